From an optimization exercise on the open Yosys and OpenROAD flow, aimed at small area; shortcuts taken in it are not production practice.
Only simulation tests tie the RTL to the original design; equivalence was not proved.
The runs stand in the order in which they began. Some may have run side by side, so a run need not build on the results above it, and the first need not be the original design.
Not every run is shown, and edits may drop behaviour that the tests do not exercise.

[design/flow/config.mk]
export PLATFORM = sky130hd
export DESIGN_NAME = cpu
export DESIGN_NICKNAME = cpu
export VERILOG_FILES = /design/flow/design.v
export SDC_FILE = /design/flow/constraint.sdc
export NUM_CORES = 4
export LEC_CHECK = 0
export CAP_MARGIN = 20
export CORE_AREA = 10 10 240 240
export DIE_AREA = 0 0 250 250
export PLACE_DENSITY = 0.6
export SLEW_MARGIN = 20
[design/flow/constraint.sdc]
create_clock -name core_clock -period 9.0 [get_ports {CLK}]
set_input_delay 1.8000 -clock core_clock [delete_from_list [all_inputs] [get_ports {CLK}]]
set_output_delay 1.8000 -clock core_clock [all_outputs]
set_load 0.01 [all_outputs]
[design/flow/design.v]
module adder (
  input  wire a,  
  input  wire b,  
  input  wire ci,  
  output wire s,  
  output wire co  
  );
  assign s = (a^b)^ci;
  assign co = ((a^b)&ci)|(a&b);
endmodule
module mux_1_4 (
  input  wire in_a,
  input  wire in_b,
  input  wire in_c,
  input  wire in_d,
  input  wire [1:0] sel,
  output wire out
  );
  wire ab;
  wire cd;
  assign ab = sel == 0 ? in_a : in_b;
  assign cd = sel == 2 ? in_c : in_d;
  assign out = (sel == 0 || sel == 1) ? ab : cd;
endmodule
module alu_cell (
  input  wire a_invert,  
  input  wire b_invert,  
  input  wire ci,        
  input  wire [1:0] op,  
  input  wire a,         
  input  wire b,         
  input  wire less,      
  output wire result,    
  output wire co         
  );
  wire ainv = a_invert ? ~a : a;
  wire binv = b_invert ? ~b : b;
  wire sum;
  adder adder(.a(ainv), .b(binv), .ci(ci), .s(sum), .co(co));
  mux_1_4 mux(.in_a(ainv & binv),
              .in_b(ainv | binv),
              .in_c(sum),
              .in_d(less),
              .sel(op),
              .out(result));
endmodule
module alu_cell_last (
  input  wire a_invert,  
  input  wire b_invert,  
  input  wire ci,        
  input  wire [1:0] op,  
  input  wire a,         
  input  wire b,         
  input  wire less,      
  output wire result,    
  output wire co,        
  output wire set
  );
  assign set = sum;
  wire ainv = a_invert ? ~a : a;
  wire binv = b_invert ? ~b : b;
  wire sum;
  adder adder(.a(ainv), .b(binv), .ci(ci), .s(sum), .co(co));
  mux_1_4 mux(.in_a(ainv & binv),
              .in_b(ainv | binv),
              .in_c(sum),
              .in_d(less),
              .sel(op),
              .out(result));
endmodule
module alu_16 (
  input  wire [4:0] aluop,    
  input  wire [15:0] a,       
  input  wire [15:0] b,       
  output wire [15:0] result,  
  output wire ovf           
  );
  wire a_invert = aluop[4];    
  wire b_invert = aluop[3];    
  wire ci       = aluop[2];    
  wire [1:0] op = aluop[1:0];  
  wire c_o0_i1;
  wire c_o1_i2;
  wire c_o2_i3;
  wire c_o3_i4;
  wire c_o4_i5;
  wire c_o5_i6;
  wire c_o6_i7;
  wire c_o7_i8;
  wire c_o8_i9;
  wire c_o9_i10;
  wire c_o10_i11;
  wire c_o11_i12;
  wire c_o12_i13;
  wire c_o13_i14;
  wire c_o14_i15;
  wire c_o15;
  wire set;
  assign ovf = c_o14_i15 ^ c_o15;
  alu_cell cell_0(.ci(ci),
                  .a(a[0]),
                  .b(b[0]),
                  .result(result[0]),
                  .a_invert(a_invert),
                  .b_invert(b_invert),
                  .op(op),
                  .less(set),
                  .co(c_o0_i1));
  alu_cell cell_1(.ci(c_o0_i1),
                  .a(a[1]),
                  .b(b[1]),
                  .result(result[1]),
                  .a_invert(a_invert),
                  .b_invert(b_invert),
                  .op(op),
                  .less(1'b0),
                  .co(c_o1_i2));
  alu_cell cell_2(.ci(c_o1_i2),
                  .a(a[2]),
                  .b(b[2]),
                  .result(result[2]),
                  .a_invert(a_invert),
                  .b_invert(b_invert),
                  .op(op),
                  .less(1'b0),
                  .co(c_o2_i3));
  alu_cell cell_3(.ci(c_o2_i3),
                  .a(a[3]),
                  .b(b[3]),
                  .result(result[3]),
                  .a_invert(a_invert),
                  .b_invert(b_invert),
                  .op(op),
                  .less(1'b0),
                  .co(c_o3_i4));
  alu_cell cell_4(.ci(c_o3_i4),
                  .a(a[4]),
                  .b(b[4]),
                  .result(result[4]),
                  .a_invert(a_invert),
                  .b_invert(b_invert),
                  .op(op),
                  .less(1'b0),
                  .co(c_o4_i5));
  alu_cell cell_5(.ci(c_o4_i5),
                  .a(a[5]),
                  .b(b[5]),
                  .result(result[5]),
                  .a_invert(a_invert),
                  .b_invert(b_invert),
                  .op(op),
                  .less(1'b0),
                  .co(c_o5_i6));
  alu_cell cell_6(.ci(c_o5_i6),
                  .a(a[6]),
                  .b(b[6]),
                  .result(result[6]),
                  .a_invert(a_invert),
                  .b_invert(b_invert),
                  .op(op),
                  .less(1'b0),
                  .co(c_o6_i7));
  alu_cell cell_7(.ci(c_o6_i7),
                  .a(a[7]),
                  .b(b[7]),
                  .result(result[7]),
                  .a_invert(a_invert),
                  .b_invert(b_invert),
                  .op(op),
                  .less(1'b0),
                  .co(c_o7_i8));
  alu_cell cell_8(.ci(c_o7_i8),
                  .a(a[8]),
                  .b(b[8]),
                  .result(result[8]),
                  .a_invert(a_invert),
                  .b_invert(b_invert),
                  .op(op),
                  .less(1'b0),
                  .co(c_o8_i9));
  alu_cell cell_9(.ci(c_o8_i9),
                  .a(a[9]),
                  .b(b[9]),
                  .result(result[9]),
                  .a_invert(a_invert),
                  .b_invert(b_invert),
                  .op(op),
                  .less(1'b0),
                  .co(c_o9_i10));
  alu_cell cell_10(.ci(c_o9_i10),
                   .a(a[10]),
                   .b(b[10]),
                   .result(result[10]),
                   .a_invert(a_invert),
                   .b_invert(b_invert),
                   .op(op),
                   .less(1'b0),
                   .co(c_o10_i11));
  alu_cell cell_11(.ci(c_o10_i11),
                   .a(a[11]),
                   .b(b[11]),
                   .result(result[11]),
                   .a_invert(a_invert),
                   .b_invert(b_invert),
                   .op(op),
                   .less(1'b0),
                   .co(c_o11_i12));
  alu_cell cell_12(.ci(c_o11_i12),
                   .a(a[12]),
                   .b(b[12]),
                   .result(result[12]),
                   .a_invert(a_invert),
                   .b_invert(b_invert),
                   .op(op),
                   .less(1'b0),
                   .co(c_o12_i13));
  alu_cell cell_13(.ci(c_o12_i13),
                   .a(a[13]),
                   .b(b[13]),
                   .result(result[13]),
                   .a_invert(a_invert),
                   .b_invert(b_invert),
                   .op(op),
                   .less(1'b0),
                   .co(c_o13_i14));
  alu_cell cell_14(.ci(c_o13_i14),
                   .a(a[14]),
                   .b(b[14]),
                   .result(result[14]),
                   .a_invert(a_invert),
                   .b_invert(b_invert),
                   .op(op),
                   .less(1'b0),
                   .co(c_o14_i15));
  alu_cell_last cell_15(.ci(c_o14_i15),
                        .a(a[15]),
                        .b(b[15]),
                        .result(result[15]),
                        .a_invert(a_invert),
                        .b_invert(b_invert),
                        .op(op),
                        .less(1'b0),
                        .co(c_o15),
                        .set(set));
endmodule
module control (
  input  wire [3:0] opcode,
  output reg        ctl_alusrc,
  output reg        ctl_memsrc,
  output reg  [4:0] ctl_aluop,
  output reg        ctl_regdst,
  output reg        ctl_memwrite,
  output reg        ctl_regwrite,
  output reg        ctl_memtoreg,
  output reg  [2:0] ctl_brop
  );
  always @ (*) begin
    case (opcode)
      4'b0000 : begin  
        ctl_alusrc <=   1'b0;
        ctl_memsrc <=   1'b0;
        ctl_aluop <=    5'b00000;
        ctl_regdst <=   1'b0;
        ctl_memwrite <= 1'b0;
        ctl_regwrite <= 1'b0;
        ctl_memtoreg <= 1'b0;
        ctl_brop <=     3'b000;
      end
      4'b0001 : begin  
        ctl_alusrc <=   1'b0;
        ctl_memsrc <=   1'b0;
        ctl_aluop <=    5'b00010;
        ctl_regdst <=   1'b1;
        ctl_memwrite <= 1'b0;
        ctl_regwrite <= 1'b1;
        ctl_memtoreg <= 1'b0;
        ctl_brop <=     3'b000;
      end
      4'b0010 : begin  
        ctl_alusrc <=   1'b1;
        ctl_memsrc <=   1'b0;
        ctl_aluop <=    5'b00010;
        ctl_regdst <=   1'b0;
        ctl_memwrite <= 1'b0;
        ctl_regwrite <= 1'b1;
        ctl_memtoreg <= 1'b0;
        ctl_brop <=     3'b000;
      end
      4'b0011 : begin  
        ctl_alusrc <=   1'b0;
        ctl_memsrc <=   1'b0;
        ctl_aluop <=    5'b01110;
        ctl_regdst <=   1'b1;
        ctl_memwrite <= 1'b0;
        ctl_regwrite <= 1'b1;
        ctl_memtoreg <= 1'b0;
        ctl_brop <=     3'b000;
      end
      4'b0100 : begin  
        ctl_alusrc <=   1'b0;
        ctl_memsrc <=   1'b0;
        ctl_aluop <=    5'b00000;
        ctl_regdst <=   1'b1;
        ctl_memwrite <= 1'b0;
        ctl_regwrite <= 1'b1;
        ctl_memtoreg <= 1'b0;
        ctl_brop <=     3'b000;
      end
      4'b0101 : begin  
        ctl_alusrc <=   1'b0;
        ctl_memsrc <=   1'b0;
        ctl_aluop <=    5'b00001;
        ctl_regdst <=   1'b1;
        ctl_memwrite <= 1'b0;
        ctl_regwrite <= 1'b1;
        ctl_memtoreg <= 1'b0;
        ctl_brop <=     3'b000;
      end
      4'b0110 : begin  
        ctl_alusrc <=   1'b0;
        ctl_memsrc <=   1'b0;
        ctl_aluop <=    5'b01111;
        ctl_regdst <=   1'b1;
        ctl_memwrite <= 1'b0;
        ctl_regwrite <= 1'b1;
        ctl_memtoreg <= 1'b0;
        ctl_brop <=     3'b000;
      end
      4'b1000 : begin  
        ctl_alusrc <=   1'b0;
        ctl_memsrc <=   1'b0;
        ctl_aluop <=    5'b00000;
        ctl_regdst <=   1'b1;
        ctl_memwrite <= 1'b0;
        ctl_regwrite <= 1'b1;
        ctl_memtoreg <= 1'b1;
        ctl_brop <=     3'b000;
      end
      4'b1001 : begin  
        ctl_alusrc <=   1'b0;
        ctl_memsrc <=   1'b0;
        ctl_aluop <=    5'b00000;
        ctl_regdst <=   1'b0;
        ctl_memwrite <= 1'b1;
        ctl_regwrite <= 1'b0;
        ctl_memtoreg <= 1'b0;
        ctl_brop <=     3'b000;
      end
      4'b1010 : begin  
        ctl_alusrc <=   1'b0;
        ctl_memsrc <=   1'b1;
        ctl_aluop <=    5'b00000;
        ctl_regdst <=   1'b0;
        ctl_memwrite <= 1'b1;
        ctl_regwrite <= 1'b0;
        ctl_memtoreg <= 1'b0;
        ctl_brop <=     3'b000;
      end
      4'b1100 : begin  
        ctl_alusrc <=   1'b0;
        ctl_memsrc <=   1'b0;
        ctl_aluop <=    5'b00000;
        ctl_regdst <=   1'b0;
        ctl_memwrite <= 1'b0;
        ctl_regwrite <= 1'b0;
        ctl_memtoreg <= 1'b0;
        ctl_brop <=     3'b100;
      end
      4'b1101 : begin  
        ctl_alusrc <=   1'b0;
        ctl_memsrc <=   1'b0;
        ctl_aluop <=    5'b00000;
        ctl_regdst <=   1'b0;
        ctl_memwrite <= 1'b0;
        ctl_regwrite <= 1'b0;
        ctl_memtoreg <= 1'b0;
        ctl_brop <=     3'b101;
      end
      4'b1110 : begin  
        ctl_alusrc <=   1'b0;
        ctl_memsrc <=   1'b0;
        ctl_aluop <=    5'b00000;
        ctl_regdst <=   1'b0;
        ctl_memwrite <= 1'b0;
        ctl_regwrite <= 1'b0;
        ctl_memtoreg <= 1'b0;
        ctl_brop <=     3'b110;
      end
      4'b1111 : begin  
        ctl_alusrc <=   1'b0;
        ctl_memsrc <=   1'b0;
        ctl_aluop <=    5'b00000;
        ctl_regdst <=   1'b0;
        ctl_memwrite <= 1'b0;
        ctl_regwrite <= 1'b0;
        ctl_memtoreg <= 1'b0;
        ctl_brop <=     3'b111;
      end
      default : begin  
        ctl_alusrc <=   1'b0;
        ctl_memsrc <=   1'b0;
        ctl_aluop <=    5'b00000;
        ctl_regdst <=   1'b0;
        ctl_memwrite <= 1'b0;
        ctl_regwrite <= 1'b0;
        ctl_memtoreg <= 1'b0;
        ctl_brop <=     3'b000;
      end
    endcase
  end
endmodule
module brctl (
  input  wire [2:0] ctl_brop,
  input  wire       zero,
  output wire [1:0] pc_next,
  output wire       flush
  );
  wire do_branch = ctl_brop[2] & ((~ctl_brop[0] & zero) | (ctl_brop[0] & ~zero));
  assign flush = do_branch;
  assign pc_next = do_branch ? { 1'b1, ctl_brop[1] } : 2'b00;
endmodule  
module register_file_16x16 (
  input  wire        clk, 
  input  wire        rst, 
  input  wire [3:0]  rwa1,
  input  wire [3:0]  ra2,
  output wire [15:0] rd1,
  output wire [15:0] rd2,
  input  wire        we,
  input  wire [15:0] wd
  );
  reg [15:0] ram [15:0];
  always @ (posedge clk) begin
    if (rst) begin
      ram[15] <= 16'h0000;
      ram[14] <= 16'h0000;
      ram[13] <= 16'h0000;
      ram[12] <= 16'h0000;
      ram[11] <= 16'h0000;
      ram[10] <= 16'h0000;
      ram[9] <= 16'h0000;
      ram[8] <= 16'h0000;
      ram[7] <= 16'h0000;
      ram[6] <= 16'h0000;
      ram[5] <= 16'h0000;
      ram[4] <= 16'h0000;
      ram[3] <= 16'h0000;
      ram[2] <= 16'h0000;
      ram[1] <= 16'h0000;
      ram[0] <= 16'h0000;
    end  
    else begin
      if (we)
        ram[rwa1] <= wd;
    end  
  end
  assign rd1 = ram[rwa1];
  assign rd2 = ram[ra2];
endmodule  
`timescale 1ns / 1ps
module debouncer(
  input wire clk,
  input wire rst,
  input wire btn,
  output reg btn_state,
  output wire btn_down,  
  output wire btn_up  
  );
  reg [5:0] db_counter;  
  always @ (posedge clk) begin
    if (rst) begin
      btn_state <= 0;
      db_counter <= 0;
    end
    else if (btn == 0)
      db_counter <= 0;
    else begin
      db_counter <= db_counter + 1;
      if (&db_counter) btn_state <= ~btn_state;
    end
  end
  assign btn_down = btn & (&db_counter) & (~btn_state);
  assign btn_up   = btn & (&db_counter) & btn_state;
endmodule
module cpu (
  input  wire        CLK,  
  input  wire        PAUSE,  
  input  wire        RST,  
  input  wire        STEP,  
  input  wire [15:0] insn,
  input  wire [15:0] mem_rdata,
  output wire [3:0]  cpuout_regfile_ra,
  output wire [15:0] cpuout_regfile_rd,
  output wire [7:0]  cpuout_PC,
  output reg [15:0]  cpuout_IF_insn,
  output reg  [15:0] cpuout_ID_insn,
  output reg  [15:0] cpuout_EX_insn,
  output reg  [15:0] cpuout_MEM_insn,
  output reg  [15:0] cpuout_WB_insn,
  output wire        cpuout_memupdate,
  output wire [7:0]  cpuout_memaddr,
  output wire [15:0] cpuout_memdata
  );
  reg [5:0] counter;
  always @ (posedge CLK) begin
    if (RST) counter <= 0;
    else if (PAUSE) counter <= 0;
    else counter <= counter + 1;
  end  
  wire PCLK = &counter;  
  wire step_btn_state;
  wire step_btn_down;
  wire step_btn_up;
  debouncer debouncer(.clk(CLK),
                      .rst(RST),
                      .btn(STEP),
                      .btn_state(step_btn_state),
                      .btn_down(step_btn_down),
                      .btn_up(step_btn_up));
  reg [1:0] advance_pipeline;
  always @ (posedge CLK) begin
    if (RST) advance_pipeline <= 2'b00;
    else begin
      advance_pipeline[0] <= ((~PAUSE) && PCLK) || (PAUSE && step_btn_down);
      advance_pipeline[1] <= advance_pipeline[0];
    end
  end
  reg [3:0] scanreg_next;
  always @ (posedge CLK) begin
    if (RST) scanreg_next <= 4'h0;
    else scanreg_next <= scanreg_next + 1;
  end
  wire       ID_RD1_zero;
  wire [1:0] ID_PC_next;
  wire       ID_IFID_flush;
  wire [7:0] ID_braddr_imm;
  wire [7:0] ID_braddr_reg;
  wire        WB_CTL_regwrite = MEMWB_CTL_WB_regwrite;
  wire [3:0]  WB_writeaddr = MEMWB_wa;
  wire [15:0] WB_writedata = MEMWB_CTL_WB_memtoreg ? MEMWB_wd_mem : MEMWB_wd_reg;
  reg [7:0] PC;
  wire [15:0] IF_insn = insn;
  reg [15:0] IFID_insn;
  always @ (posedge CLK or posedge RST) begin
    if (RST) begin
      IFID_insn <= 16'h0000;
      PC <= 8'h00;
    end
    else if (advance_pipeline[1]) begin
      if      (ID_PC_next == 2'b00) PC <= PC + 1;
      else if (ID_PC_next == 2'b10) PC <= ID_braddr_imm;
      else if (ID_PC_next == 2'b11) PC <= ID_braddr_reg;
      IFID_insn <= ID_IFID_flush ? 16'h0000 : IF_insn;
    end  
  end
  wire       ID_alusrc;
  wire       ID_memsrc;
  wire [4:0] ID_aluop;
  wire       ID_regdst;
  wire       ID_memwrite;
  wire       ID_regwrite;
  wire       ID_memtoreg;
  wire [2:0] ID_brop;
  control control(.opcode(IFID_insn[15:12]),
                  .ctl_alusrc(ID_alusrc),
                  .ctl_memsrc(ID_memsrc),
                  .ctl_aluop(ID_aluop),
                  .ctl_regdst(ID_regdst),
                  .ctl_memwrite(ID_memwrite),
                  .ctl_regwrite(ID_regwrite),
                  .ctl_memtoreg(ID_memtoreg),
                  .ctl_brop(ID_brop));
  brctl brctl(.ctl_brop(ID_brop),
              .zero(ID_RD1_zero),
              .pc_next(ID_PC_next),
              .flush(ID_IFID_flush));
  wire [3:0]  ID_rs = IFID_insn[11:8];
  wire [3:0]  ID_rt = IFID_insn[7:4];
  wire [15:0] ID_RD1;
  wire [15:0] ID_RD2;
  reg ID_writewindow;
  always @ (posedge CLK) begin
    if (RST) ID_writewindow <= 0;
    else if (advance_pipeline[1]) ID_writewindow <= 1;
    else ID_writewindow <= 0;
  end
  wire WB_regwrite = WB_CTL_regwrite & ID_writewindow;
  wire [3:0] ID_rwa1 = WB_regwrite ? WB_writeaddr : ID_rs;
  wire [3:0] ID_rwa1_or_scanreg = (|advance_pipeline | ID_writewindow) ? ID_rwa1 : scanreg_next;
  register_file_16x16 regfile(.clk(CLK),
                              .rst(RST),
                              .rwa1(ID_rwa1_or_scanreg),  
                              .ra2(ID_rt),  
                              .rd1(ID_RD1),
                              .rd2(ID_RD2),
                              .we(WB_regwrite),  
                              .wd(WB_writedata));
  assign ID_RD1_zero = ~(|ID_RD1);
  assign ID_braddr_imm = IFID_insn[7:0];
  assign ID_braddr_reg = ID_RD2[7:0];
  reg        IDEX_CTL_EX_alusrc;
  reg        IDEX_CTL_EX_memsrc;
  reg [4:0]  IDEX_CTL_EX_aluop;
  reg        IDEX_CTL_EX_regdst;
  reg        IDEX_CTL_MEM_memwrite;
  reg        IDEX_CTL_WB_regwrite;
  reg        IDEX_CTL_WB_memtoreg;
  reg [15:0] IDEX_RD1;
  reg [15:0] IDEX_RD2;
  reg [7:0]  IDEX_imm;
  reg [3:0]  IDEX_rs;  
  reg [3:0]  IDEX_rd;  
  always @ (posedge CLK or posedge RST) begin
    if (RST) begin
      IDEX_CTL_EX_alusrc <= 0;
      IDEX_CTL_EX_memsrc <= 0;
      IDEX_CTL_EX_aluop <= 0;
      IDEX_CTL_EX_regdst <= 0;
      IDEX_CTL_MEM_memwrite <= 0;
      IDEX_CTL_WB_regwrite <= 0;
      IDEX_CTL_WB_memtoreg <= 0;
      IDEX_RD1 <= 0;
      IDEX_RD2 <= 0;
      IDEX_imm <= 0;
      IDEX_rs <= 0;
      IDEX_rd <= 0;
    end
    else if (advance_pipeline[1]) begin
      IDEX_CTL_EX_alusrc <= ID_alusrc;
      IDEX_CTL_EX_memsrc <= ID_memsrc;
      IDEX_CTL_EX_aluop <= ID_aluop;
      IDEX_CTL_EX_regdst <= ID_regdst;
      IDEX_CTL_MEM_memwrite <= ID_memwrite;
      IDEX_CTL_WB_regwrite <= ID_regwrite;
      IDEX_CTL_WB_memtoreg <= ID_memtoreg;
      IDEX_RD1 <= ID_RD1;
      IDEX_RD2 <= ID_RD2;
      IDEX_imm <= IFID_insn[7:0];
      IDEX_rs <= IFID_insn[11:8];
      IDEX_rd <= IFID_insn[3:0];
    end
  end
  wire [15:0] EX_sext_imm = { {8{IDEX_imm[7]}}, IDEX_imm[7:0] };
  wire [15:0] EX_aluin_b = IDEX_CTL_EX_alusrc == 0 ? IDEX_RD2 : EX_sext_imm;
  wire [15:0] EX_aluout;
  alu_16 alu(.aluop(IDEX_CTL_EX_aluop),
             .a(IDEX_RD1),
             .b(EX_aluin_b),
             .result(EX_aluout),
             .ovf());
  reg        EXMEM_CTL_MEM_memwrite;
  reg        EXMEM_CTL_WB_regwrite;
  reg        EXMEM_CTL_WB_memtoreg;
  reg [15:0] EXMEM_aluout;
  reg [15:0] EXMEM_mem_wd;
  reg [7:0]  EXMEM_mem_rwa;
  reg [15:0] EXMEM_reg_wa;
  always @ (posedge CLK or posedge RST) begin
    if (RST) begin
      EXMEM_CTL_MEM_memwrite <= 0;
      EXMEM_CTL_WB_regwrite <= 0;
      EXMEM_CTL_WB_memtoreg <= 0;
      EXMEM_aluout <= 0;
      EXMEM_mem_wd <= 0;
      EXMEM_mem_rwa <= 0;
      EXMEM_reg_wa <= 0;
    end
    else if (advance_pipeline[1]) begin
      EXMEM_CTL_MEM_memwrite <= IDEX_CTL_MEM_memwrite;
      EXMEM_CTL_WB_regwrite <= IDEX_CTL_WB_regwrite;
      EXMEM_CTL_WB_memtoreg <= IDEX_CTL_WB_memtoreg;
      EXMEM_aluout <= EX_aluout;
      EXMEM_mem_wd <= IDEX_RD1;
      EXMEM_mem_rwa <= IDEX_CTL_EX_memsrc ? IDEX_imm : IDEX_RD2;
      EXMEM_reg_wa <= IDEX_CTL_EX_regdst ? IDEX_rd : IDEX_rs;
    end
  end
  wire [15:0] MEM_data;
  wire MEM_memwrite = EXMEM_CTL_MEM_memwrite & ID_writewindow;
  assign MEM_data = mem_rdata;
  assign cpuout_memupdate = MEM_memwrite;
  assign cpuout_memaddr = EXMEM_mem_rwa;
  assign cpuout_memdata = EXMEM_mem_wd;
  reg        MEMWB_CTL_WB_regwrite;
  reg        MEMWB_CTL_WB_memtoreg;
  reg [15:0] MEMWB_wd_mem;
  reg [15:0] MEMWB_wd_reg;
  reg [3:0]  MEMWB_wa;
  always @ (posedge CLK or posedge RST) begin
    if (RST) begin
      MEMWB_CTL_WB_regwrite <= 0;
      MEMWB_CTL_WB_memtoreg <= 0;
      MEMWB_wd_mem <= 0;
      MEMWB_wd_reg <= 0;
      MEMWB_wa <= 0;
    end
    else if (advance_pipeline[1]) begin
      MEMWB_CTL_WB_regwrite <= EXMEM_CTL_WB_regwrite;
      MEMWB_CTL_WB_memtoreg <= EXMEM_CTL_WB_memtoreg;
      MEMWB_wd_mem <= MEM_data;
      MEMWB_wd_reg <= EXMEM_aluout;
      MEMWB_wa <= EXMEM_reg_wa;
    end
  end
  assign cpuout_PC = PC;
  always @ (posedge CLK or posedge RST) begin
    if (RST) begin
      cpuout_IF_insn <= 0;
      cpuout_ID_insn <= 0;
      cpuout_EX_insn <= 0;
      cpuout_MEM_insn <= 0;
      cpuout_WB_insn <= 0;
    end
    else if (advance_pipeline[1]) begin
      cpuout_IF_insn <= ID_IFID_flush ? 16'h0000 : IF_insn;
      cpuout_ID_insn <= cpuout_IF_insn;
      cpuout_EX_insn <= cpuout_ID_insn;
      cpuout_MEM_insn <= cpuout_EX_insn;
      cpuout_WB_insn <= cpuout_MEM_insn;
    end
  end
  assign cpuout_regfile_ra = scanreg_next;
  assign cpuout_regfile_rd = ID_RD1;
endmodule  
[design/flow/run.sh]
#!/bin/bash
# synth_recipe.tcl (not shown) runs the flow's synth.tcl, then flattens the netlist and writes it again
# the make line also repeats each setting of config.mk as NAME=value (left out here)
make -C /OpenROAD-flow-scripts/flow DESIGN_CONFIG=/design/flow/config.mk WORK_HOME=/design/flow/orfs CLKGATE_MAP_FILE= SYNTH_SCRIPT=/design/flow/synth_recipe.tcl finish
==> results of run 1 <==
## final timing paths
path                                     from  depth (start not counted)               end  slack (ns)
max                        IDEX_CTL_EX_alusrc                         19   EXMEM_aluout[0]        0.79
min                                counter[0]                          1        counter[0]        0.44
max reg2reg                IDEX_CTL_EX_alusrc                         19   EXMEM_aluout[0]        0.79
min reg2reg                        counter[0]                          1        counter[0]        0.44
max in group asynchronous                 RST                          3  MEMWB_wd_mem[10]        5.20
min in group asynchronous                 RST                          2      IDEX_RD2[14]        2.39
## Yosys cell counts (all sizes together), types with 4 or more instances
library cell and n:
fa 14, buf 27, and3 79, o22ai 39, edfxtp 256, a221o 4
a211o 5, nor4b 6, nor2 321, nand3 20, dfxtp 20, or3 5
xor2 8, a2111oi 16, dfrtp 214, nor4 19, nand2b 4, nor3 4
and2 6, a211oi 19, xnor2 21, o21ai 44, clkinv 4, a21oi 64
mux4 77, mux2 134, inv 64, nand2 151, clkbuf 116, a21boi 9
ha 39, a22oi 42, o211ai 4, mux2i 89, a311oi 7
## through the flow
stage	hold slack, ns	std cells
after floorplan	0.413	1974
after global placement	0.424	2731
after detailed placement	0.431	2731
after CTS	0.439	2831
after global routing	0.459	2831
final	0.436	2831
## placed cells by master (no fill, tap or decap), types with 5 or more instances in the layout
cell type	synthesis	final
sky130_fd_sc_hd__a2111oi_0	14	14
sky130_fd_sc_hd__a211o_1	5	5
sky130_fd_sc_hd__a211oi_1	18	18
sky130_fd_sc_hd__a21boi_0	8	8
sky130_fd_sc_hd__a21oi_1	63	63
sky130_fd_sc_hd__a22oi_1	42	41
sky130_fd_sc_hd__a311oi_1	7	7
sky130_fd_sc_hd__and2_1	6	5
sky130_fd_sc_hd__and3_1	79	79
sky130_fd_sc_hd__buf_4	0	43
sky130_fd_sc_hd__clkbuf_1	116	12
sky130_fd_sc_hd__clkbuf_16	0	57
sky130_fd_sc_hd__clkbuf_8	0	12
sky130_fd_sc_hd__clkdlybuf4s50_1	0	168
sky130_fd_sc_hd__clkinv_1	4	5
sky130_fd_sc_hd__clkinv_2	0	12
sky130_fd_sc_hd__dfrtp_1	214	212
sky130_fd_sc_hd__dfxtp_1	20	19
sky130_fd_sc_hd__edfxtp_1	256	256
sky130_fd_sc_hd__fa_1	14	14
sky130_fd_sc_hd__ha_1	39	39
sky130_fd_sc_hd__inv_1	64	64
sky130_fd_sc_hd__mux2_2	134	134
sky130_fd_sc_hd__mux2i_1	88	88
sky130_fd_sc_hd__mux4_2	77	77
sky130_fd_sc_hd__nand2_1	151	151
sky130_fd_sc_hd__nand3_1	20	20
sky130_fd_sc_hd__nor2_1	321	320
sky130_fd_sc_hd__nor4_1	18	17
sky130_fd_sc_hd__nor4b_1	6	6
sky130_fd_sc_hd__o21ai_0	44	44
sky130_fd_sc_hd__o22ai_1	39	39
sky130_fd_sc_hd__xnor2_1	21	21
sky130_fd_sc_hd__xor2_1	8	8
## routing by layer
layer	part of all wire, %	wire length [um]	global-route usage, %	up-vias
met3	8.1	5870	4.28	137
li1	-	-	-	7425
met5	0	0	0	-
met1	41	29900	30.2	8575
met2	47	34300	36.3	799
met4	3.7	2700	8.98	0
## final cells by class
type                            count  share of cell area [%]
Tap cell                          688                    3.06
Clock buffer                       81                    5.82
Multi-Input combinational cell   1273                    34.6
Timing Repair Buffer              212                    7.19
Sequential cell                   490                    47.8
Clock inverter                     19                   0.618
Inverter                           68                   0.934
## worst max-delay path, cell delays in order, from the launching register on
cell and delay (ns):
sky130_fd_sc_hd__dfrtp_1 0.57, sky130_fd_sc_hd__mux2i_1 0.37, sky130_fd_sc_hd__o21ai_0 0.18, sky130_fd_sc_hd__fa_1 0.44
sky130_fd_sc_hd__fa_1 0.43, sky130_fd_sc_hd__fa_1 0.43, sky130_fd_sc_hd__fa_1 0.42, sky130_fd_sc_hd__fa_1 0.43
sky130_fd_sc_hd__fa_1 0.43, sky130_fd_sc_hd__fa_1 0.43, sky130_fd_sc_hd__fa_1 0.44, sky130_fd_sc_hd__fa_1 0.44
sky130_fd_sc_hd__fa_1 0.43, sky130_fd_sc_hd__fa_1 0.43, sky130_fd_sc_hd__fa_1 0.45, sky130_fd_sc_hd__fa_1 0.45
sky130_fd_sc_hd__fa_1 0.43, sky130_fd_sc_hd__xor2_1 0.18, sky130_fd_sc_hd__mux4_2 0.45, sky130_fd_sc_hd__mux2_2 0.27
## cell families (layout without fill, tap and decap cells)
group,count (synthesis),count (layout),synth area share [%]
mux,300,300,17.3
xor+xnor,29,29,1.06
compound gates,269,269,7.48
fa+ha+maj,53,53,3.21
buf+inv,211,380,3.46
flops,490,490,56.1
simple gates,622,622,11.4
==> summary.txt, run 1 <==
Status -> no timing/DRC/antenna violations
Core Region -> 52400 um^2
Post-detailed-route via-to-cell ratio -> 5.98
Share of cells above drive strength 1 -> 16.9%
Ranking of synthesized cells by area -> sky130_fd_sc_hd__edfxtp_1, sky130_fd_sc_hd__dfrtp_1, sky130_fd_sc_hd__mux4_2
Min setup slack post-route -> 0.787 ns
Slew at the pin closest to its max-slew limit -> 1.19 ns
Startpoint Class -> flip-flop
Number of warnings printed during yosys synthesis -> 4
Share of the yosys chip area belonging to registers -> 56.1%
Final design utilization -> 53.7%
Half-perimeter wire length after placement -> 49500 um
CTS tree -> yes
FMAX -> 0.122 GHz
Reg with most FFs -> regfile.ram
Post-Syn Nets -> 2063
Cell count after synthesis -> 1974
Max_slew headroom -> 20.1%
Cell at the root of the clock tree -> sky130_fd_sc_hd__clkbuf_16
Skew-Pair Late Insertion Delay -> 0.61 ns
Hold_buf cts -> 0
H-Tree Level Count -> 2
Cell Area, Synth -> 24000 um^2
Number of antenna violations at the first check in global routing -> 1
Via count of the first global-routing pass -> 16700
Flip-flop count of the largest register after layout -> 256
Final hold violation count -> 0
Post-synth EDFFs -> 256
WL final -> 72800 um
Final setup violating endpoints -> 0
Detailed Routing Iterations Pass 1 -> 6
Number of slew-limit violations in the final report -> 0
Total die area -> 62500 um^2
Number of sinks driven by the clock tree -> 490
Signal arrival time at the worst endpoint -> 8.70 ns
Top-level I/O count -> 169
#FFs+latches synth -> 490
Crit Path Category -> flip-flop to flip-flop
Height of the die -> 250 um
Cell type with the largest total area after synthesis -> sky130_fd_sc_hd__edfxtp_1
Horizontal extent of the die -> 250 um
Number of CTS-inserted buffers -> 54
Drt wl/cell -> 25.7 um
Num rows -> 84
Largest net degree at the start of global routing -> 204
Setup repair after global routing missed its margin -> no
Critical-path maximum fanout -> 8
Top cell type's share of synthesized area -> 32.1%
Starting utilization of the core area -> 45.7%
Async set or reset register ratio after synthesis -> 43.7%
Sum of overflow across all layers after global routing -> 0
Final layout net count -> 2188
Detailed router's first-iteration violation count -> 1670
Synthesized area per cell -> 12.1 um^2
Min Tclk post-route -> 8.21 ns
Area of all placed cells without fillers -> 28100 um^2
I/O Buffers -> 168
Number of gates resized after cts -> 0
Clock-pin slew on the worst setup and hold paths -> 0.06 ns
Max-cap viol count -> 0
Post-Place Worst Slack -> 0.784 ns
Global Route Usage Sum -> 22.7%
Number of library cell types mapped by synthesis -> 63
Hold WC Path Type -> flip-flop to flip-flop
Post-CTS Setup Repair Bufs -> 0
Clk buf depth -> 3
Area taken by flip-flops and latches -> 13500 um^2
Detailed-route via count -> 16900
Critical Path RT -> 9.49 ns
Period utilization -> 91.3%
TNS Setup -> 0 ns
# DRC -> 0
Synthesis-to-layout area growth -> 17.5%
Fillers -> 4375
Post-detailed-route count of antenna-violating nets -> 0
Instance area after placement -> 26300 um^2
Clock Skew -> 0.0235 ns
Wire length of the first global-routing pass -> 109000 um
Endpoint type of the worst setup path -> flip-flop
Count of antenna diodes in the layout -> 0
RePlAce Congestion -> 0.860
Area of the multi-input gates -> 9730 um^2
Top FF cell, synth -> sky130_fd_sc_hd__edfxtp_1
Power of run 1 is not shown: the default activity estimate is doubtful for this run.
==> run 2: changes to the inputs <==
==> design/flow/design.v (replaced) <==
module cpu (
  input  wire        CLK,
  input  wire        PAUSE,
  input  wire        RST,
  input  wire        STEP,
  input  wire [15:0] insn,
  input  wire [15:0] mem_rdata,
  output wire [3:0]  cpuout_regfile_ra,
  output wire [15:0] cpuout_regfile_rd,
  output wire [7:0]  cpuout_PC,
  output reg  [15:0] cpuout_IF_insn,
  output reg  [15:0] cpuout_ID_insn,
  output reg  [15:0] cpuout_EX_insn,
  output reg  [15:0] cpuout_MEM_insn,
  output reg  [15:0] cpuout_WB_insn,
  output wire        cpuout_memupdate,
  output wire [7:0]  cpuout_memaddr,
  output wire [15:0] cpuout_memdata
  );
  reg [5:0] counter;
  always @ (posedge CLK) begin
    if (RST | PAUSE) counter <= 6'd0;
    else counter <= counter + 6'd1;
  end
  reg [5:0] db_counter;
  reg       btn_state;
  always @ (posedge CLK) begin
    if (RST) begin
      btn_state <= 1'b0;
      db_counter <= 6'd0;
    end
    else if (!STEP)
      db_counter <= 6'd0;
    else begin
      db_counter <= db_counter + 6'd1;
      if (&db_counter) btn_state <= ~btn_state;
    end
  end
  wire step_down = STEP & (&db_counter) & ~btn_state;
  reg adv0, adv1, writewindow;
  always @ (posedge CLK) begin
    if (RST) begin
      adv0 <= 1'b0;
      adv1 <= 1'b0;
      writewindow <= 1'b0;
    end
    else begin
      adv0 <= PAUSE ? step_down : (&counter);
      adv1 <= adv0;
      writewindow <= adv1;
    end
  end
  reg [3:0] scanreg;
  always @ (posedge CLK) begin
    if (RST) scanreg <= 4'h0;
    else scanreg <= scanreg + 4'h1;
  end
  wire [3:0] id_op = cpuout_IF_insn[15:12];
  wire [3:0] id_rs = cpuout_IF_insn[11:8];
  wire [3:0] id_rt = cpuout_IF_insn[7:4];
  wire [7:0] id_imm = cpuout_IF_insn[7:0];
  wire [3:0] mem_op = cpuout_EX_insn[15:12];    
  wire [3:0] wb_op = cpuout_MEM_insn[15:12];    
  wire wb_regwrite = (wb_op != 4'b0000) & (wb_op != 4'b0111) & ~wb_op[3]
                   | (wb_op == 4'b1000);
  wire [3:0] wb_wa = (wb_op == 4'b0010) ? cpuout_MEM_insn[11:8] : cpuout_MEM_insn[3:0];
  reg [15:0] wb_val;
  wire we = wb_regwrite & writewindow;
  wire [3:0] rwa1 = (adv0 | adv1 | writewindow) ? (we ? wb_wa : id_rs) : scanreg;
  reg [15:0] ram [0:15];
  wire [15:0] wd = RST ? 16'h0000 : wb_val;
  genvar gi;
  generate
    for (gi = 0; gi < 16; gi = gi + 1) begin : rf
      always @ (posedge CLK) begin
        if (RST | (we & (rwa1 == gi))) ram[gi] <= wd;
      end
    end
  endgenerate
  wire [15:0] rd1 = ram[rwa1];
  wire [15:0] rd2 = ram[id_rt];
  reg [7:0] PC;
  wire zero = ~(|rd1);
  wire taken = (id_op[3:2] == 2'b11) & (id_op[0] ^ zero);
  wire [7:0] pc_next = taken ? (id_op[1] ? rd2[7:0] : id_imm) : PC + 8'd1;
  wire is_sub = (id_op == 4'b0011) | (id_op == 4'b0110);
  wire [15:0] b = (id_op == 4'b0010) ? {{8{id_imm[7]}}, id_imm} : rd2;
  wire [15:0] sum = rd1 + (b ^ {16{is_sub}}) + {15'd0, is_sub};
  reg [15:0] alu;
  always @ (*) begin
    case (id_op)
      4'b0100: alu = rd1 & rd2;
      4'b0101: alu = rd1 | rd2;
      4'b0110: alu = {15'd0, sum[15]};
      4'b1001, 4'b1010: alu = rd1;
      default: alu = sum;
    endcase
  end
  wire [7:0] id_addr = (id_op == 4'b1010) ? id_imm : rd2[7:0];
  always @ (posedge CLK or posedge RST) begin
    if (RST) begin
      PC <= 8'h00;
      cpuout_IF_insn <= 16'h0000;
      cpuout_ID_insn <= 16'h0000;
      cpuout_EX_insn <= 16'h0000;
      cpuout_MEM_insn <= 16'h0000;
      cpuout_WB_insn <= 16'h0000;
    end
    else if (adv1) begin
      PC <= pc_next;
      cpuout_IF_insn <= taken ? 16'h0000 : insn;
      cpuout_ID_insn <= cpuout_IF_insn;
      cpuout_EX_insn <= cpuout_ID_insn;
      cpuout_MEM_insn <= cpuout_EX_insn;
      cpuout_WB_insn <= cpuout_MEM_insn;
    end
  end
  reg [15:0] ex_val;
  reg [7:0]  ex_addr;
  reg [15:0] mem_val;
  reg [7:0]  mem_addr;
  always @ (posedge CLK) begin
    if (adv1) begin
      ex_val <= alu;
      ex_addr <= id_addr;
      mem_val <= ex_val;
      mem_addr <= ex_addr;
      wb_val <= (mem_op == 4'b1000) ? mem_rdata : mem_val;
    end
  end
  assign cpuout_memupdate = writewindow & ((mem_op == 4'b1001) | (mem_op == 4'b1010));
  assign cpuout_memaddr = mem_addr;
  assign cpuout_memdata = mem_val;
  assign cpuout_PC = PC;
  assign cpuout_regfile_ra = scanreg;
  assign cpuout_regfile_rd = rd1;
endmodule
==> summary.txt, run 2 <==
Starting utilization of the core area -> 39.6% (-6.1 points)
#FFs+latches synth -> 428 (-13%)
Horizontal extent of the die -> 250 um (unchanged)
RePlAce Congestion -> 0.954 (+11%)
Global Route Usage Sum -> 25.0% (+2.3 points)
CP Launch Point -> cpuout_MEM_insn[14]
Sum of overflow across all layers after global routing -> 0 (unchanged)
Detailed-route via count -> 16800 (-0.81%)
Number of slew-limit violations in the final report -> 0 (unchanged)
Setup repair after global routing missed its margin -> no
Number of warnings printed during yosys synthesis -> 2 (-2)
Startpoint Class -> flip-flop
Crit Path Category -> flip-flop to output port
Final Instance Count excl. Fillers -> 2642 (-6.7%)
Post-detailed-route count of antenna-violating nets -> 0 (unchanged)
Flip-flop count of the largest register after layout -> 256 (unchanged)
Total buffers and inverters traversed by the critical path -> 2 (+2)
CP delay by family, top -> simple AND/OR/NAND/NOR gates
Ranking of synthesized cells by area -> sky130_fd_sc_hd__edfxtp_1, sky130_fd_sc_hd__dfrtp_1, sky130_fd_sc_hd__mux2_2
Critical-path maximum fanout -> 32 (+24)
WL final -> 81400 um (+12%)
Number of CTS-inserted buffers -> 45 (-17%)
Share of the yosys chip area belonging to registers -> 58.8% (+2.7 points)
Synthesis-to-layout area growth -> 19.6%
Cell Area, Synth -> 20800 um^2 (-13%)
Cell type with the largest total area after synthesis -> sky130_fd_sc_hd__edfxtp_1
Placed Cells incl. Taps -> 2558 (-6.3%)
Period utilization -> 81.5% (-9.8 points)
Post-detailed-route via-to-cell ratio -> 6.36 (+6.3%)
Slowest cell on the critical path -> sky130_fd_sc_hd__a31oi_1
Detailed router's first-iteration violation count -> 2366 (+42%)
Origin of the worst min-delay path -> ex_val[11]
Reg with most FFs -> ram
TNS Setup -> 0 ns (unchanged)
Clock-pin slew on the worst setup and hold paths -> 0.06 ns (about the same)
Area taken by flip-flops and latches -> 12200 um^2 (-9.2%)
H-Tree Level Count -> 2 (unchanged)
Post-CTS Setup Repair Bufs -> 0 (unchanged)
Post-synth EDFFs -> 320 (+25%)
Async set or reset register ratio after synthesis -> 20.6% (-23 points)
CTS tree -> yes
Num rows -> 84 (unchanged)
Wire length of the first global-routing pass -> 117000 um (+7.7%)
Leading cell types in the layout, fill and taps excluded -> sky130_fd_sc_hd__edfxtp_1, sky130_fd_sc_hd__clkdlybuf4s50_1, sky130_fd_sc_hd__nand2_1
FMAX -> 0.136 GHz (+12%)
Cell at the root of the clock tree -> sky130_fd_sc_hd__clkbuf_16
Cell count after synthesis -> 1741 (-12%)
Most frequent standard cell in the layout excluding fill and tap cells -> sky130_fd_sc_hd__edfxtp_1
Slew at the pin closest to its max-slew limit -> 1.18 ns (-0.00798 ns)
Critical Path RT -> 7.20 ns (-2.29 ns)
Top cell type's share of synthesized area -> 46.3% (+14 points)
Hold_buf cts -> 0 (unchanged)
Fillers -> 4667 (+6.7%)
Half-perimeter wire length after placement -> 54800 um (+11%)
Max_slew headroom -> 21.1% (+0.97 points)
Total die area -> 62500 um^2 (unchanged)
Min Tclk post-route -> 7.33 ns (-0.879 ns)
Core Region -> 52400 um^2 (unchanged)
Hold WC Path Type -> flip-flop to flip-flop
Clk buf depth -> 3 (unchanged)
Number of gates resized after cts -> 0 (unchanged)
Area of all placed cells without fillers -> 24800 um^2 (-12%)
Drt wl/cell -> 30.8 um (+20%)
Endpoint type of the worst setup path -> output port
Post-Syn Nets -> 1792 (-13%)
Instance area after placement -> 23300 um^2 (-11%)
Area of the multi-input gates -> 7930 um^2 (-19%)
Clock Skew -> 0.0295 ns (+0.00602 ns)
Top-level I/O count -> 169 (unchanged)
Height of the die -> 250 um (unchanged)
R2r startpoint -> cpuout_MEM_insn[14]
Cell with the most instances after synthesis -> sky130_fd_sc_hd__edfxtp_1
Share of cells above drive strength 1 -> 13.9% (-3.0 points)
Leading cell types by count after synthesis -> sky130_fd_sc_hd__edfxtp_1, sky130_fd_sc_hd__nand2_1, sky130_fd_sc_hd__a21oi_1
Series of cell instances along the critical path -> nor4b_4 > mux2_2 > and3_4 > nor2_4 > buf_4 > nand2_1 > a21oi_1 > nor4_1 > a31oi_1 > clkdlybuf4s50_1
Via count of the first global-routing pass -> 16500 (-1.2%)
Skew-Pair Late Insertion Delay -> 0.61 ns (about the same)
Number of sinks driven by the clock tree -> 428 (-13%)
Count of antenna diodes in the layout -> 0 (unchanged)
Final layout net count -> 1968 (-10%)
Worst hold-check slack -> 0.416 ns (-0.0195 ns)
Signal arrival time at the worst endpoint -> 5.53 ns (-3.17 ns)
# DRC -> 0 (unchanged)
Max stage delay on crit path -> 0.76 ns (+0.19 ns)
Number of library cell types mapped by synthesis -> 86 (+37%)
Synthesized area per cell -> 11.9 um^2 (-1.8%)
Detailed Routing Iterations Pass 1 -> 8 (+2)
Max-cap viol count -> 0 (unchanged)
Top FF cell, synth -> sky130_fd_sc_hd__edfxtp_1
Number of antenna violations at the first check in global routing -> 0 (-1)
Status -> no timing/DRC/antenna violations
Final hold violation count -> 0 (unchanged)
I/O Buffers -> 168 (unchanged)
Largest net degree at the start of global routing -> 80 (-61%)
Final setup violating endpoints -> 0 (unchanged)
-- run 2: cell types whose count changed in the layout (fill, tap and decap cells not counted), moves of 35 or more --
cell,before,now
sky130_fd_sc_hd__nand3_1,20,83
sky130_fd_sc_hd__a21oi_1,63,98
sky130_fd_sc_hd__mux2_2,134,90
sky130_fd_sc_hd__mux4_2,77,0
sky130_fd_sc_hd__nor2_1,320,84
sky130_fd_sc_hd__edfxtp_1,256,320
sky130_fd_sc_hd__and3_1,79,19
sky130_fd_sc_hd__dfrtp_1,212,88
sky130_fd_sc_hd__a22oi_1,41,81
-- run 2: worst paths after layout --
| check | slack [ns] | cells after the start | end |
|---|---|---|---|
| worst max-delay path | 1.67 | 10 | cpuout_regfile_rd[4] |
| worst min-delay path | 0.42 | 0 | mem_val[11] |
| worst max register to register | 2.17 | 19 | ex_val[12] |
| worst min register to register | 0.42 | 0 | mem_val[11] |
| max in group asynchronous | 6.08 | 4 | cpuout_EX_insn[7] |
| min in group asynchronous | 1.83 | 3 | cpuout_EX_insn[15] |
-- run 2: area by class of cell --
cell class | count | area share, %
timing repair buffer | 240 | 8.97
multi-input combinational | 1165 | 31.9
tap | 688 | 3.47
clock buffer | 51 | 4.71
inverter | 37 | 0.570
clock inverter | 33 | 1.14
sequential | 428 | 49.2
-- run 2: per-stage QoR --
| stage | setup WS, ns | util, % |
|---|---|---|
| 5_1_grt | 1.58 | 47.3 |
| 2_1_floorplan | 1.91 | - |
| 3_5_place_dp | 2.39 | 44.5 |
| 4_1_cts | 1.79 | 47.3 |
| 3_3_place_gp | 2.55 | 44.5 |
| 6_report | 1.67 | 47.3 |
-- run 2: layer usage --
layer / track usage [%] / vias up / part of all wire (%)
li1: - / 7117 / -
met5: 0 / - / 0
met2: 39.7 / 1089 / 46
met1: 32.1 / 8366 / 39
met3: 6.10 / 226 / 10
met4: 10.3 / 0 / 4.4
-- run 2: worst reg2reg max path: stages, from the launching register on --
cell	delay, ns
sky130_fd_sc_hd__dfrtp_1	0.51
sky130_fd_sc_hd__nor4b_4	0.49
sky130_fd_sc_hd__mux2_2	0.40
sky130_fd_sc_hd__and3_4	0.17
sky130_fd_sc_hd__nor2_4	0.61
sky130_fd_sc_hd__buf_4	0.52
sky130_fd_sc_hd__nand2_1	0.43
sky130_fd_sc_hd__a21oi_1	0.26
sky130_fd_sc_hd__nor4_1	0.08
sky130_fd_sc_hd__a31oi_1	0.76
sky130_fd_sc_hd__ha_1	0.29
sky130_fd_sc_hd__inv_1	0.08
sky130_fd_sc_hd__o31ai_1	0.23
sky130_fd_sc_hd__o21ai_0	0.18
sky130_fd_sc_hd__maj3_1	0.40
sky130_fd_sc_hd__o21ai_1	0.18
sky130_fd_sc_hd__o22ai_1	0.13
sky130_fd_sc_hd__maj3_2	0.37
sky130_fd_sc_hd__or4_1	0.51
sky130_fd_sc_hd__nand3_1	0.10
-- run 2: cells by family (layout without fill, tap and decap cells) --
logic type      Yosys count  after routing  share of synthesized area, %
flops                   428            428                          58.8
buf+inv                 148            361                          3.33
mux                     146            146                          7.59
compound gates          478            478                          15.9
simple gates            481            481                          11.5
fa+ha+maj                19             19                          1.15
xor+xnor                 41             41                          1.73
Power of run 2 is not shown: the default activity estimate is doubtful for this run.
==> run 3: changes to the inputs <==
==> design/flow/flow/run.sh (new file) <==
#!/bin/bash
# Own layout flow: the standard flow (standard.sh) with
#  - an area-oriented ABC script in synthesis (flow/synth.tcl, flow/abc.script),
#  - the smallest buffer on the ports,
#  - CTS and power-recovery settings below.
# make's full output goes to flow.log in the work folder; ORFS keeps each
# step's own log under orfs/logs.
set -euo pipefail
W=$(pwd)
export AREA_ABC_SCRIPT=$W/flow/abc.script
export FLOW_SYNTH_TCL=$W/synth_recipe.tcl
export BUFFER_PORTS_ARGS="-buffer_cell sky130_fd_sc_hd__buf_1"
export RECOVER_POWER=100
export CTS_ARGS="-sink_clustering_enable -repair_clock_nets -buf_list {sky130_fd_sc_hd__clkbuf_4 sky130_fd_sc_hd__clkbuf_8 sky130_fd_sc_hd__clkbuf_16}"
sed "s#SYNTH_SCRIPT=[^ ]*#SYNTH_SCRIPT=$W/flow/synth.tcl#" standard.sh > own_standard.sh
grep -q "SYNTH_SCRIPT=$W/flow/synth.tcl" own_standard.sh
bash own_standard.sh finish > $W/flow.log 2>&1
==> design/flow/flow/abc.script (new file) <==
strash
&get -n
&fraig -x
&put
scorr
dc2
strash
&get -n
&dch -f
&nf -R 1000
&put
topo
==> design/flow/flow/synth.tcl (new file) <==
# The standard flow's synthesis (synth_recipe.tcl), with the final ABC mapping run on an
# area-oriented script instead of ORFS's delay-oriented one.
proc abc {args} {
  set i [lsearch -exact $args -script]
  if {$i >= 0} { lset args [expr {$i + 1}] $::env(AREA_ABC_SCRIPT) }
  yosys abc {*}$args
}
source $::env(FLOW_SYNTH_TCL)
==> design/flow/standard.sh (new file) <==
#!/bin/bash
# synth_recipe.tcl (not shown) runs the flow's synth.tcl, then flattens the netlist and writes it again
# the make line also repeats each setting of config.mk as NAME=value (left out here)
make -C /OpenROAD-flow-scripts/flow DESIGN_CONFIG=/design/flow/config.mk WORK_HOME=/design/flow/orfs CLKGATE_MAP_FILE= SYNTH_SCRIPT=/design/flow/synth_recipe.tcl "${@:-finish}"
removed: design/flow/run.sh
==> summary.txt, run 3 <==
FMAX -> 0.127 GHz (-6.6%)
Total die area -> 62500 um^2 (unchanged)
Via count of the first global-routing pass -> 14100 (-15%)
Top-level I/O count -> 169 (unchanged)
Number of warnings printed during yosys synthesis -> 2 (unchanged)
M1 GR Usage -> 24.8% (-7.3 points)
Hold_buf cts -> 0 (unchanged)
Top cell type's share of synthesized area -> 52.9% (+6.6 points)
RePlAce Congestion -> 0.933 (-2.2%)
Total buffers and inverters traversed by the critical path -> 2 (unchanged)
Post-detailed-route via-to-cell ratio -> 6.13 (-3.5%)
I/O Buffers -> 168 (unchanged)
Met2 capacity usage during global routing -> 30.6% (-9.1 points)
Horizontal extent of the die -> 250 um (unchanged)
Cell Area, Synth -> 18200 um^2 (-12%)
Setup repair after global routing missed its margin -> no
Causes of the layout check failure -> max-capacitance violations, max-slew violations
Flip-flop count of the largest register after layout -> 256 (unchanged)
Post-CTS Setup Repair Bufs -> 0 (unchanged)
Detailed-route via count -> 14300 (-15%)
Most congested layer reported by global routing -> met2
Skew-Pair Late Insertion Delay -> 0.58 ns (-0.03 ns)
CP delay by family, top -> simple AND/OR/NAND/NOR gates
Endpoint type of the worst setup path -> flip-flop
Number of CTS-inserted buffers -> 43 (-4.4%)
Height of the die -> 250 um (unchanged)
Period utilization -> 87.3% (+5.8 points)
Leading cell types in the layout, fill and taps excluded -> sky130_fd_sc_hd__edfxtp_1, sky130_fd_sc_hd__buf_1, sky130_fd_sc_hd__nand2_1
Detailed Routing Iterations Pass 1 -> 14 (+6)
Half-perimeter wire length after placement -> 41400 um (-25%)
Number of library cell types mapped by synthesis -> 44 (-49%)
H-Tree Level Count -> 2 (unchanged)
Most frequent standard cell in the layout excluding fill and tap cells -> sky130_fd_sc_hd__edfxtp_1
WL final -> 64400 um (-21%)
# DRC -> 0 (unchanged)
Area of the multi-input gates -> 5960 um^2 (-25%)
Wire length of the first global-routing pass -> 93400 um (-20%)
Ranking of synthesized cells by area -> sky130_fd_sc_hd__edfxtp_1, sky130_fd_sc_hd__dfrtp_1, sky130_fd_sc_hd__mux2_1
Final setup violating endpoints -> 0 (unchanged)
Slowest cell on the critical path -> sky130_fd_sc_hd__a211oi_1
Detailed router's first-iteration violation count -> 3146 (+33%)
Reg with most FFs -> ram
Clk buf depth -> 3 (unchanged)
Sum of overflow across all layers after global routing -> 0 (unchanged)
Clock-pin slew on the worst setup and hold paths -> 0.06 ns (about the same)
Startpoint Class -> flip-flop
Signal arrival time at the worst endpoint -> 8.15 ns (+2.62 ns)
Fillers -> 4872 (+4.4%)
Cell count after synthesis -> 1343 (-23%)
Post-detailed-route count of antenna-violating nets -> 0 (unchanged)
Crit Path Category -> flip-flop to flip-flop
Number of sinks driven by the clock tree -> 428 (unchanged)
Min Tclk post-route -> 7.85 ns (+0.519 ns)
Share of cells above drive strength 1 -> 7.57% (-6.3 points)
Count of antenna diodes in the layout -> 0 (unchanged)
Series of cell instances along the critical path -> nor3_1 > xnor2_1 > and3_1 > mux2i_1 > o21ai_0 > or2_0 > nor2_1 > clkbuf_1 > a22o_1 > a221oi_1 > and4_1 > nand3_1 > nor4_1 > nand4_1 > nor4_1 > o21ai_0 > a211oi_1 > buf_4 > o21ai_0 > a21oi_1 > o22ai_1
Cell with the most instances after synthesis -> sky130_fd_sc_hd__edfxtp_1
Max-cap viol count -> 7 (+7)
Final layout net count -> 1655 (-16%)
Starting utilization of the core area -> 34.7% (-4.9 points)
TNS Setup -> 0 ns (unchanged)
Top FF cell, synth -> sky130_fd_sc_hd__edfxtp_1
Num rows -> 84 (unchanged)
Area taken by flip-flops and latches -> 12200 um^2 (unchanged)
Global Route Usage Sum -> 19.5% (-5.5 points)
Number of antenna violations at the first check in global routing -> 0 (unchanged)
GR Layer Usage met3 -> 5.62% (-0.49 points)
Async set or reset register ratio after synthesis -> 20.6% (unchanged)
Post-Syn Nets -> 1394 (-22%)
Most prevalent standard cell on the critical path -> sky130_fd_sc_hd__o21ai_0
Max_slew headroom -> -127% (-150 points)
Leading cell types by count after synthesis -> sky130_fd_sc_hd__edfxtp_1, sky130_fd_sc_hd__nand2_1, sky130_fd_sc_hd__nor2_1
Clock Skew -> 0.0377 ns (+0.00821 ns)
#FFs+latches synth -> 428 (unchanged)
Critical Path RT -> 9.30 ns (+2.10 ns)
Core Region -> 52400 um^2 (unchanged)
CTS tree -> yes
Max stage delay on crit path -> 1.44 ns (+0.68 ns)
Drt wl/cell -> 27.7 um (-10%)
Final hold violation count -> 0 (unchanged)
Hold WC Path Type -> flip-flop to flip-flop
Number of gates resized after cts -> 0 (unchanged)
Cell type with the largest total area after synthesis -> sky130_fd_sc_hd__edfxtp_1
Synthesized area per cell -> 13.5 um^2 (+14%)
Number of slew-limit violations in the final report -> 310 (+310)
Synthesis-to-layout area growth -> 18.5%
Status -> complete, but fails checks
Slew at the pin closest to its max-slew limit -> 3.40 ns (+2.22 ns)
Share of the yosys chip area belonging to registers -> 67.2% (+8.3 points)
Critical-path maximum fanout -> 23 (-28%)
Cell at the root of the clock tree -> sky130_fd_sc_hd__clkbuf_16
Largest net degree at the start of global routing -> 77 (-3.8%)
Post-synth EDFFs -> 320 (unchanged)
## run 3: cell count changes after synthesis, moves of 24 or more
cell,delta
sky130_fd_sc_hd__inv_1,-32
sky130_fd_sc_hd__clkbuf_1,-61
sky130_fd_sc_hd__a22oi_1,-24
sky130_fd_sc_hd__a222oi_1,+71
sky130_fd_sc_hd__mux2i_1,-46
sky130_fd_sc_hd__mux2_1,+65
sky130_fd_sc_hd__mux2_2,-90
sky130_fd_sc_hd__nor2_1,+24
sky130_fd_sc_hd__o21ai_0,-33
sky130_fd_sc_hd__nand3_1,-68
## run 3: final cells by class
type	count	share of cell area [%]
clock buffers	57	5.73
clock inverters	21	1.08
inverters	25	0.441
multi-input cells	890	27.7
flip-flops and latches	428	56.7
well taps	688	3.99
repair buffers	216	4.41
## run 3: final timing paths
check | start | end | slack, ns | cells past startpoint
worst min-delay path | ex_addr[7] | mem_addr[7] | 0.41 | 0
worst max-delay path | cpuout_MEM_insn[14] | PC[3] | 1.15 | 21
worst max register to register | cpuout_MEM_insn[14] | PC[3] | 1.15 | 21
worst min register to register | ex_addr[7] | mem_addr[7] | 0.41 | 0
max in group asynchronous | RST | cpuout_MEM_insn[7] | 2.41 | 4
min in group asynchronous | RST | cpuout_EX_insn[10] | 3.01 | 3
## run 3: cell families (layout without fill, tap and decap cells)
| logic type | count (synthesis) | in the layout | synth area share [%] |
|---|---|---|---|
| AOI/OAI and AO/OA | 402 | 402 | 16.0 |
| xor gates and xnor gates | 31 | 31 | 1.49 |
| adders and majority gates | 15 | 15 | 1.07 |
| buffers and inverters | 25 | 319 | 0.516 |
| DFF | 428 | 428 | 67.2 |
| muxes | 75 | 75 | 4.58 |
| and+or+nand+nor | 367 | 367 | 9.19 |
## run 3: metal layers
layer	wire length, um	up-vias	part of all wire, %
li1	-	6002	-
met1	25000	6921	39
met2	28800	1105	45
met3	7770	233	12
met4	2830	0	4.4
met5	0	-	0
## run 3: worst reg2reg max path, stage by stage, from the launching register on
cell,delay [ns]
sky130_fd_sc_hd__dfrtp_1,0.43
sky130_fd_sc_hd__nor3_1,0.26
sky130_fd_sc_hd__xnor2_1,0.14
sky130_fd_sc_hd__and3_1,0.77
sky130_fd_sc_hd__mux2i_1,0.19
sky130_fd_sc_hd__o21ai_0,0.45
sky130_fd_sc_hd__or2_0,0.27
sky130_fd_sc_hd__nor2_1,0.27
sky130_fd_sc_hd__clkbuf_1,0.42
sky130_fd_sc_hd__a22o_1,0.29
sky130_fd_sc_hd__a221oi_1,0.20
sky130_fd_sc_hd__and4_1,0.23
sky130_fd_sc_hd__nand3_1,0.32
sky130_fd_sc_hd__nor4_1,0.42
sky130_fd_sc_hd__nand4_1,0.15
sky130_fd_sc_hd__nor4_1,0.41
sky130_fd_sc_hd__o21ai_0,0.15
sky130_fd_sc_hd__a211oi_1,1.44
sky130_fd_sc_hd__buf_4,0.45
sky130_fd_sc_hd__o21ai_0,0.12
sky130_fd_sc_hd__a21oi_1,0.13
sky130_fd_sc_hd__o22ai_1,0.10
## run 3: through the flow
step / util [%] / instances / worst slack (ns) / area (um^2) / hold WS [ns]
2_1_floorplan: - / 1343 / 1.32 / 18200 / 0.400
3_3_place_gp: 38.3 / 2243 / 2.20 / 20100 / 0.403
3_5_place_dp: 38.4 / 2244 / 1.94 / 20100 / 0.406
4_1_cts: 41.2 / 2322 / 1.89 / 21600 / 0.412
5_1_grt: 41.1 / 2325 / 0.733 / 21600 / 0.417
6_report: 41.1 / 2325 / 1.15 / 21600 / 0.410
Power of run 3 is not shown: the default activity estimate is doubtful for this run.
==> run 4: changes to the inputs <==
==> design/flow/flow/run.sh (replaced) <==
#!/bin/bash
# Own layout flow: the standard flow (standard.sh) with
#  - an area-oriented ABC script in synthesis (flow/synth.tcl, flow/abc.script),
#  - the smallest buffer on the ports,
#  - a clock tree of small buffers, without dummy loads (CTS_ARGS).
# make's full output goes to flow.log in the work folder; ORFS keeps each
# step's own log under orfs/logs.
set -euo pipefail
W=$(pwd)
export AREA_ABC_SCRIPT=$W/flow/abc.script
export FLOW_SYNTH_TCL=$W/synth_recipe.tcl
export BUFFER_PORTS_ARGS="-buffer_cell sky130_fd_sc_hd__buf_1"
export CTS_ARGS="-sink_clustering_enable -repair_clock_nets -dont_use_dummy_load -buf_list sky130_fd_sc_hd__clkbuf_4 -sink_clustering_size 10 -sink_clustering_max_diameter 40"
sed "s#SYNTH_SCRIPT=[^ ]*#SYNTH_SCRIPT=$W/flow/synth.tcl#" standard.sh > own_standard.sh
grep -q "SYNTH_SCRIPT=$W/flow/synth.tcl" own_standard.sh
bash own_standard.sh finish > $W/flow.log 2>&1
--- a/design/flow/config.mk
+++ b/design/flow/config.mk
@@ -6,7 +6,7 @@
 export NUM_CORES = 4
 export LEC_CHECK = 0
 export CAP_MARGIN = 20
-export CORE_AREA = 10 10 240 240
-export DIE_AREA = 0 0 250 250
+export CORE_AREA = 5 5 225 225
+export DIE_AREA = 0 0 230 230
 export PLACE_DENSITY = 0.6
 export SLEW_MARGIN = 20
==> summary.txt, run 4 <==
CP delay by family, top -> simple AND/OR/NAND/NOR gates
Endpoint type of the worst setup path -> output port
Share of synthesized cell area in full adder, half adder and majority cells -> 1.07% (unchanged)
Worst R2R End -> ex_val[15]
# DRC -> 0 (unchanged)
Detailed-route via count -> 14300 (+0.49%)
Top-level I/O count -> 169 (unchanged)
Critical Path RT -> 7.20 ns (-2.10 ns)
Cell at the root of the clock tree -> sky130_fd_sc_hd__clkbuf_4
Min-Delay Endpoint -> mem_val[4]
Min Tclk post-route -> 7.37 ns (-0.481 ns)
Largest net degree at the start of global routing -> 101 (+31%)
Leading cell types in the layout, fill and taps excluded -> sky130_fd_sc_hd__edfxtp_1, sky130_fd_sc_hd__buf_1, sky130_fd_sc_hd__nand2_1
Clk buf depth -> 3 (unchanged)
Max stage delay on crit path -> 0.85 ns (-0.59 ns)
Half-perimeter wire length after placement -> 40100 um (-3.2%)
Cell type with the largest total area after synthesis -> sky130_fd_sc_hd__edfxtp_1
Final hold violation count -> 0 (unchanged)
CP Launch Point -> cpuout_MEM_insn[14]
Cell count after synthesis -> 1343 (unchanged)
Series of cell instances along the critical path -> nor3_1 > xnor2_1 > and3_1 > mux2i_1 > o21ai_0 > nand2_1 > nor2_1 > buf_4 > a22oi_1 > nand2_1 > a21oi_1 > nand4_1 > a21oi_1 > nor2_1 > buf_1
Number of library cell types mapped by synthesis -> 44 (unchanged)
Total die area -> 52900 um^2 (-15%)
Origin of the worst min-delay path -> ex_val[4]
WL final -> 63300 um (-1.6%)
Detailed router's first-iteration violation count -> 2577 (-18%)
Core Region -> 47800 um^2 (-8.8%)
Num rows -> 80 (-4.8%)
Drt wl/cell -> 28.3 um (+2.1%)
Post-CTS Setup Repair Bufs -> 0 (unchanged)
Status -> no timing/DRC/antenna violations
Sum of overflow across all layers after global routing -> 0 (unchanged)
Horizontal extent of the die -> 230 um (-8.0%)
Top cell type's share of synthesized area -> 52.9% (unchanged)
Synthesized-area fraction occupied by xor and xnor cells -> 1.49% (unchanged)
Max_slew headroom -> 20.0% (+150 points)
R2r startpoint -> cpuout_MEM_insn[14]
Most frequent standard cell in the layout excluding fill and tap cells -> sky130_fd_sc_hd__edfxtp_1
H-Tree Level Count -> 2 (unchanged)
Leading cell types by count after synthesis -> sky130_fd_sc_hd__edfxtp_1, sky130_fd_sc_hd__nand2_1, sky130_fd_sc_hd__nor2_1
Startpoint Class -> flip-flop
I/O Buffers -> 168 (unchanged)
Share of the yosys chip area belonging to registers -> 67.2% (unchanged)
Slowest cell on the critical path -> sky130_fd_sc_hd__nor2_1
Number of antenna violations at the first check in global routing -> 2 (+2)
Simple-gate portion of the synthesized area -> 9.19% (unchanged)
Post-detailed-route via-to-cell ratio -> 6.39 (+4.3%)
Async set or reset register ratio after synthesis -> 20.6% (unchanged)
TNS Setup -> 0 ns (unchanged)
Clock Skew -> 0.108 ns (+0.0698 ns)
Post-Syn Nets -> 1394 (unchanged)
Cell with the most instances after synthesis -> sky130_fd_sc_hd__edfxtp_1
Final setup violating endpoints -> 0 (unchanged)
Crit Path Category -> flip-flop to output port
Ranking of synthesized cells by area -> sky130_fd_sc_hd__edfxtp_1, sky130_fd_sc_hd__dfrtp_1, sky130_fd_sc_hd__mux2_1
Global Route Usage Sum -> 23.1% (+3.6 points)
RePlAce Congestion -> 0.934 (+0.17%)
Hold WC Path Type -> flip-flop to flip-flop
Synthesized area per cell -> 13.5 um^2 (unchanged)
Starting utilization of the core area -> 38.0% (+3.3 points)
CTS tree -> yes
Number of warnings printed during yosys synthesis -> 2 (unchanged)
Fraction of synthesized area in multiplexers -> 4.58% (unchanged)
Synthesized-area fraction occupied by ao, oa, aoi and oai cells -> 16.0% (unchanged)
Total buffers and inverters traversed by the critical path -> 2 (unchanged)
Post-synth EDFFs -> 320 (unchanged)
Height of the die -> 230 um (-8.0%)
Number of CTS-inserted buffers -> 61 (+42%)
Slew at the pin closest to its max-slew limit -> 1.20 ns (-2.20 ns)
Dominant combinational cell family by area after synthesis -> compound AO/OA/AOI/OAI gates
Top FF cell, synth -> sky130_fd_sc_hd__edfxtp_1
Synthesis-to-layout area growth -> 13.0%
Max-cap viol count -> 0 (-7)
Reg with most FFs -> ram
Via count of the first global-routing pass -> 14200 (+0.90%)
Detailed Routing Iterations Pass 1 -> 17 (+3)
Signal arrival time at the worst endpoint -> 5.57 ns (-2.58 ns)
FMAX -> 0.136 GHz (+6.5%)
Post-detailed-route count of antenna-violating nets -> 0 (unchanged)
Period utilization -> 81.9% (-5.3 points)
Number of slew-limit violations in the final report -> 0 (-100%)
Critical-path maximum fanout -> 23 (unchanged)
Number of sinks driven by the clock tree -> 428 (unchanged)
Skew-Pair Late Insertion Delay -> 0.85 ns (+0.27 ns)
Hold_buf cts -> 0 (unchanged)
Number of gates resized after cts -> 0 (unchanged)
Worst r2r path cells -> 32 (+52%)
Flip-flop count of the largest register after layout -> 256 (unchanged)
#FFs+latches synth -> 428 (unchanged)
Clock-pin slew on the worst setup and hold paths -> 0.11 ns (+0.05 ns)
Setup repair after global routing missed its margin -> no
Share of cells above drive strength 1 -> 8.37% (+0.80 points)
Worst reg-to-reg setup slack -> 1.73 ns (+0.58 ns)
Cell Area, Synth -> 18200 um^2 (unchanged)
Final layout net count -> 1677 (+1.3%)
Hold-critical path depth -> 0 (unchanged)
Wire length of the first global-routing pass -> 92300 um (-1.2%)
run 4: cell counts after synthesis:
No cell type changed its count.
run 4: how the worst max path moves through the flow:
stage	to	slack (ns)	depth (start not counted)
after floorplan	PC[1]	1.32	18
after global routing	ex_val[15]	1.26	32
after CTS	cpuout_regfile_rd[7]	1.77	15
after global placement	ex_val[15]	2.39	32
final	cpuout_regfile_rd[7]	1.63	15
after detailed placement	ex_val[14]	2.11	33
run 4: cells by family after synthesis:
logic type / count (synthesis)
compound gates: 402
buf+inv: 25
fa+ha+maj: 15
simple gates: 367
xor+xnor: 31
mux: 75
flops: 428
run 4: final cells by class:
| type | instances | area, um^2 |
|---|---|---|
| antenna | 2 | 5.00 |
| clock buffer | 61 | 458 |
| fill | 4359 | 27300 |
| inverter | 25 | 96.3 |
| multi-input combinational | 890 | 5970 |
| sequential | 428 | 12200 |
| tap | 615 | 769 |
| timing repair buffer | 220 | 1030 |
run 4: per-layer routing:
layer | GRT usage [%] | up-vias | share of wire [%]
li1 | - | 6043 | -
met1 | 29.8 | 6865 | 38
met2 | 35.3 | 1115 | 43
met3 | 7.35 | 308 | 13
met4 | 11.2 | 0 | 6.0
met5 | 0 | - | 0
run 4: per-stage QoR:
| stage | hold slack, ns | setup slack, ns | instance area (um^2) | cells | util, % |
|---|---|---|---|---|---|
| after detailed placement | 0.405 | 2.11 | 20100 | 2178 | 42.0 |
| after global routing | 0.377 | 1.26 | 20500 | 2240 | 42.9 |
| final | 0.373 | 1.63 | 20500 | 2241 | 42.9 |
| after floorplan | 0.400 | 1.32 | 18200 | 1343 | - |
| after CTS | 0.379 | 1.77 | 20500 | 2239 | 42.9 |
| after global placement | 0.400 | 2.39 | 20100 | 2177 | 41.9 |
Power of run 4 is not shown: the default activity estimate is doubtful for this run.
==> run 5: changes to the inputs <==
--- a/design/flow/config.mk
+++ b/design/flow/config.mk
@@ -6,7 +6,7 @@
 export NUM_CORES = 4
 export LEC_CHECK = 0
 export CAP_MARGIN = 20
-export CORE_AREA = 5 5 225 225
-export DIE_AREA = 0 0 230 230
-export PLACE_DENSITY = 0.6
+export CORE_AREA = 5 5 185 185
+export DIE_AREA = 0 0 190 190
+export PLACE_DENSITY = 0.7
 export SLEW_MARGIN = 20
==> summary.txt, run 5 <==
Skew-Pair Late Insertion Delay -> 0.74 ns (-0.11 ns)
Most prevalent standard cell on the critical path -> sky130_fd_sc_hd__nand2_1
#FFs+latches synth -> 428 (unchanged)
Number of library cell types mapped by synthesis -> 44 (unchanged)
Post-synth EDFFs -> 320 (unchanged)
Area of the multi-input gates -> 5980 um^2 (+0.19%)
Number of slew-limit violations in the final report -> 0 (unchanged)
Share of the yosys chip area belonging to registers -> 67.2% (unchanged)
Fraction of synthesized area in multiplexers -> 4.58% (unchanged)
Max_slew headroom -> 15.3% (-4.7 points)
M1 GR Usage -> 42.8% (+13 points)
Max-cap viol count -> 0 (unchanged)
Height of the die -> 190 um (-17%)
Hold WC Path Type -> flip-flop to flip-flop
Origin of the worst min-delay path -> ex_addr[4]
Cell at the root of the clock tree -> sky130_fd_sc_hd__clkbuf_4
Number of CTS-inserted buffers -> 54 (-11%)
Area of all placed cells without fillers -> 20300 um^2 (-1.4%)
Num rows -> 66 (-18%)
Final layout net count -> 1663 (-0.83%)
FMAX -> 0.132 GHz (-2.5%)
Leading cell types in the layout, fill and taps excluded -> sky130_fd_sc_hd__edfxtp_1, sky130_fd_sc_hd__buf_1, sky130_fd_sc_hd__nand2_1
Worst reg-to-reg setup slack -> 1.44 ns (-0.29 ns)
Worst r2r path cells -> 33 (+3.1%)
Most congested layer reported by global routing -> met2
Number of warnings printed during yosys synthesis -> 2 (unchanged)
Async set or reset register ratio after synthesis -> 20.6% (unchanged)
Synthesized-area fraction occupied by xor and xnor cells -> 1.49% (unchanged)
Clock Skew -> 0.0958 ns (-0.0117 ns)
CTS tree -> yes
Largest net degree at the start of global routing -> 95 (-5.9%)
Final setup violating endpoints -> 0 (unchanged)
Critical-path maximum fanout -> 23 (unchanged)
Share of synthesized cell area in full adder, half adder and majority cells -> 1.07% (unchanged)
Detailed-route via count -> 14200 (-0.57%)
Status -> no timing/DRC/antenna violations
Detailed Routing Iterations Pass 1 -> 13 (-4)
Horizontal extent of the die -> 190 um (-17%)
Leading cell types by count after synthesis -> sky130_fd_sc_hd__edfxtp_1, sky130_fd_sc_hd__nand2_1, sky130_fd_sc_hd__nor2_1
Starting utilization of the core area -> 56.3% (+18 points)
Global Route Usage Sum -> 31.5% (+8.5 points)
# DRC -> 0 (unchanged)
Area taken by flip-flops and latches -> 12200 um^2 (unchanged)
Via count of the first global-routing pass -> 13500 (-4.9%)
Core Region -> 32300 um^2 (-33%)
Dominant combinational cell family by area after synthesis -> compound AO/OA/AOI/OAI gates
Wire length of the first global-routing pass -> 85000 um (-7.9%)
Min Tclk post-route -> 7.56 ns (+0.190 ns)
Crit Path Category -> flip-flop to flip-flop
Min-Delay Endpoint -> mem_addr[4]
WL final -> 58500 um (-7.6%)
Simple-gate portion of the synthesized area -> 9.19% (unchanged)
Post-detailed-route count of antenna-violating nets -> 0 (unchanged)
Sum of overflow across all layers after global routing -> 0 (unchanged)
Cell type with the largest total area after synthesis -> sky130_fd_sc_hd__edfxtp_1
RePlAce Congestion -> 0.989 (+5.8%)
Signal arrival time at the worst endpoint -> 8.04 ns (+2.47 ns)
Total die area -> 36100 um^2 (-32%)
Clock-pin slew on the worst setup and hold paths -> 0.11 ns (about the same)
Half-perimeter wire length after placement -> 36800 um (-8.1%)
Synthesis-to-layout area growth -> 11.4%
Reg with most FFs -> ram
Slowest cell on the critical path -> sky130_fd_sc_hd__nor2_1
Post-detailed-route via-to-cell ratio -> 6.94 (+8.5%)
Cell Area, Synth -> 18200 um^2 (unchanged)
Share of cells above drive strength 1 -> 7.70% (-0.67 points)
Number of sinks driven by the clock tree -> 428 (unchanged)
Top cell type's share of synthesized area -> 52.9% (unchanged)
Most frequent standard cell in the layout excluding fill and tap cells -> sky130_fd_sc_hd__edfxtp_1
Top FF cell, synth -> sky130_fd_sc_hd__edfxtp_1
Slew at the pin closest to its max-slew limit -> 1.27 ns (+0.0682 ns)
Cell with the most instances after synthesis -> sky130_fd_sc_hd__edfxtp_1
Instance area after placement -> 19800 um^2 (-1.4%)
Detailed router's first-iteration violation count -> 3064 (+19%)
Clk buf depth -> 3 (unchanged)
Met2 capacity usage during global routing -> 46.6% (+11 points)
Setup repair after global routing missed its margin -> no
Critical Path RT -> 9.48 ns (+2.28 ns)
I/O Buffers -> 168 (unchanged)
Endpoint type of the worst setup path -> flip-flop
Worst R2R End -> ex_val[14]
Synthesized area per cell -> 13.5 um^2 (unchanged)
Fillers -> 2531 (-42%)
Flip-flop count of the largest register after layout -> 256 (unchanged)
Cell count after synthesis -> 1343 (unchanged)
TNS Setup -> 0 ns (unchanged)
Period utilization -> 84.0% (+2.1 points)
Max stage delay on crit path -> 0.99 ns (+0.14 ns)
Ranking of synthesized cells by area -> sky130_fd_sc_hd__edfxtp_1, sky130_fd_sc_hd__dfrtp_1, sky130_fd_sc_hd__mux2_1
H-Tree Level Count -> 2 (unchanged)
Post-Syn Nets -> 1394 (unchanged)
Hold-critical path depth -> 0 (unchanged)
Post-CTS Setup Repair Bufs -> 0 (unchanged)
Number of gates resized after cts -> 0 (unchanged)
GR Layer Usage met3 -> 8.90% (+1.5 points)
R2r startpoint -> cpuout_MEM_insn[14]
Final hold violation count -> 0 (unchanged)
Number of antenna violations at the first check in global routing -> 1 (-1)
Synthesized-area fraction occupied by ao, oa, aoi and oai cells -> 16.0% (unchanged)
Drt wl/cell -> 28.5 um (+0.86%)
Startpoint Class -> flip-flop
Hold_buf cts -> 0 (unchanged)
Top-level I/O count -> 169 (unchanged)
## run 5: cell count changes in the layout (fill, tap and decap cells not counted), moves of 3 or more
cell and change:
sky130_fd_sc_hd__buf_4 -8, sky130_fd_sc_hd__nor2_1 -3, sky130_fd_sc_hd__clkbuf_4 -7, sky130_fd_sc_hd__nor2_2 +3
## run 5: cell type report
type                            instances  area share [%]
Inverter                               25           0.476
Timing Repair Buffer                  213            4.95
Sequential cell                       428            60.3
Antenna cell                            1          0.0124
Tap cell                              442            2.73
Clock buffer                           54            2.00
Multi-Input combinational cell        890            29.5
## run 5: kinds of logic after synthesis
family | after synthesis
adder cells (fa/ha/maj) | 15
multiplexers | 75
flip-flops | 428
XOR/XNOR | 31
AO/OA/AOI/OAI | 402
AND/OR/NAND/NOR | 367
buffers and inverters | 25
## run 5: critical path, delay by kind of cell, from the launching register on
family          cells  cell delay [ns]
fa+ha+maj           1             0.41
xor+xnor            1             0.14
simple gates       14             3.32
buf+inv             2             0.54
compound gates     14             2.27
flops               1             0.47
mux                 1             0.17
## run 5: metrics by stage
stage	setup slack [ns]	hold WS [ns]	instances	utilization (%)
final	1.44	0.409	2053	62.7
after global routing	1.18	0.414	2053	62.7
after CTS	1.57	0.405	2050	62.6
after detailed placement	1.81	0.407	1996	61.3
after global placement	2.21	0.401	1995	61.2
after floorplan	1.32	0.400	1343	-
## run 5: worst max-delay path by stage
stage	depth (start not counted)	slack, ns	to	start
finish	33	1.44	ex_val[14]	cpuout_MEM_insn[14]
global route	33	1.18	ex_val[14]	cpuout_MEM_insn[14]
CTS	13	1.57	cpuout_regfile_rd[7]	cpuout_MEM_insn[15]
detailed placement	31	1.81	ex_val[0]	cpuout_MEM_insn[15]
global placement	30	2.21	ex_val[14]	cpuout_MEM_insn[15]
floorplan	18	1.32	PC[1]	adv1
## run 5: routing by layer
metal,vias to the layer above,wire length [um]
met1,6726,21000
met3,296,8400
met4,0,3780
met2,1232,25400
met5,-,0
li1,5995,-
Power of run 5 is not shown: the default activity estimate is doubtful for this run.
==> run 6: changes to the inputs <==
==> design/flow/config.mk (replaced) <==
export PLATFORM = sky130hd
export DESIGN_NAME = cpu
export DESIGN_NICKNAME = cpu
export VERILOG_FILES = /design/flow/design.v
export SDC_FILE = /design/flow/constraint.sdc
export NUM_CORES = 4
export LEC_CHECK = 0
export CAP_MARGIN = 5
export CORE_AREA = 5 5 225 225
export DIE_AREA = 0 0 230 230
export PLACE_DENSITY = 0.6
export SLEW_MARGIN = 5
==> summary.txt, run 6 <==
Status -> no timing/DRC/antenna violations
Synthesized-area fraction occupied by ao, oa, aoi and oai cells -> 16.0% (unchanged)
Max_slew headroom -> 14.8% (-0.48 points)
I/O Buffers -> 168 (unchanged)
Crit Path Category -> flip-flop to flip-flop
Startpoint Class -> flip-flop
Leading cell types by count after synthesis -> sky130_fd_sc_hd__edfxtp_1, sky130_fd_sc_hd__nand2_1, sky130_fd_sc_hd__nor2_1
FMAX -> 0.136 GHz (+3.2%)
Number of library cell types mapped by synthesis -> 44 (unchanged)
Starting utilization of the core area -> 38.0% (-18 points)
Largest net degree at the start of global routing -> 101 (+6.3%)
Wire length of the first global-routing pass -> 92000 um (+8.3%)
Leading cell types in the layout, fill and taps excluded -> sky130_fd_sc_hd__edfxtp_1, sky130_fd_sc_hd__buf_1, sky130_fd_sc_hd__nand2_1
Placed Cells incl. Taps -> 2177 (+9.1%)
Max-cap viol count -> 0 (unchanged)
Number of antenna violations at the first check in global routing -> 1 (unchanged)
Sum of overflow across all layers after global routing -> 0 (unchanged)
Detailed-route via count -> 14400 (+0.84%)
Final Instance Count excl. Fillers -> 2236 (+8.9%)
Setup repair after global routing missed its margin -> no
Height of the die -> 230 um (+21%)
Skew-Pair Late Insertion Delay -> 0.84 ns (+0.10 ns)
Drt wl/cell -> 28.5 um (-0.13%)
Endpoint type of the worst setup path -> flip-flop
WL final -> 63700 um (+8.8%)
Global Route Usage Sum -> 23.0% (-8.5 points)
Top-level I/O count -> 169 (unchanged)
Slew at the pin closest to its max-slew limit -> 1.27 ns (+0.00886 ns)
CP Launch Point -> cpuout_MEM_insn[14]
Reg with most FFs -> ram
Detailed Routing Iterations Pass 1 -> 19 (+6)
Via count of the first global-routing pass -> 14100 (+4.6%)
Cell type with the largest total area after synthesis -> sky130_fd_sc_hd__edfxtp_1
Clk buf depth -> 3 (unchanged)
Final layout net count -> 1673 (+0.60%)
CTS tree -> yes
Share of cells above drive strength 1 -> 7.84% (+0.14 points)
Fraction of synthesized area in multiplexers -> 4.58% (unchanged)
Post-CTS Setup Repair Bufs -> 0 (unchanged)
Hold_buf cts -> 0 (unchanged)
Most frequent standard cell in the layout excluding fill and tap cells -> sky130_fd_sc_hd__edfxtp_1
Synthesized area per cell -> 13.5 um^2 (unchanged)
Cell count after synthesis -> 1343 (unchanged)
Dominant combinational cell family by area after synthesis -> compound AO/OA/AOI/OAI gates
Simple-gate portion of the synthesized area -> 9.19% (unchanged)
Area of the multi-input gates -> 5960 um^2 (-0.40%)
Total die area -> 52900 um^2 (+47%)
Origin of the worst min-delay path -> ex_val[4]
Number of CTS-inserted buffers -> 58 (+7.4%)
Slowest cell on the critical path -> sky130_fd_sc_hd__and3_1
Worst reg-to-reg setup slack -> 1.67 ns (+0.23 ns)
TNS Setup -> 0 ns (unchanged)
Top cell type's share of synthesized area -> 52.9% (unchanged)
Number of gates resized after cts -> 0 (unchanged)
Ranking of synthesized cells by area -> sky130_fd_sc_hd__edfxtp_1, sky130_fd_sc_hd__dfrtp_1, sky130_fd_sc_hd__mux2_1
Period utilization -> 81.4% (-2.6 points)
Detailed router's first-iteration violation count -> 2428 (-21%)
Post-Syn Nets -> 1394 (unchanged)
# DRC -> 0 (unchanged)
Critical-path maximum fanout -> 23 (unchanged)
Core Region -> 47800 um^2 (+48%)
Final hold violation count -> 0 (unchanged)
Flip-flop count of the largest register after layout -> 256 (unchanged)
Min Tclk post-route -> 7.33 ns (-0.234 ns)
Post-detailed-route via-to-cell ratio -> 6.43 (-7.4%)
Half-perimeter wire length after placement -> 40000 um (+8.5%)
Hold WC Path Type -> flip-flop to flip-flop
Fillers -> 4432 (+75%)
Share of the yosys chip area belonging to registers -> 67.2% (unchanged)
Critical Path RT -> 9.53 ns (+0.05 ns)
Num rows -> 80 (+21%)
Synthesis-to-layout area growth -> 12.7%
R2r startpoint -> cpuout_MEM_insn[14]
Signal arrival time at the worst endpoint -> 7.86 ns (-0.18 ns)
Post-detailed-route count of antenna-violating nets -> 0 (unchanged)
Post-synth EDFFs -> 320 (unchanged)
Clock Skew -> 0.101 ns (+0.00505 ns)
H-Tree Level Count -> 2 (unchanged)
Horizontal extent of the die -> 230 um (+21%)
Top FF cell, synth -> sky130_fd_sc_hd__edfxtp_1
Area taken by flip-flops and latches -> 12200 um^2 (unchanged)
Number of warnings printed during yosys synthesis -> 2 (unchanged)
Cell at the root of the clock tree -> sky130_fd_sc_hd__clkbuf_4
Number of slew-limit violations in the final report -> 0 (unchanged)
Synthesized-area fraction occupied by xor and xnor cells -> 1.49% (unchanged)
Clock-pin slew on the worst setup and hold paths -> 0.12 ns (about the same)
Cell with the most instances after synthesis -> sky130_fd_sc_hd__edfxtp_1
Number of sinks driven by the clock tree -> 428 (unchanged)
Async set or reset register ratio after synthesis -> 20.6% (unchanged)
#FFs+latches synth -> 428 (unchanged)
Cell Area, Synth -> 18200 um^2 (unchanged)
Final setup violating endpoints -> 0 (unchanged)
Share of synthesized cell area in full adder, half adder and majority cells -> 1.07% (unchanged)
RePlAce Congestion -> 0.934 (-5.5%)
Max stage delay on crit path -> 0.74 ns (-0.25 ns)
==> run 6: cell count changes in the layout (fill, tap and decap cells not counted), moves of 2 or more <==
cell	before	now
sky130_fd_sc_hd__nand2_1	130	133
sky130_fd_sc_hd__nand2_2	3	0
sky130_fd_sc_hd__buf_8	2	0
sky130_fd_sc_hd__clkbuf_4	54	58
sky130_fd_sc_hd__buf_4	42	51
sky130_fd_sc_hd__nor2_2	9	5
sky130_fd_sc_hd__nor2_1	100	104
==> run 6: final cells by class <==
class | instances | area share (%)
Timing Repair Buffer | 219 | 4.95
Sequential cell | 428 | 59.6
Clock buffer | 58 | 2.12
Antenna cell | 1 | 0.0122
Multi-Input combinational cell | 890 | 29.1
Inverter | 25 | 0.470
Tap cell | 615 | 3.75
==> run 6: through the flow <==
| step | area [um^2] | util [%] | setup WS [ns] | hold WS, ns |
|---|---|---|---|---|
| 2_1_floorplan | 18200 | - | 1.32 | 0.400 |
| 3_3_place_gp | 20100 | 41.9 | 2.39 | 0.400 |
| 3_5_place_dp | 20100 | 41.9 | 2.06 | 0.405 |
| 4_1_cts | 20500 | 42.8 | 1.79 | 0.369 |
| 5_1_grt | 20500 | 42.8 | 1.21 | 0.368 |
| 6_report | 20500 | 42.8 | 1.67 | 0.365 |
==> run 6: cell families after synthesis <==
family | count (synthesis)
adders and majority gates | 15
AOI/OAI and AO/OA | 402
and+or+nand+nor | 367
buffers and inverters | 25
DFF | 428
muxes | 75
xor gates and xnor gates | 31
==> run 6: path summary, 6_finish.rpt <==
kind,to,cells past startpoint
worst max-delay path,ex_val[14],33
worst min-delay path,mem_val[4],0
worst max register to register,ex_val[14],33
worst min register to register,mem_val[4],0
max in group asynchronous,cpuout_IF_insn[2],4
min in group asynchronous,cpuout_ID_insn[0],3
==> run 6: metal layers <==
layer | wire [um] | GRT usage, % | part of all wire [%] | vias to the layer above
li1 | - | - | - | 6028
met1 | 24500 | 30.5 | 38 | 6933
met2 | 27500 | 35.2 | 43 | 1130
met3 | 8260 | 6.59 | 13 | 277
met4 | 3470 | 10.8 | 5.4 | 0
met5 | 0 | 0 | 0 | -
==> run 6: critical path, delay by kind of cell (launching register included) <==
family | cells | cell delay [ns]
compound gates | 14 | 2.35
xor+xnor | 1 | 0.14
fa+ha+maj | 1 | 0.40
buf+inv | 2 | 0.57
flops | 1 | 0.45
mux | 1 | 0.17
simple gates | 14 | 2.99
Power of run 6 is not shown: the default activity estimate is doubtful for this run.
==> run 7: changes to the inputs <==
--- a/design/flow/design.v
+++ b/design/flow/design.v
@@ -125,8 +125,10 @@
       ex_addr <= id_addr;
       mem_val <= ex_val;
       mem_addr <= ex_addr;
-      wb_val <= (mem_op == 4'b1000) ? mem_rdata : mem_val;
     end
+  end
+  always @ (posedge CLK) begin
+    wb_val <= (mem_op == 4'b1000) ? mem_rdata : mem_val;
   end
   assign cpuout_memupdate = writewindow & ((mem_op == 4'b1001) | (mem_op == 4'b1010));
   assign cpuout_memaddr = mem_addr;
==> design/flow/config.mk (replaced) <==
export PLATFORM = sky130hd
export DESIGN_NAME = cpu
export DESIGN_NICKNAME = cpu
export VERILOG_FILES = /design/flow/design.v
export SDC_FILE = /design/flow/constraint.sdc
export NUM_CORES = 4
export LEC_CHECK = 0
export CAP_MARGIN = 20
export CORE_AREA = 5 5 225 225
export DIE_AREA = 0 0 230 230
export PLACE_DENSITY = 0.6
export SLEW_MARGIN = 20
==> summary.txt, run 7 <==
Critical Path RT -> 7.20 ns (-2.33 ns)
Global Route Usage Sum -> 23.1% (+0.037 points)
Series of cell instances along the critical path -> nor3_1 > xnor2_1 > and3_1 > o21ai_0 > o21ai_0 > nand2_1 > nor2_1 > buf_4 > a222oi_1 > nand4_1 > a221oi_1 > a21oi_1 > buf_1
Skew-Pair Late Insertion Delay -> 0.84 ns (about the same)
Worst reg-to-reg setup slack -> 1.91 ns (+0.24 ns)
# DRC -> 0 (unchanged)
Setup repair after global routing missed its margin -> no
Ranking of synthesized cells by area -> sky130_fd_sc_hd__edfxtp_1, sky130_fd_sc_hd__dfrtp_1, sky130_fd_sc_hd__a222oi_1
Share of cells above drive strength 1 -> 8.70% (+0.86 points)
Leading cell types by count after synthesis -> sky130_fd_sc_hd__edfxtp_1, sky130_fd_sc_hd__nand2_1, sky130_fd_sc_hd__nor2_1
Cell with the most instances after synthesis -> sky130_fd_sc_hd__edfxtp_1
FMAX -> 0.134 GHz (-2.0%)
Detailed-route via count -> 14300 (-0.80%)
Period utilization -> 83.1% (+1.7 points)
Hold_buf cts -> 0 (unchanged)
Top-level I/O count -> 169 (unchanged)
Number of library cell types mapped by synthesis -> 43 (-2.3%)
Reg with most FFs -> ram
Signal arrival time at the worst endpoint -> 5.68 ns (-2.18 ns)
Largest net degree at the start of global routing -> 96 (-5.0%)
WL final -> 63500 um (-0.25%)
Slew at the pin closest to its max-slew limit -> 1.16 ns (-0.114 ns)
Number of gates resized after cts -> 0 (unchanged)
RePlAce Congestion -> 0.936 (+0.21%)
Total die area -> 52900 um^2 (unchanged)
Num rows -> 80 (unchanged)
Cell Area, Synth -> 18000 um^2 (-0.98%)
Flip-flop count of the largest register after layout -> 256 (unchanged)
Max stage delay on crit path -> 0.73 ns (about the same)
Final layout net count -> 1673 (unchanged)
Final setup violating endpoints -> 0 (unchanged)
Clk buf depth -> 3 (unchanged)
Critical-path maximum fanout -> 24 (+4.3%)
Synthesized area per cell -> 13.4 um^2 (-1.1%)
Fillers -> 4494 (+1.4%)
Number of sinks driven by the clock tree -> 428 (unchanged)
Top cell type's share of synthesized area -> 50.7% (-2.1 points)
Final hold violation count -> 0 (unchanged)
Starting utilization of the core area -> 37.6% (-0.37 points)
Hold WC Path Type -> flip-flop to flip-flop
Leading cell types in the layout, fill and taps excluded -> sky130_fd_sc_hd__edfxtp_1, sky130_fd_sc_hd__buf_1, sky130_fd_sc_hd__nand2_1
Core Region -> 47800 um^2 (unchanged)
Number of antenna violations at the first check in global routing -> 4 (+3)
Detailed Routing Iterations Pass 1 -> 10 (-9)
Endpoint type of the worst setup path -> output port
Cell at the root of the clock tree -> sky130_fd_sc_hd__clkbuf_4
Half-perimeter wire length after placement -> 39900 um (-0.11%)
Share of the yosys chip area belonging to registers -> 66.9% (-0.22 points)
Detailed router's first-iteration violation count -> 2435 (+0.29%)
Synthesis-to-layout area growth -> 13.2%
Drt wl/cell -> 28.4 um (-0.25%)
Number of slew-limit violations in the final report -> 0 (unchanged)
Clock Skew -> 0.100 ns (-0.000830 ns)
Wire length of the first global-routing pass -> 92000 um (unchanged)
Height of the die -> 230 um (unchanged)
Status -> no timing/DRC/antenna violations
Top FF cell, synth -> sky130_fd_sc_hd__edfxtp_1
H-Tree Level Count -> 2 (unchanged)
I/O Buffers -> 168 (unchanged)
Post-synth EDFFs -> 304 (-5.0%)
Post-CTS Setup Repair Bufs -> 0 (unchanged)
Horizontal extent of the die -> 230 um (unchanged)
Clock-pin slew on the worst setup and hold paths -> 0.10 ns (-0.02 ns)
TNS Setup -> 0 ns (unchanged)
Cell type with the largest total area after synthesis -> sky130_fd_sc_hd__edfxtp_1
Number of warnings printed during yosys synthesis -> 2 (unchanged)
Post-Syn Nets -> 1395 (+0.072%)
Min Tclk post-route -> 7.48 ns (+0.150 ns)
Slowest cell on the critical path -> sky130_fd_sc_hd__and3_1
Max_slew headroom -> 22.5% (+7.6 points)
Startpoint Class -> flip-flop
Max-cap viol count -> 0 (unchanged)
Crit Path Category -> flip-flop to output port
Number of CTS-inserted buffers -> 58 (unchanged)
Post-detailed-route count of antenna-violating nets -> 0 (unchanged)
Cell count after synthesis -> 1344 (+0.074%)
Async set or reset register ratio after synthesis -> 20.6% (unchanged)
Most frequent standard cell in the layout excluding fill and tap cells -> sky130_fd_sc_hd__edfxtp_1
CP delay by family, top -> simple AND/OR/NAND/NOR gates
#FFs+latches synth -> 428 (unchanged)
Post-detailed-route via-to-cell ratio -> 6.37 (-0.80%)
Sum of overflow across all layers after global routing -> 0 (unchanged)
Most prevalent standard cell on the critical path -> sky130_fd_sc_hd__o21ai_0
Total buffers and inverters traversed by the critical path -> 2 (unchanged)
CTS tree -> yes
Via count of the first global-routing pass -> 14000 (-0.62%)
[run 7: cell count changes in the layout (fill, tap and decap cells not counted), sizes merged, moves of 5 or more]
cell,delta
dfxtp,+16
edfxtp,-16
nand2,+15
a222oi,+12
nor2,-10
a22o,-9
a22oi,-9
nand3,+9
nand4,-6
o211ai,+5
[run 7: logic make-up (layout without fill, tap and decap cells)]
group	Yosys count	count (layout)	share of synthesized area [%]
compound gates	389	389	15.7
other cells	0	1	0
mux	76	76	4.68
xor+xnor	30	30	1.46
buf+inv	27	303	0.563
fa+ha+maj	15	15	1.08
flops	428	428	66.9
simple gates	379	379	9.54
[run 7: worst reg2reg max path: cells and delay by family (launching register included)]
family,cells,cell delay [ns]
adder cells (fa/ha/maj),1,0.48
flip-flops,1,0.46
XOR/XNOR,1,0.15
AO/OA/AOI/OAI,14,2.80
AND/OR/NAND/NOR,13,2.94
[run 7: metrics by stage]
stage,hold slack [ns],cell area [um^2],util [%],instances,worst slack [ns]
after floorplan,0.400,18000,-,1344,1.69
after global placement,0.401,19900,41.6,2176,2.27
after detailed placement,0.405,19900,41.6,2177,2.09
after CTS,0.366,20400,42.6,2235,1.52
after global routing,0.375,20400,42.6,2236,1.21
final,0.367,20400,42.6,2236,1.52
[run 7: area by class of cell]
| class | count | area, um^2 | share of cell area [%] |
|---|---|---|---|
| sequential | 428 | 12100 | 59.1 |
| multi-input combinational | 889 | 5990 | 29.4 |
| timing repair buffer | 218 | 1030 | 5.04 |
| tap | 615 | 769 | 3.77 |
| clock buffer | 58 | 435 | 2.14 |
| inverter | 27 | 104 | 0.509 |
| antenna | 1 | 2.50 | 0.0123 |
[run 7: metal layers]
metal / wire, um / track usage (%)
met5: 14 / 0.276
met4: 3550 / 11.7
met3: 7550 / 5.95
met2: 27900 / 35.1
met1: 24500 / 30.7
[run 7: path summary, 6_finish.rpt]
path                                      from               endpoint  depth (start not counted)
max                        cpuout_MEM_insn[14]  cpuout_regfile_rd[15]                         13
min                                 ex_val[10]            mem_val[10]                          0
max reg2reg                cpuout_MEM_insn[14]             ex_val[14]                         29
min reg2reg                         ex_val[10]            mem_val[10]                          0
max in group asynchronous                  RST                  PC[0]                          4
min in group asynchronous                  RST     cpuout_MEM_insn[0]                          3
Power of run 7 is not shown: the default activity estimate is doubtful for this run.
==> run 8: changes to the inputs <==
==> design/flow/config.mk (replaced) <==
export PLATFORM = sky130hd
export DESIGN_NAME = cpu
export DESIGN_NICKNAME = cpu
export VERILOG_FILES = /design/flow/design.v
export SDC_FILE = /design/flow/constraint.sdc
export NUM_CORES = 4
export LEC_CHECK = 0
export CAP_MARGIN = 5
export CORE_AREA = 5 5 185 185
export DIE_AREA = 0 0 190 190
export PLACE_DENSITY = 0.7
export SLEW_MARGIN = 5
==> summary.txt, run 8 <==
Number of CTS-inserted buffers -> 55 (-5.2%)
Status -> no timing/DRC/antenna violations
Setup repair after global routing missed its margin -> no
#FFs+latches synth -> 428 (unchanged)
Synthesized area per cell -> 13.4 um^2 (unchanged)
R2r startpoint -> cpuout_MEM_insn[14]
Final setup violating endpoints -> 0 (unchanged)
Ranking of synthesized cells by area -> sky130_fd_sc_hd__edfxtp_1, sky130_fd_sc_hd__dfrtp_1, sky130_fd_sc_hd__a222oi_1
Largest net degree at the start of global routing -> 97 (+1.0%)
H-Tree Level Count -> 2 (unchanged)
Post-detailed-route count of antenna-violating nets -> 0 (unchanged)
Wire length of the first global-routing pass -> 86300 um (-6.2%)
Hold WC Path Type -> flip-flop to flip-flop
Number of warnings printed during yosys synthesis -> 2 (unchanged)
Wl on met1 -> 22300 um (-9.0%)
Skew-Pair Late Insertion Delay -> 0.75 ns (-0.09 ns)
Final layout net count -> 1663 (-0.60%)
Met3 routed wirelength -> 8110 um (+7.5%)
Min setup slack post-route -> 1.69 ns (+0.167 ns)
Max_slew headroom -> 9.65% (-13 points)
FMAX -> 0.137 GHz (+2.3%)
Share of the yosys chip area belonging to registers -> 66.9% (unchanged)
Number of gates resized after cts -> 0 (unchanged)
Post-Syn Nets -> 1395 (unchanged)
Cell count after synthesis -> 1344 (unchanged)
Cell with the most instances after synthesis -> sky130_fd_sc_hd__edfxtp_1
Flip-flop count of the largest register after layout -> 256 (unchanged)
Final Instance Count excl. Fillers -> 2054 (-8.1%)
Detailed Routing Iterations Pass 1 -> 11 (+1)
Share of cells above drive strength 1 -> 7.58% (-1.1 points)
Post-detailed-route via-to-cell ratio -> 6.85 (+7.5%)
Period utilization -> 81.2% (-1.9 points)
Signal arrival time at the worst endpoint -> 5.51 ns (-0.17 ns)
CP Launch Point -> cpuout_MEM_insn[14]
Cell at the root of the clock tree -> sky130_fd_sc_hd__clkbuf_4
Final hold violation count -> 0 (unchanged)
Worst R2R End -> ex_val[14]
Via count of the first global-routing pass -> 13600 (-3.2%)
Half-perimeter wire length after placement -> 36700 um (-8.0%)
Endpoint type of the worst setup path -> output port
Post-synth EDFFs -> 304 (unchanged)
TNS Setup -> 0 ns (unchanged)
Total die area -> 36100 um^2 (-32%)
Number of library cell types mapped by synthesis -> 43 (unchanged)
Capture point of the worst path -> cpuout_regfile_rd[15]
Number of slew-limit violations in the final report -> 0 (unchanged)
Num rows -> 66 (-18%)
Startpoint Class -> flip-flop
Slew at the pin closest to its max-slew limit -> 1.35 ns (+0.190 ns)
Max-cap viol count -> 0 (unchanged)
Reg with most FFs -> ram
Horizontal extent of the die -> 190 um (-17%)
Leading cell types in the layout, fill and taps excluded -> sky130_fd_sc_hd__edfxtp_1, sky130_fd_sc_hd__buf_1, sky130_fd_sc_hd__nand2_1
Global Route Usage Sum -> 31.9% (+8.8 points)
Placed Cells incl. Taps -> 1997 (-8.3%)
Metal2 WL -> 25300 um (-9.3%)
Leading cell types by count after synthesis -> sky130_fd_sc_hd__edfxtp_1, sky130_fd_sc_hd__nand2_1, sky130_fd_sc_hd__nor2_1
Async set or reset register ratio after synthesis -> 20.6% (unchanged)
CTS tree -> yes
Crit Path Category -> flip-flop to output port
Min Tclk post-route -> 7.31 ns (-0.167 ns)
Critical Path RT -> 7.20 ns (about the same)
Clock Skew -> 0.0672 ns (-0.0328 ns)
Top-level I/O count -> 169 (unchanged)
Detailed-route via count -> 14100 (-1.2%)
I/O Buffers -> 168 (unchanged)
Detailed router's first-iteration violation count -> 2918 (+20%)
Drt wl/cell -> 28.8 um (+1.4%)
Starting utilization of the core area -> 55.8% (+18 points)
RePlAce Congestion -> 0.959 (+2.4%)
WL final -> 59100 um (-6.9%)
Worst r2r path cells -> 29 (unchanged)
Sum of overflow across all layers after global routing -> 0 (unchanged)
Top cell type's share of synthesized area -> 50.7% (unchanged)
Critical-path maximum fanout -> 24 (unchanged)
Clock-pin slew on the worst setup and hold paths -> 0.11 ns (about the same)
Number of antenna violations at the first check in global routing -> 2 (-2)
Hold_buf cts -> 0 (unchanged)
Cell type with the largest total area after synthesis -> sky130_fd_sc_hd__edfxtp_1
Post-CTS Setup Repair Bufs -> 0 (unchanged)
Top routing layer in use -> met4
Most frequent standard cell in the layout excluding fill and tap cells -> sky130_fd_sc_hd__edfxtp_1
# DRC -> 0 (unchanged)
Post-Place Worst Slack -> 2.18 ns (+0.0862 ns)
Synthesis-to-layout area growth -> 11.4%
Height of the die -> 190 um (-17%)
Clk buf depth -> 3 (unchanged)
Number of sinks driven by the clock tree -> 428 (unchanged)
Core Region -> 32300 um^2 (-33%)
Top FF cell, synth -> sky130_fd_sc_hd__edfxtp_1
Cell Area, Synth -> 18000 um^2 (unchanged)
Fillers -> 2566 (-43%)
Worst reg-to-reg setup slack -> 1.87 ns (-0.04 ns)
==> run 8: how the worst min path moves through the flow <==
stage | slack [ns] | cells past startpoint | to | from
global placement | 0.40 | 0 | mem_val[2] | ex_val[2]
detailed placement | 0.40 | 0 | mem_addr[4] | ex_addr[4]
global route | 0.42 | 0 | mem_val[7] | ex_val[7]
floorplan | 0.40 | 0 | mem_addr[0] | ex_addr[0]
finish | 0.40 | 0 | mem_val[7] | ex_val[7]
CTS | 0.40 | 0 | mem_val[7] | ex_val[7]
==> run 8: worst max-delay path: stages (launching register included) <==
cell                       delay (ns)
sky130_fd_sc_hd__dfrtp_1         0.45
sky130_fd_sc_hd__nor3_1          0.25
sky130_fd_sc_hd__xnor2_1         0.14
sky130_fd_sc_hd__and3_1          0.67
sky130_fd_sc_hd__nand2_1         0.09
sky130_fd_sc_hd__o21ai_0         0.10
sky130_fd_sc_hd__o21ai_0         0.17
sky130_fd_sc_hd__or2_0           0.36
sky130_fd_sc_hd__nor2_1          0.95
sky130_fd_sc_hd__buf_4           0.37
sky130_fd_sc_hd__a22o_1          0.16
sky130_fd_sc_hd__a221oi_1        0.05
sky130_fd_sc_hd__nand4_1         0.11
sky130_fd_sc_hd__a221oi_1        0.06
sky130_fd_sc_hd__a21oi_1         0.62
sky130_fd_sc_hd__buf_1           0.22
==> run 8: stage by stage <==
step / instance area (um^2) / hold slack (ns) / util (%)
2_1_floorplan: 18000 / 0.400 / -
3_3_place_gp: 19600 / 0.403 / 60.8
3_5_place_dp: 19600 / 0.405 / 60.8
4_1_cts: 20000 / 0.397 / 62.1
5_1_grt: 20000 / 0.420 / 62.1
6_report: 20000 / 0.403 / 62.1
==> run 8: routing by layer <==
metal	vias to the layer above	global-route usage (%)
li1	5980	-
met1	6632	42.9
met2	1164	47.3
met3	304	10.3
met4	0	15.2
met5	-	0
==> run 8: logic make-up after synthesis <==
group	count (synthesis)	share of synthesized area (%)
XOR/XNOR	30	1.46
AND/OR/NAND/NOR	379	9.54
AO/OA/AOI/OAI	389	15.7
adder cells (fa/ha/maj)	15	1.08
flip-flops	428	66.9
multiplexers	76	4.68
buffers and inverters	27	0.563
==> run 8: area by class of cell <==
cell class / instances / area (um^2) / share of cell area [%]
sequential: 428 / 12100 / 60.1
multi-input combinational: 889 / 5960 / 29.7
tap: 442 / 553 / 2.76
clock buffer: 55 / 413 / 2.06
antenna: 2 / 5.00 / 0.0250
timing repair buffer: 211 / 955 / 4.76
inverter: 27 / 104 / 0.518
Power of run 8 is not shown: the default activity estimate is doubtful for this run.
==> run 9: changes to the inputs <==
--- a/design/flow/config.mk
+++ b/design/flow/config.mk
@@ -8,5 +8,6 @@
 export CAP_MARGIN = 5
 export CORE_AREA = 5 5 185 185
 export DIE_AREA = 0 0 190 190
+export GPL_TIMING_DRIVEN = 0
 export PLACE_DENSITY = 0.7
 export SLEW_MARGIN = 5
==> summary.txt, run 9 <==
Horizontal extent of the die -> 190 um (unchanged)
Cell Area, Synth -> 18000 um^2 (unchanged)
Setup repair after global routing missed its margin -> no
Post-CTS Setup Repair Bufs -> 0 (unchanged)
Number of library cell types mapped by synthesis -> 43 (unchanged)
Detailed Routing Iterations Pass 1 -> 10 (-1)
Min Tclk post-route -> 7.62 ns (+0.309 ns)
Detailed-route via count -> 14300 (+1.7%)
Async set or reset register ratio after synthesis -> 20.6% (unchanged)
Synthesized-area fraction occupied by ao, oa, aoi and oai cells -> 15.7% (unchanged)
Critical-path maximum fanout -> 24 (unchanged)
Origin of the worst min-delay path -> ex_val[10]
Synthesis-to-layout area growth -> 13.6%
Final Instance Count excl. Fillers -> 2057 (+0.15%)
Synthesized-area fraction occupied by xor and xnor cells -> 1.46% (unchanged)
WL final -> 59300 um (+0.24%)
Flip-flop count of the largest register after layout -> 256 (unchanged)
Number of sinks driven by the clock tree -> 428 (unchanged)
Wire length of the first global-routing pass -> 86200 um (-0.13%)
Num rows -> 66 (unchanged)
Detailed router's first-iteration violation count -> 3129 (+7.2%)
Reg with most FFs -> ram
Max_slew headroom -> 14.2% (+4.6 points)
Global Route Usage Sum -> 32.0% (+0.078 points)
Final design utilization -> 63.3% (+1.2 points)
Sum of overflow across all layers after global routing -> 0 (unchanged)
Dominant combinational cell family by area after synthesis -> compound AO/OA/AOI/OAI gates
Final layout net count -> 1667 (+0.24%)
Crit Path Category -> flip-flop to flip-flop
Half-perimeter wire length after placement -> 39100 um (+6.4%)
Post-Syn Nets -> 1395 (unchanged)
Simple-gate portion of the synthesized area -> 9.54% (unchanged)
I/O Buffers -> 168 (unchanged)
# DRC -> 0 (unchanged)
Critical Path RT -> 9.46 ns (+2.26 ns)
Post-detailed-route via-to-cell ratio -> 6.96 (+1.5%)
Top FF cell, synth -> sky130_fd_sc_hd__edfxtp_1
Share of synthesized cell area in full adder, half adder and majority cells -> 1.08% (unchanged)
Cell count after synthesis -> 1344 (unchanged)
Worst r2r path cells -> 29 (unchanged)
Slew at the pin closest to its max-slew limit -> 1.28 ns (-0.0664 ns)
Skew-Pair Late Insertion Delay -> 0.79 ns (+0.04 ns)
#FFs+latches synth -> 428 (unchanged)
Fraction of synthesized area in multiplexers -> 4.68% (unchanged)
Endpoint type of the worst setup path -> flip-flop
Ranking of synthesized cells by area -> sky130_fd_sc_hd__edfxtp_1, sky130_fd_sc_hd__dfrtp_1, sky130_fd_sc_hd__a222oi_1
Total die area -> 36100 um^2 (unchanged)
CTS tree -> yes
Hold-critical path depth -> 0 (unchanged)
Period utilization -> 84.7% (+3.4 points)
Share of cells above drive strength 1 -> 8.92% (+1.3 points)
Hold_buf cts -> 0 (unchanged)
Placed Cells incl. Taps -> 2001 (+0.20%)
Number of gates resized after cts -> 0 (unchanged)
Top cell type's share of synthesized area -> 50.7% (unchanged)
Status -> no timing/DRC/antenna violations
Final setup violating endpoints -> 0 (unchanged)
Share of the yosys chip area belonging to registers -> 66.9% (unchanged)
R2r startpoint -> cpuout_MEM_insn[14]
Clock Skew -> 0.0734 ns (+0.00621 ns)
Number of CTS-inserted buffers -> 55 (unchanged)
Cell at the root of the clock tree -> sky130_fd_sc_hd__clkbuf_4
Synthesized area per cell -> 13.4 um^2 (unchanged)
RePlAce Congestion -> 0.917 (-4.4%)
Clock-pin slew on the worst setup and hold paths -> 0.11 ns (about the same)
Leading cell types in the layout, fill and taps excluded -> sky130_fd_sc_hd__edfxtp_1, sky130_fd_sc_hd__buf_1, sky130_fd_sc_hd__nand2_1
Post-synth EDFFs -> 304 (unchanged)
Top-level I/O count -> 169 (unchanged)
CP Launch Point -> cpuout_MEM_insn[14]
Startpoint Class -> flip-flop
Max-cap viol count -> 0 (unchanged)
Number of warnings printed during yosys synthesis -> 2 (unchanged)
Fillers -> 2437 (-5.0%)
Worst reg-to-reg setup slack -> 1.38 ns (-0.49 ns)
Number of slew-limit violations in the final report -> 0 (unchanged)
Most frequent standard cell in the layout excluding fill and tap cells -> sky130_fd_sc_hd__edfxtp_1
Cell with the most instances after synthesis -> sky130_fd_sc_hd__edfxtp_1
Number of antenna violations at the first check in global routing -> 1 (-1)
Hold WC Path Type -> flip-flop to flip-flop
Max stage delay on crit path -> 0.77 ns (-0.18 ns)
Min-Delay Endpoint -> mem_val[10]
Clk buf depth -> 3 (unchanged)
Cell type with the largest total area after synthesis -> sky130_fd_sc_hd__edfxtp_1
Signal arrival time at the worst endpoint -> 8.08 ns (+2.57 ns)
H-Tree Level Count -> 2 (unchanged)
Height of the die -> 190 um (unchanged)
Core Region -> 32300 um^2 (unchanged)
Worst R2R End -> ex_val[15]
Starting utilization of the core area -> 55.8% (unchanged)
Drt wl/cell -> 28.8 um (about the same)
Post-detailed-route count of antenna-violating nets -> 0 (unchanged)
Final hold violation count -> 0 (unchanged)
Slowest cell on the critical path -> sky130_fd_sc_hd__and3_1
Leading cell types by count after synthesis -> sky130_fd_sc_hd__edfxtp_1, sky130_fd_sc_hd__nand2_1, sky130_fd_sc_hd__nor2_1
FMAX -> 0.131 GHz (-4.1%)
Largest net degree at the start of global routing -> 89 (-8.2%)
Most prevalent standard cell on the critical path -> sky130_fd_sc_hd__o21ai_0
Via count of the first global-routing pass -> 13800 (+1.8%)
-- run 9: cell types whose count changed in the layout (fill, tap and decap cells not counted), moves of 5 or more --
cell,change
sky130_fd_sc_hd__nor2_2,+16
sky130_fd_sc_hd__buf_16,+9
sky130_fd_sc_hd__buf_8,+19
sky130_fd_sc_hd__nor2_1,-16
sky130_fd_sc_hd__nor3_2,+6
sky130_fd_sc_hd__buf_6,+7
sky130_fd_sc_hd__nor3_4,-5
sky130_fd_sc_hd__buf_4,-31
-- run 9: stage by stage --
step | setup WS [ns] | setup TNS [ns] | hold slack [ns] | cell area [um^2]
finish | 1.38 | 0 | 0.367 | 20400
global route | 1.05 | 0 | 0.370 | 20400
CTS | 1.45 | 0 | 0.362 | 20400
detailed placement | 1.56 | 0 | 0.405 | 20000
global placement | -2.06 | -233.77 | 0.401 | 19200
floorplan | 1.69 | 0 | 0.400 | 18000
-- run 9: cells by family (layout without fill, tap and decap cells) --
group / Yosys count / after routing
other: 0 / 1
XOR/XNOR: 30 / 30
AO/OA/AOI/OAI: 389 / 389
AND/OR/NAND/NOR: 379 / 379
buffers and inverters: 27 / 297
flip-flops: 428 / 428
adder cells (fa/ha/maj): 15 / 15
multiplexers: 76 / 76
-- run 9: layout make-up --
class,instances,area [um^2],area share [%]
Inverter,27,106,0.520
Timing Repair Buffer,215,1330,6.52
Sequential cell,428,12100,59.0
Multi-Input combinational cell,889,5980,29.3
Antenna cell,1,2.50,0.0122
Tap cell,442,553,2.70
Clock buffer,55,413,2.02
-- run 9: metal layers --
metal / global-route usage (%) / share of wire, %
met3: 9.39 / 15
met2: 48.7 / 44
met1: 42.6 / 36
met4: 15.1 / 5.6
met5: 0 / 0
-- run 9: how the worst max path moves through the flow --
stage	to
after CTS	ex_val[15]
final	ex_val[15]
after detailed placement	ex_val[0]
after global placement	PC[4]
after global routing	ex_val[15]
after floorplan	PC[1]
-- run 9: critical path: cells and delay by family, from the launching register on --
| family | cells | cell delay [ns] |
|---|---|---|
| xor gates and xnor gates | 2 | 0.35 |
| DFF | 1 | 0.46 |
| and+or+nand+nor | 10 | 2.43 |
| AOI/OAI and AO/OA | 16 | 3.86 |
| buffers and inverters | 1 | 0.22 |
Power of run 9 is not shown: the default activity estimate is doubtful for this run.
==> run 10: changes to the inputs <==
==> design/flow/config.mk (replaced) <==
export PLATFORM = sky130hd
export DESIGN_NAME = cpu
export DESIGN_NICKNAME = cpu
export VERILOG_FILES = /design/flow/design.v
export SDC_FILE = /design/flow/constraint.sdc
export NUM_CORES = 4
export LEC_CHECK = 0
export CAP_MARGIN = 5
export CORE_AREA = 5 5 175 175
export DIE_AREA = 0 0 180 180
export PLACE_DENSITY = 0.75
export SLEW_MARGIN = 5
==> summary.txt, run 10 <==
Max-cap viol count -> 0 (unchanged)
I/O Buffers -> 168 (unchanged)
Reg with most FFs -> ram
Critical-path maximum fanout -> 24 (unchanged)
Placed Cells incl. Taps -> 1942 (-2.9%)
H-Tree Level Count -> 2 (unchanged)
Hold-critical path depth -> 0 (unchanged)
Cell with the most instances after synthesis -> sky130_fd_sc_hd__edfxtp_1
Flip-flop count of the largest register after layout -> 256 (unchanged)
Origin of the worst min-delay path -> ex_val[7]
TNS Setup -> 0 ns (unchanged)
Number of antenna violations at the first check in global routing -> 1 (unchanged)
#FFs+latches synth -> 428 (unchanged)
Largest net degree at the start of global routing -> 88 (-1.1%)
Min Tclk post-route -> 7.41 ns (-0.209 ns)
Core Region -> 28600 um^2 (-11%)
Number of slew-limit violations in the final report -> 0 (unchanged)
Leading cell types by count after synthesis -> sky130_fd_sc_hd__edfxtp_1, sky130_fd_sc_hd__nand2_1, sky130_fd_sc_hd__nor2_1
Max_slew headroom -> 7.80% (-6.4 points)
RePlAce Congestion -> 0.945 (+3.0%)
Number of sinks driven by the clock tree -> 428 (unchanged)
Most frequent standard cell in the layout excluding fill and tap cells -> sky130_fd_sc_hd__edfxtp_1
Signal arrival time at the worst endpoint -> 5.61 ns (-2.47 ns)
Wire length of the first global-routing pass -> 88100 um (+2.3%)
WL final -> 59900 um (+1.0%)
Drt wl/cell -> 30.0 um (+4.0%)
Period utilization -> 82.3% (-2.3 points)
Synthesized area per cell -> 13.4 um^2 (unchanged)
Leading cell types in the layout, fill and taps excluded -> sky130_fd_sc_hd__edfxtp_1, sky130_fd_sc_hd__buf_1, sky130_fd_sc_hd__nand2_1
Final hold violation count -> 0 (unchanged)
Instance area after placement -> 19600 um^2 (-2.3%)
Sum of overflow across all layers after global routing -> 0 (unchanged)
Endpoint type of the worst setup path -> output port
Half-perimeter wire length after placement -> 36600 um (-6.4%)
Hold_buf cts -> 0 (unchanged)
Number of gates resized after cts -> 0 (unchanged)
Cell count after synthesis -> 1344 (unchanged)
Via count of the first global-routing pass -> 13800 (-0.30%)
Detailed Routing Iterations Pass 1 -> 14 (+4)
Final setup violating endpoints -> 0 (unchanged)
Starting utilization of the core area -> 62.9% (+7.1 points)
Post-Syn Nets -> 1395 (unchanged)
Final layout net count -> 1666 (-0.060%)
Post-detailed-route via-to-cell ratio -> 7.18 (+3.2%)
Worst reg-to-reg setup slack -> 1.74 ns (+0.36 ns)
Number of warnings printed during yosys synthesis -> 2 (unchanged)
Status -> no timing/DRC/antenna violations
Synthesis-to-layout area growth -> 11.0%
Startpoint Class -> flip-flop
Clock Skew -> 0.0863 ns (+0.0129 ns)
Area of all placed cells without fillers -> 20000 um^2 (-2.3%)
Detailed-route via count -> 14300 (+0.20%)
Top-level I/O count -> 169 (unchanged)
Number of library cell types mapped by synthesis -> 43 (unchanged)
FMAX -> 0.135 GHz (+2.8%)
Height of the die -> 180 um (-5.3%)
Async set or reset register ratio after synthesis -> 20.6% (unchanged)
CTS tree -> yes
Share of cells above drive strength 1 -> 7.44% (-1.5 points)
Ranking of synthesized cells by area -> sky130_fd_sc_hd__edfxtp_1, sky130_fd_sc_hd__dfrtp_1, sky130_fd_sc_hd__a222oi_1
Cell Area, Synth -> 18000 um^2 (unchanged)
Post-synth EDFFs -> 304 (unchanged)
Share of the yosys chip area belonging to registers -> 66.9% (unchanged)
Number of CTS-inserted buffers -> 55 (unchanged)
# DRC -> 0 (unchanged)
Detailed router's first-iteration violation count -> 2904 (-7.2%)
Skew-Pair Late Insertion Delay -> 0.74 ns (-0.05 ns)
Cell at the root of the clock tree -> sky130_fd_sc_hd__clkbuf_4
Top FF cell, synth -> sky130_fd_sc_hd__edfxtp_1
Num rows -> 62 (-6.1%)
Post-detailed-route count of antenna-violating nets -> 0 (unchanged)
Post-CTS Setup Repair Bufs -> 0 (unchanged)
Total die area -> 32400 um^2 (-10%)
Cell type with the largest total area after synthesis -> sky130_fd_sc_hd__edfxtp_1
Final Instance Count excl. Fillers -> 1998 (-2.9%)
Clk buf depth -> 3 (unchanged)
Hold WC Path Type -> flip-flop to flip-flop
R2r startpoint -> cpuout_MEM_insn[14]
Setup repair after global routing missed its margin -> no
Worst r2r path cells -> 30 (+3.4%)
Global Route Usage Sum -> 36.0% (+4.1 points)
Horizontal extent of the die -> 180 um (-5.3%)
Min-Delay Endpoint -> mem_val[7]
Worst R2R End -> ex_val[14]
Slew at the pin closest to its max-slew limit -> 1.38 ns (+0.0940 ns)
Clock-pin slew on the worst setup and hold paths -> 0.10 ns (about the same)
Top cell type's share of synthesized area -> 50.7% (unchanged)
Critical Path RT -> 7.20 ns (-2.26 ns)
Crit Path Category -> flip-flop to output port
## run 10: cell types whose count changed in the layout (fill, tap and decap cells not counted), moves of 3 or more
| cell | delta |
|---|---|
| sky130_fd_sc_hd__nor3_4 | +3 |
| sky130_fd_sc_hd__buf_6 | -7 |
| sky130_fd_sc_hd__buf_16 | -9 |
| sky130_fd_sc_hd__nor3_2 | -3 |
| sky130_fd_sc_hd__nor2_1 | +22 |
| sky130_fd_sc_hd__buf_4 | +34 |
| sky130_fd_sc_hd__buf_8 | -19 |
| sky130_fd_sc_hd__nor2_2 | -22 |
## run 10: cells by family after synthesis
group / share of synthesized area [%]
AND/OR/NAND/NOR: 9.54
XOR/XNOR: 1.46
buffers and inverters: 0.563
adder cells (fa/ha/maj): 1.08
multiplexers: 4.68
flip-flops: 66.9
AO/OA/AOI/OAI: 15.7
## run 10: worst max path at each step
stage | startpoint | end | slack [ns] | cells after the start
global placement | cpuout_MEM_insn[14] | ex_val[14] | 2.29 | 30
detailed placement | cpuout_MEM_insn[14] | ex_val[14] | 2.03 | 30
finish | cpuout_MEM_insn[14] | cpuout_regfile_rd[14] | 1.59 | 15
global route | cpuout_MEM_insn[14] | ex_val[14] | 1.10 | 30
CTS | cpuout_MEM_insn[14] | cpuout_regfile_rd[14] | 1.82 | 15
floorplan | adv1 | PC[1] | 1.69 | 16
## run 10: routing by layer
layer	global-route usage [%]	wire length, um	up-vias
met5	0	0	-
met4	18.0	3720	0
met3	10.1	8980	311
met2	54.1	26300	1333
met1	48.8	20800	6722
li1	-	-	5977
## run 10: worst max-delay path, stage by stage, from the launching register on
cell and delay, ns:
sky130_fd_sc_hd__dfrtp_1 0.45, sky130_fd_sc_hd__nor3_1 0.25, sky130_fd_sc_hd__xnor2_1 0.16, sky130_fd_sc_hd__and3_1 0.67, sky130_fd_sc_hd__a21oi_1 0.13, sky130_fd_sc_hd__mux2_1 0.36
sky130_fd_sc_hd__or2_0 0.29, sky130_fd_sc_hd__nor2_1 1.02, sky130_fd_sc_hd__buf_4 0.40, sky130_fd_sc_hd__a222oi_1 0.12, sky130_fd_sc_hd__nand2_1 0.14, sky130_fd_sc_hd__a221oi_1 0.05
sky130_fd_sc_hd__nand4_1 0.12, sky130_fd_sc_hd__a221oi_1 0.05, sky130_fd_sc_hd__nor2_1 0.46, sky130_fd_sc_hd__buf_1 0.21
## run 10: cell type report
class | instances | area, um^2
Timing Repair Buffer | 214 | 977
Antenna cell | 1 | 2.50
Fill cell | 2027 | 8650
Sequential cell | 428 | 12100
Clock buffer | 55 | 413
Multi-Input combinational cell | 889 | 5940
Tap cell | 384 | 480
Inverter | 27 | 104
## run 10: through the flow
| stage | utilization, % | hold WS (ns) | setup slack, ns |
|---|---|---|---|
| 2_1_floorplan | - | 0.400 | 1.69 |
| 3_3_place_gp | 68.3 | 0.401 | 2.29 |
| 3_5_place_dp | 68.3 | 0.405 | 2.03 |
| 4_1_cts | 69.8 | 0.362 | 1.82 |
| 5_1_grt | 69.8 | 0.376 | 1.10 |
| 6_report | 69.8 | 0.363 | 1.59 |
Power of run 10 is not shown: the default activity estimate is doubtful for this run.

-- re-timing with driven ports --
No port has a modelled driver above. Below, the same layouts with a new extraction and two added sets of constraints. Step 1 (the two cells are an assumption about what drives the block):
set clk [get_ports {CLK}]
set_driving_cell -lib_cell sky130_fd_sc_hd__clkbuf_16 $clk
set_driving_cell -lib_cell sky130_fd_sc_hd__buf_2 [delete_from_list [all_inputs] $clk]
Step 2 times the ports against the registers' clock, not the clock port: input delays grow and output delays shrink by t, the midpoint of the rising clock arrivals with the driver on. Three values: ideal, step 1, step 2; two values: the first two.
run	t (ns)	setup WS [ns]	worst hold slack (ns)
run 1	0.659	0.787 / 0.787 / 0.787	0.436 / 0.436 / 0.436
run 2	0.653	1.666 / 1.605 / 2.170	0.416 / 0.416 / 0.416
run 3	0.624	1.147 / 1.147 / 0.623	0.410 / 0.410 / 0.410
run 4	0.831	1.628 / 1.580 / 1.727	0.373 / 0.373 / 0.373
run 5	0.751	1.438 / 1.438 / 1.438	0.409 / 0.409 / 0.409
run 6	0.839	1.672 / 1.652 / 1.672	0.365 / 0.365 / 0.365
run 7	0.836	1.521 / 1.469 / 1.905	0.367 / 0.367 / 0.367
run 8	0.764	1.689 / 1.639 / 1.873	0.403 / 0.403 / 0.403
run 9	0.796	1.380 / 1.380 / 1.380	0.367 / 0.367 / 0.367
run 10	0.746	1.589 / 1.539 / 1.736	0.363 / 0.363 / 0.363
For run 3, which loses most, drivers alone change the setup slack by 0.000 ns; drivers and shift together by -0.524 ns.
